This is an optimization exercise on Yosys and OpenROAD, whose aim is small area, not a production implementation.
RTL that was checked went through simulation tests only; none was proved equivalent to the original.
Runs are listed by start time; runs that overlapped did not see each other's results, and the first one shown may already differ from the original design.
Some runs may be left out. An edit can pass the tests and still lose a function that they never use.
The RTL of runs 2 and 6 to 8 was laid out without a check of its function.
The clock port is modelled as an ideal driver; clocking choices that lean on that would not hold on a real chip.
No activity file was given, so power comes from the tool's default toggle rates.

### flow/config.mk
export PLATFORM = sky130hd
export DESIGN_NAME = whack_a_mole
export DESIGN_NICKNAME = whack_a_mole
export VERILOG_FILES = /design/flow/design.v
export SDC_FILE = /design/flow/constraint.sdc
export NUM_CORES = 4
export LEC_CHECK = 0
export CAP_MARGIN = 20
export CORE_MARGIN = 2
export CORE_UTILIZATION = 40
export SLEW_MARGIN = 20
### flow/constraint.sdc
create_clock -name core_clock -period 6.0 [get_ports {clk}]
set_input_delay 1.2000 -clock core_clock [delete_from_list [all_inputs] [get_ports {clk}]]
set_output_delay 1.2000 -clock core_clock [all_outputs]
set_load 0.01 [all_outputs]
### flow/design.v
module time_divider #(
	parameter N=2,
	WIDTH=8)
(
	input clk,
	input rst,
	input en,
	output reg clk_out,
	output tick);
reg [WIDTH-1:0] cnt;
wire wrap = (cnt==(N>>1)-1);
assign tick = en & wrap & ~clk_out;
always @(posedge clk)
begin
	if(rst) begin
		cnt<=0;
		clk_out<=0;
	end
	else if(en) begin
		if(wrap)	 
		begin
			clk_out<=~clk_out;
			cnt<=0;
		end
		else cnt<=cnt+1;
	end
end
endmodule
module getrandom(clk,rst,en,ran1,ran2);	 
	parameter MIN=2,MAX=5;            
input clk,rst,en;
output [2:0] ran1,ran2;
wire ran_tmp0,ran_tmp1,ran_tmp2,ran_tmp3,ran_tmp4,ran_tmp5;
wire w,z;
wire y;
D_ff FF0(clk,rst,en,y,ran_tmp0);
D_ff FF1(clk,rst,en,ran_tmp0,ran_tmp1);
D_ff FF2(clk,rst,en,ran_tmp1,ran_tmp2);
D_ff FF3(clk,rst,en,ran_tmp2,ran_tmp3);
D_ff FF4(clk,rst,en,ran_tmp3,ran_tmp4);
D_ff FF5(clk,rst,en,ran_tmp4,ran_tmp5);
nor nr1(z,ran_tmp0,ran_tmp1,ran_tmp2,ran_tmp3,ran_tmp4,ran_tmp5);
xor xr1(w,ran_tmp0,ran_tmp5);
xor xr2(y,w,z);
assign ran1=2+{ran_tmp4,ran_tmp3}%(MAX-MIN+1);           
assign ran2=2+{ran_tmp1,ran_tmp0}%(MAX-MIN+1);
endmodule
module D_ff(clk,clr,en,D,Q);	 
input clk,D,clr,en;
output reg Q;
always @(posedge clk)
begin
	if(clr) Q<=1'b0;
	else if(en) Q<=D;
end
endmodule
module keyboard_scan(clk,rst,row_b,col,row_location,col_location);	 
input clk,rst;
input [3:0] row_b;					 
output reg [3:0] col;
output reg [2:0] row_location,col_location;
wire [3:0] row;
reg [2:0] state;
reg [1:0] cnt;
wire clk_500k,en;
assign row=row_b;
time_divider #(4,1) td_500k(clk,rst,1'b1,clk_500k,en);
always@(posedge clk)
begin
	if(rst) begin
		col<=4'b0000;
		state<=0;
		row_location<=3'b100;
		col_location<=3'b100;
	end
	else if(en) begin
	case(state)
	0:
	begin
		col<=4'b0000;                
		row_location<=3'b100;        
		col_location<=3'b100;
		if(row!=4'b1111)             
		begin
			col<=4'b1110;
			state<=1;
		end
		else state<=0;
	end
	1:
	begin
		if(row!=4'b1111) state<=5;
		else begin
			col<=4'b1101;
			state<=2;
		end
	end
	2:
	begin
		if(row!=4'b1111) state<=5;
		else begin
			col<=4'b1011;
			state<=3;
		end
	end
	3:
	begin
		if(row!=4'b1111) state<=5;
		else begin
			col<=4'b0111;
			state<=4;
		end
	end
	4:
	begin
		if(row!=4'b1111) state<=5;
		else state<=0;
	end
	5:
	begin
		if(row!=4'b1111)
		begin
			if(row[0]==0) row_location<=3'b000;
			else if(row[1]==0) row_location<=3'b001;
			else if(row[2]==0) row_location<=3'b010;
			else row_location<=3'b011;
			if(col[0]==0) col_location<=3'b000;
			else if(col[1]==0) col_location<=3'b001;
			else if(col[2]==0) col_location<=3'b010;
			else col_location<=3'b011;
			state<=5;
		end
		else state<=0;
	end
	default: state<=state;
	endcase
	end
end
endmodule
module timer(clk,en,state,rst,time_shi,time_ge);	 
input clk,en,rst;
input [1:0] state;
output reg [3:0] time_shi,time_ge;
always@(posedge clk)
begin
	if(rst)                               
	begin
		time_shi<=4'b0100;
		time_ge<=4'b0000;
	end
	else if(en) begin
	if(state==2'b00)                      
	begin
		time_shi<=4'b0100;
		time_ge<=4'b0000;
	end
	else if(state==2'b01)					  
	begin
		if(time_ge==0&&time_shi!=0)
		begin
			time_ge<=4'b1001;
			time_shi<=time_shi-1;
		end
		else if(time_ge==0&&time_shi==0)   
		begin
			time_ge<=time_ge;
			time_shi<=time_shi;
		end
		else time_ge<=time_ge-1;
	end
	else begin									  
		time_ge<=time_ge;
		time_shi<=time_shi;
	end
	end
end
endmodule
module fsm(clk,rst,state,Ts,Tt);		 
input clk,rst,Ts,Tt;
output [1:0] state;
reg [1:0] state,next_state;
parameter state0=2'b00,state1=2'b01,state2=2'b10,state3=2'b11;
always @(posedge clk)
begin
	if(rst) state<=state0;
	else state<=next_state;
end
always @(state or Ts or Tt or rst)
begin
	case(state)
	state0:begin
	if(!rst) next_state=state1;
	else next_state=state0;
	end
	state1:begin
	if(Ts) next_state=state2;           
	else if(Tt) next_state=state3;      
	else next_state=state1;
	end
	state2:begin
	if(rst) next_state=state0;
	else next_state=state2;
	end
	default:begin
	if(rst) next_state=state0;
	else next_state=state3;
	end
endcase
end
endmodule
module controller(rowran,colran,row,col,time_shi,time_ge,clk,en_50,en_half,rst,hit,state,score_shi,score_ge);    
input [2:0] rowran,colran,row,col;               
input clk,en_50,en_half,rst;						 
input [3:0] time_shi,time_ge;                     
output reg hit;                                   
output [1:0] state;                               
output reg [3:0] score_shi,score_ge;              
reg Ts,Tt;
reg flag;
reg hit_tmp;
fsm central_fsm(clk,rst,state,Ts,Tt);
always@(posedge clk)
begin
	if(rst) begin
		hit<=0;
	end
	else if(en_50) begin
	if(state==2'b01)                    
	begin
		if((rowran==row+2)&&(colran==col+2))        
		begin
			hit<=1;
		end
		else begin
			hit<=0;
		end
	end
	else begin
		hit<=0;
	end
	end
end
always @(posedge clk)  
begin
 if(rst) hit_tmp<=0;
 else if(hit) hit_tmp<=1;
 else if(en_half) hit_tmp<=0;
end
always @(posedge clk)
begin
	if(rst)                              
	begin
	 flag<=1;
	 score_shi<=0;
	 score_ge<=0;
	end
	else if(en_50) begin
	if((hit==1)&&(flag==1)==1)       
	begin
		if(score_ge<9)
		begin
		 score_ge<=score_ge+1;
		 score_shi<=score_shi;
		end
		else begin
		 score_ge<=0;
		 score_shi<=score_shi+1;
		end
		flag<=0;
	end
	else begin
	 score_ge<=score_ge;
	 score_shi<=score_shi;
	 if(hit_tmp==0) flag<=1;            
	 else flag<=flag;
	end
	end
end
always @(score_shi or rst)
begin
	if(rst) Ts=0;
	else if(score_shi==1)                          
	Ts=1;
	else Ts=0;
end
always @(time_shi or time_ge or rst)
begin
	if(rst) Tt=0;
	else if(time_shi==0&&time_ge==0)               
	Tt=1;
	else Tt=0;
end
endmodule
module led_88(clk,en,en_half,rst,hit,row,col_r,col_g,state,rowran,colran);	 
input clk,en,en_half,rst,hit;
input [2:0] rowran,colran;
output reg [7:0] row,col_r,col_g;
input [1:0] state;
reg [2:0] cnt;
reg hit_tmp;
reg [3:0] col_4;
always @(colran)                
begin
	case(colran)
	3'b010: col_4=4'b0001;
	3'b011: col_4=4'b0010;
	3'b100: col_4=4'b0100;
	3'b101: col_4=4'b1000;
	default: col_4=4'b0000;
	endcase
end
always@(posedge clk)   
begin
 if(rst) hit_tmp<=0;
 else if(hit) hit_tmp<=1;
 else if(en_half) hit_tmp<=0;
end
always@(posedge clk)	          
begin
	if(rst)	cnt<=0;
	else if(en) begin
	if(cnt==3'b111) cnt<=0;
	else	cnt<=cnt+1;
	end
end
always @(cnt or state or col_4 or rowran or hit_tmp)
begin
	case(cnt)
	3'b000:begin
		row=8'b1111_1110;
		if(state!=2'b10) col_g=8'h00;
		else col_g=8'b0001_1000;
		col_r=8'h00;
	end
	3'b001:begin
		row=8'b1111_1101;
		if(state==2'b00||state==2'b01) col_g=8'b0111_1110;
		else if(state==2'b10) col_g=8'b0010_0100;
		else col_g=8'h00;
		if(state!=2'b11) col_r=8'h00;
		else col_r=8'b0100_0010;
	end
	3'b010:begin
		row=8'b1111_1011;
		if(state!=2'b11) col_g=8'b0100_0010;
		else col_g=8'h00;
		if(state==2'b01) begin
			if(cnt==rowran&&!hit_tmp) begin
				col_r={2'b00,col_4,2'b00};
			end
			else col_r=8'h00;
		end
		else if(state==2'b11) col_r=8'b0011_1100;
		else col_r=8'h00;
	end
	3'b011:begin
		row=8'b1111_0111;
		if(state==2'b00||state==2'b01) col_g=8'b0100_0010;
		else col_g=8'h00;
		if(state==2'b01) begin
			if(cnt==rowran&&!hit_tmp) begin
				col_r={2'b00,col_4,2'b00};
			end
			else col_r=8'h00;
		end
		else col_r=8'h00;
	end
	3'b100:begin
		row=8'b1110_1111;
		if(state==2'b00||state==2'b01) col_g=8'b0100_0010;
		else col_g=8'h00;
		if(state==2'b01) begin
			if(cnt==rowran&&!hit_tmp) begin
				col_r={2'b00,col_4,2'b00};
			end
			else col_r=8'h00;
		end
		else col_r=8'h00;
	end
	3'b101:begin
		row=8'b1101_1111;
		if(state==2'b00||state==2'b01) col_g=8'b0100_0010;
		else if(state==2'b10) col_g=8'b1010_0101;
		else col_g=8'h00;
		if(state==2'b01) begin
			if(cnt==rowran&&!hit_tmp) begin
				col_r={2'b00,col_4,2'b00};
			end
			else col_r=8'h00;
		end
		else if(state==2'b11) col_r=8'b0100_0010;
		else col_r=8'h00;
	end
	3'b110:begin
		row=8'b1011_1111;
		if(state==2'b00||state==2'b01) col_g=8'b0111_1110;
		else if(state==2'b10) col_g=8'b0100_0010;
		else col_g=8'h00;
		if(state!=2'b11) col_r=8'h00;
		else col_r=8'b1010_0101;
	end
	3'b111:begin
		row=8'b0111_1111;
		col_g=8'h00;
		col_r=8'h00;
	end
endcase
end
endmodule
module decoder(num,seg_led);	 
input [3:0] num;
output reg [7:0] seg_led;
always @(num)                     
begin
	case(num)
	4'd0: seg_led=8'b11111100;
	4'd1: seg_led=8'b01100000;
	4'd2: seg_led=8'b11011010;
	4'd3: seg_led=8'b11110010;
	4'd4: seg_led=8'b01100110;
	4'd5: seg_led=8'b10110110;
	4'd6: seg_led=8'b10111110;
	4'd7: seg_led=8'b11100000;
	4'd8: seg_led=8'b11111110;
	4'd9: seg_led=8'b11110110;
	default: seg_led=8'b00000000;
	endcase
end
endmodule
module buzzer(clk,clk_la,en_50,en_half,hit,rst,beep);	 
	input clk,clk_la,en_50,en_half,hit,rst;
	output beep;
	reg en,hit_tmp,flag;
	always@(posedge clk)	 
	begin
		if(rst) hit_tmp<=0;
		else if(hit) hit_tmp<=1;
		else if(en_half) hit_tmp<=0;
	end
	always@(posedge clk)
	begin
		if(rst)
		begin
			flag<=1;
			en<=0;
		end
		else if(en_50) begin
		if((hit==1)&&(flag==1)==1)			 
		begin
			en<=1;
			flag<=0;
		end
		else begin
			if(hit_tmp==0) flag<=1;
			else flag<=flag;
			if(hit==0) en<=0;                     
			else en<=en;
		end
		end
	end
	assign beep=en?clk_la:1'b0;
endmodule
module whack_a_mole (clk,rst,matrow,matcol_r,matcol_g,
		row_b,col,seg_select,dig_select,beep);		 
input clk,rst;           
input [3:0] row_b;       
output [3:0] col;        
output [7:0] matrow,matcol_r,matcol_g;   
output reg [7:0] seg_select;    
output reg [7:0] dig_select;    
output beep;				 
wire [2:0] colran,rowran;
wire [2:0] row_location,col_location;
wire hit;
wire [3:0] time_shi,time_ge;
wire [3:0]score_shi,score_ge;
wire [1:0] state;
wire [7:0] seg_time_1,seg_time_0;
wire [7:0] seg_score_1,seg_score_0;
wire clk_1k,clk_500,clk_1,clk_half,clk_50,clk_la;
wire en_1k,en_500,en_1,en_half,en_50,en_la;
time_divider #(20,4) td_1k(clk,rst,1'b1,clk_1k,en_1k);	 
time_divider #(2,2) td_500(clk,rst,en_1k,clk_500,en_500);  
time_divider #(10,4) td_50(clk,rst,en_500,clk_50,en_50);  
time_divider #(50,6) td_1(clk,rst,en_50,clk_1,en_1);   
time_divider #(2,2) td_half(clk,rst,en_1,clk_half,en_half); 
time_divider #(22,4) td_fa(clk,rst,1'b1,clk_la,en_la); 
getrandom gr1(.clk(clk),.rst(rst),.en(en_half),.ran1(rowran),.ran2(colran));
keyboard_scan kb(.clk(clk),.rst(rst),.row_b(row_b),.col(col),
	.row_location(row_location),.col_location(col_location));
timer time_counter(.clk(clk),.en(en_1),.state(state),.rst(rst),.time_shi(time_shi),.time_ge(time_ge));
controller center_control(.rowran(rowran),.colran(colran),.row(row_location),.col(col_location),
	.time_shi(time_shi),.time_ge(time_ge),.clk(clk),.en_50(en_50),.en_half(en_half),.rst(rst),.hit(hit),
	.state(state),.score_shi(score_shi),.score_ge(score_ge));
led_88 ld(.clk(clk),.en(en_500),.en_half(en_half),.rst(rst),.row(matrow),.col_g(matcol_g),.state(state),
				.col_r(matcol_r),.rowran(rowran),.colran(colran),.hit(hit));
always@(posedge clk)		 
begin
	if(rst)
	dig_select<=8'b1111_1110;
	else if(en_1k) begin
	dig_select[3:0]<={dig_select[2:0],dig_select[3]};
	dig_select[7:4]<=4'b1111;
	end
end
decoder deco_time_shi(time_shi,seg_time_1);
decoder deco_time_ge(time_ge,seg_time_0);
decoder deco_score_shi(score_shi,seg_score_1);
decoder deco_score_ge(score_ge,seg_score_0);
always @(dig_select[3:0] or seg_time_0 or seg_time_1 or seg_score_0 or seg_score_1)	       
begin
	case(dig_select[3:0])
	4'b1110: seg_select=seg_time_0;
	4'b1101: seg_select=seg_time_1;
	4'b1011: seg_select=seg_score_0;
	4'b0111: seg_select=seg_score_1;
	default: seg_select=8'b0000_0000;
	endcase
end
buzzer bz(.clk(clk),.clk_la(clk_la),.en_50(en_50),.en_half(en_half),.hit(hit),.rst(rst),.beep(beep));
endmodule
### flow/run.sh
#!/bin/bash
# synth_recipe.tcl (not shown) runs the flow's synth.tcl, then flattens the netlist and writes it again
# the make line also repeats each setting of config.mk as NAME=value (left out here)
make -C /OpenROAD-flow-scripts/flow DESIGN_CONFIG=/design/flow/config.mk WORK_HOME=/design/flow/orfs CLKGATE_MAP_FILE= SYNTH_SCRIPT=/design/flow/synth_recipe.tcl finish
==> run notes, run 1 <==
final setup skew=slightly below 9 ps; vias in the first global route=roughly 4700; initial DRC count=around 320; outcome=finished clean; Critical Path AT=about 3000 ps; Ys Warns=15; Cell variety after synth=79; slowest CP cell=or4b_2; FF/Latch Area=around 2100 um^2; via-per-instance ratio=5.428; routed wire length per instance=approximately 14 um; initial antenna violation count=0; final critical-path required period=4286 ps; CTS clk-pin slew, worst paths=about 70 ps; # DRC=0; CP Class=reg2out; Worst Min Path Start=kb.td_500k.cnt; fin nets=about 780; dominant synthesized flop cell=dfxtp_1; Leak=2.640 nW; Max stage delay on crit path=~660 ps; CTS Sinks=106; Max FO, Critical Path=7; reg-to-reg slack, setup=~2700 ps; first-pass GRT wire length=between 20000 and 25000 um; cell row count=between 40 and 50; endpoints failing setup=0; Crit path max-delay family=simple AND/OR/NAND/NOR gates; Slew HR=0.3907; CTS root buffer=clkbuf_16; Routed Antenna Nets=0; crit-path cells=ha_1 > nor2_1 > a21oi_1 > nor2b_1 > o21ai_0 > or4b_2 > o21ai_0 > clkdlybuf4s50_1; crit share post-route=0.7144; CTS tree=built; routability congestion estimate=0.8173; max-slew violation count=0; unrepaired setup endpoints after global routing=no; Max-Cap Viols=0; hold endpoint=kb.td_500k.cnt; CTS Hold Bufs=0; synth cell count leaders=dfxtp_1, nor2_1, nand2_1; share of cells above drive strength 1=0.06438; worst-margin pin slew=between 900 and 1000 ps; fmax=around 0.23 GHz; startpoint types=flop; most frequent cell after synthesis=dfxtp_1; post-synthesis sequential area ratio=0.3517; Initial Util=0.4120; Hold Path Class=reg2reg; Power Density=a little over 200 nW/um^2; average size of a mapped cell=between 8 and 9 um^2; reg2reg path depth=10; largest net degree at the start of global routing=47; Num CTS Buffers=9; Area Overhead vs Synth=12.55%; crit end category=output port; synthesized flop and latch total=106; RR Startpoint=td_1k.cnt[0]; Synth area leader=dfxtp_1; H-tree levels=3; Die Y=about 130 um; Area contributors post-synth=dfxtp_1, ha_1, nor2_1; Critical Path RT=about 4800 ps; CTS max path bufs=2; Detailed Route WL=between 10000 and 15000 um; # diodes=0; number of synthesized flops with an enable pin=0; via count=approximately 5000; drt first pass iters=5; Die X=between 100 and 150 um; Syn Inst Count=around 700; Pwr Total=1.378 mW; area of the multi-input gates=about 3500 um^2; post-cts resize count=0; clock latency (worst-skew pair)=360 ps; Peak VDD IR=0.1378 mV; IO buf count=45; final hold vios=0; Post-CTS Setup Bufs=0; io pins=51; Mapped Area=slightly above 6000 um^2; gr ovfl total=0; Core ar.=between 10000 and 15000 um^2; Detail Placement HPWL=9494 um; setup_tns=0 ps; GRT Total Usage=0.1676; FF-to-FF End=seg_time_0[7]; fill cell count=approximately 1400; DIE AREA=roughly 16000 um^2; share of the synthesized area in the top cell type=0.3517; Post-synth ARST share=0; cell mode on critical path=o21ai_0; Hold Slack=435.6 ps; hold path depth=1; Worst Path Buf+Inv=1
-- per-stage QoR --
| step | setup WS, ps | cell area, um^2 | util | cells |
|---|---|---|---|---|
| floorplan | 2843 | 6045 | - | 714 |
| global placement | 2199 | 6490 | 0.4432 | 898 |
| detailed placement | 2118 | 6490 | 0.4432 | 898 |
| CTS | 1727 | 6790 | 0.4637 | 914 |
| global route | 1521 | 6790 | 0.4637 | 914 |
| finish | 1714 | 6790 | 0.4637 | 914 |
-- worst reg2reg max path, cell delays in order (launching register included) --
cell      delay [ps]
dfxtp_1          380
ha_1             240
and4bb_2         450
nand3_1          480
nor3_1           470
nand2_1          160
a21oi_1          280
inv_1            150
ha_1             230
mux2_2           250
o21ai_0          160
-- flip-flops by register name, indices dropped and copies added (netlist names), 3 cells and up --
signal and count:
time_counter.time_ge 4, td_1k.cnt 4, dig_select 4, kb.state 3, kb.col 4, seg_score_1 7, time_counter.time_shi 4, td_50.cnt 4
seg_time_1 7, td_fa.cnt 4, center_control.score_ge 4, center_control.score_shi 4, td_1.cnt 6, seg_time_0 7, ld.cnt 3, kb.col_location 3
seg_score_0 7
-- worst max-delay path by stage --
stage / slack, ps / endpoint / cells past startpoint / startpoint
after floorplan: 2840 / matcol_r[2] / 8 / ld.cnt[0]
after global placement: 2200 / matcol_r[2] / 8 / ld.cnt[0]
after detailed placement: 2120 / matcol_r[2] / 8 / ld.cnt[0]
after CTS: 1730 / matcol_r[2] / 8 / ld.cnt[0]
after global routing: 1520 / matcol_r[2] / 8 / ld.cnt[0]
final: 1710 / matcol_r[2] / 8 / ld.cnt[0]
-- final cells by class --
cell class	count	area share
Sequential cell	106	0.3125
Clock inverter	7	0.01106
Multi-Input combinational cell	515	0.5165
Tap cell	184	0.03390
Inverter	47	0.02617
Timing Repair Buffer	46	0.06670
Clock buffer	9	0.03317
-- cell usage in the layout (no fill, tap or decap), types with 5 or more instances in the layout --
cell type        instances
or3_1                    8
nand2_1                 63
nor4_1                   5
nor3b_1                  5
clkbuf_16                9
nand3b_1                 5
nor2b_1                 12
a22o_1                  24
ha_1                    50
xnor2_1                 10
o21ai_0                 28
a31oi_1                  5
nand2b_1                 6
a21oi_1                 55
and2_1                   5
dfxtp_1                106
nor2_1                  74
inv_1                   45
nand3_1                 15
nor3_1                  20
and3_1                   8
a21o_1                   6
a41oi_1                  5
nand4_1                  8
mux2i_1                 11
a211oi_1                12
clkdlybuf4s50_1         44
conb_1                   5
-- metal layers --
metal | GRT usage | vias up | part of all wire
li1 | - | 2521 | -
met1 | 0.2204 | 2334 | 0.49
met2 | 0.2707 | 85 | 0.46
met3 | 0.03332 | 21 | 0.028
met4 | 0.06723 | 0 | 0.022
met5 | 0 | - | 0
-- power by group --
group | switching [mW] | internal (mW) | total [mW]
registers | 0.00970 | 0.712 | 0.721
clock network | 0.274 | 0.328 | 0.602
logic | 0.0329 | 0.0219 | 0.0548
-- kinds of logic (layout without fill, tap and decap cells) --
kind of cell,count (synthesis),after routing,synth area share
AOI/OAI and AO/OA,171,171,0.1987
muxes,14,14,0.02385
buffers and inverters,93,109,0.06885
xor gates and xnor gates,14,14,0.02032
DFF,106,106,0.3517
adders and majority gates,50,50,0.1037
and+or+nand+nor,261,261,0.2317
other,2,5,0.001245
==> inputs of run 2 (changes only) <==
==> flow/design.v (replaced) <==
module whack_a_mole (clk,rst,matrow,matcol_r,matcol_g,
		row_b,col,seg_select,dig_select,beep);
input clk,rst;
input [3:0] row_b;
output [3:0] col;
output [7:0] matrow,matcol_r,matcol_g;
output [7:0] seg_select;
output [7:0] dig_select;
output beep;
reg [1:0] a;
reg [2:0] b;
reg       c;
reg [2:0] m;
reg [2:0] e;
reg [4:0] f;
reg [3:0] q;
wire t1k   = (a==2'd1) & (b==3'd2);           
wire t500  = t1k & ~c;
wire t50   = t500 & (e==3'd4) & ~m[0];        
wire t1    = t50 & (f==5'd24) & (m[1:0]==2'b00);    
wire thalf = t1 & m[2];                       
wire kb_en = (a==2'd1);                       
always @(posedge clk) begin
	if (rst) begin
		a <= 0; b <= 0; c <= 0; m <= 0; e <= 0; f <= 0; q <= 0;
	end else begin
		a <= a + 2'd1;
		if (a==2'd3) b <= (b==3'd4) ? 3'd0 : b + 3'd1;
		if (t1k) c <= ~c;
		if (t500) begin
			m <= m + 3'd1;
			e <= (e==3'd4) ? 3'd0 : e + 3'd1;
		end
		if (t50) f <= (f==5'd24) ? 5'd0 : f + 5'd1;
		q <= (q==4'd10) ? 4'd0 : q + 4'd1;
	end
end
wire clk_la = q[0] ^ a[0];                    
reg [5:0] r;
wire r_in = (r[0]^r[5]) ^ ~|r;
always @(posedge clk) begin
	if (rst) r <= 6'd0;
	else if (thalf) r <= {r[4:0], r_in};
end
wire [1:0] R = {r[4], r[3]};                  
wire [1:0] C = {r[1], r[0]};                  
reg [1:0] mode;
reg [1:0] i;
reg       valid;
reg [1:0] rowloc;
wire key = ~&row_b;
always @(posedge clk) begin
	if (rst) begin
		mode <= 2'b00;
		valid <= 1'b0;
	end else if (kb_en) begin
		case (mode)
		2'b00, 2'b10: begin
			valid <= 1'b0;
			if (key) begin mode <= 2'b01; i <= 2'd0; end
			else mode <= 2'b00;
		end
		2'b01: begin
			if (key) mode <= 2'b11;
			else if (i==2'd3) mode <= 2'b10;
			else i <= i + 2'd1;
		end
		2'b11: begin
			if (key) begin
				valid <= 1'b1;
				rowloc <= ~row_b[0] ? 2'd0 : ~row_b[1] ? 2'd1 : ~row_b[2] ? 2'd2 : 2'd3;
			end else mode <= 2'b10;
		end
		endcase
	end
end
assign col = (mode==2'b00) ? 4'b0000 : ~(4'b0001 << i);
reg won, lost;
reg hit, hit_tmp, flag, en;
reg [3:0] sg;         
reg       ss;         
reg [2:0] ts;         
reg [3:0] tg;         
wire playing = ~won & ~lost;
wire score = hit & flag;
always @(posedge clk) begin
	if (rst) begin
		won <= 0; lost <= 0;
		hit <= 0; hit_tmp <= 0; flag <= 1; en <= 0;
		sg <= 0; ss <= 0; ts <= 3'd4; tg <= 0;
	end else begin
		if (playing & ss) won <= 1'b1;
		if (playing & ~ss & (ts==3'd0) & (tg==4'd0)) lost <= 1'b1;
		if (hit) hit_tmp <= 1'b1;
		else if (thalf) hit_tmp <= 1'b0;
		if (t50) begin
			hit <= playing & valid & (rowloc==R) & (i==C);
			if (score) begin
				flag <= 1'b0;
				en <= 1'b1;
				if (sg==4'd9) begin sg <= 0; ss <= 1'b1; end
				else sg <= sg + 4'd1;
			end else begin
				if (~hit_tmp) flag <= 1'b1;
				if (~hit) en <= 1'b0;
			end
		end
		if (t1 & playing) begin
			if (tg==4'd0) begin tg <= 4'd9; ts <= ts - 3'd1; end
			else tg <= tg - 4'd1;
		end
	end
end
assign beep = en & clk_la;
wire [1:0] di = {m[0]^c, c};
assign dig_select = {4'b1111, ~(4'b0001 << di)};
reg [3:0] digit;
always @(*) begin
	case (di)
	2'd0: digit = tg;
	2'd1: digit = {1'b0, ts};
	2'd2: digit = sg;
	default: digit = {3'b000, ss};
	endcase
end
reg [7:0] seg;
always @(*) begin
	case (digit)
	4'd0: seg = 8'b11111100;
	4'd1: seg = 8'b01100000;
	4'd2: seg = 8'b11011010;
	4'd3: seg = 8'b11110010;
	4'd4: seg = 8'b01100110;
	4'd5: seg = 8'b10110110;
	4'd6: seg = 8'b10111110;
	4'd7: seg = 8'b11100000;
	4'd8: seg = 8'b11111110;
	4'd9: seg = 8'b11110110;
	default: seg = 8'b00000000;
	endcase
end
assign seg_select = seg;
assign matrow = ~(8'b0000_0001 << m);
wire mole_on = playing & ~hit_tmp & (m[2]^m[1]) & ({m[2],m[0]}==R);
wire [7:0] mole = mole_on ? {2'b00, (4'b0001 << C), 2'b00} : 8'h00;
reg [7:0] cg, cr;
always @(*) begin
	cg = 8'h00; cr = 8'h00;
	case (m)
	3'd0: begin cg = won ? 8'h18 : 8'h00; end
	3'd1: begin cg = playing ? 8'h7E : won ? 8'h24 : 8'h00; cr = lost ? 8'h42 : 8'h00; end
	3'd2: begin cg = lost ? 8'h00 : 8'h42; cr = lost ? 8'h3C : mole; end
	3'd3: begin cg = playing ? 8'h42 : 8'h00; cr = mole; end
	3'd4: begin cg = playing ? 8'h42 : 8'h00; cr = mole; end
	3'd5: begin cg = playing ? 8'h42 : won ? 8'hA5 : 8'h00; cr = lost ? 8'h42 : mole; end
	3'd6: begin cg = playing ? 8'h7E : won ? 8'h42 : 8'h00; cr = lost ? 8'hA5 : 8'h00; end
	default: ;
	endcase
end
assign matcol_g = cg;
assign matcol_r = cr;
endmodule
==> run 2 against run 1 <==
Critical endpoint is now seg_select[7]. Clock-buffer cell count shrank 2. Sequential cell count fell by 54. Hold slack gained 21 ps. Global-route usage is 1.0 points lower. Synthesized cell count decreased by 45%. Still clean. Highest routed layer unchanged. Routed wire length decreased by 50%. Largest power group unchanged.
==> run notes, run 2 <==
worst-margin pin slew=813.9 ps (was 913.9 ps); H-tree levels=2 (was 3); IO buf count=45 (unchanged); RR Startpoint=m[0] (was td_1k.cnt[0]); vias in the first global route=2497 (was 4652); fin nets=453 (was 781); Cell Count, Final, Fillers Out=522 (was 914); highest-count cells in the layout ignoring fill and taps=dfxtp_1, nor2_1, clkdlybuf4s50_1 (was dfxtp_1, nor2_1, nand2_1); CTS Hold Bufs=0 (unchanged); via count=2657 (was 4961); Synth area leader=dfxtp_1 (unchanged); final setup skew=7.638 ps (was 8.725 ps); Initial Util=0.4068 (was 0.4120); first-pass GRT wire length=11380 um (was 22190 um); CTS clk-pin slew, worst paths=90 ps (was 70 ps); post-synthesis sequential area ratio=0.3284 (was 0.3517); # DRC=0 (unchanged); Post-synth ARST share=0 (unchanged); clock latency (worst-skew pair)=300 ps (was 360 ps); initial DRC count=142 (was 323); Detailed Route WL=6506 um (was 12970 um); fill cell count=828 (was 1408); placed instance count=515 (was 898); crit end category=output port (unchanged); Routed Antenna Nets=0 (unchanged); Area Overhead vs Synth=15.93% (was 12.55%); CP Class=reg2out (unchanged); GRT Total Usage=0.1573 (was 0.1676); global-route layer with the greatest usage=met2 (unchanged); Ys Warns=1 (was 15); setup slack after layout=1883 ps (was 1714 ps); Die Y=94.72 um (was 126.8 um); hold endpoint=valid (was kb.td_500k.cnt); max-slew violation count=0 (unchanged); Syn Inst Count=389 (was 711); Num CTS Buffers=5 (was 9); Power Density=161.8 nW/um^2 (was 203.0 nW/um^2); DIE AREA=8972 um^2 (was 16080 um^2); outcome=finished clean (unchanged); share of cells above drive strength 1=0.06954 (was 0.06438); startpoint types=flop (unchanged); Leak=1.467 nW (was 2.640 nW); number of synthesized flops with an enable pin=4 (was 0); fmax=0.2429 GHz (was 0.2333 GHz); largest net degree at the start of global routing=25 (was 47); Pwr Total=0.6174 mW (was 1.378 mW); Max-Cap Viols=0 (unchanged); final critical-path required period=4117 ps (was 4286 ps); average size of a mapped cell=8.462 um^2 (was 8.486 um^2); GR Util met1=0.1957 (was 0.2204); gr ovfl total=0 (unchanged); fin area=3816 um^2 (was 6790 um^2); commonest non-fill, non-tap cell in the layout=dfxtp_1 (unchanged); Cell variety after synth=62 (was 79); Post-CTS Setup Bufs=0 (unchanged); final hold vios=0 (unchanged); Detail Placement HPWL=4871 um (was 9494 um); Slew HR=0.4557 (was 0.3907); Final Core Density=0.4716 (was 0.4637); Core ar.=8093 um^2 (was 14640 um^2); Die X=94.72 um (was 126.8 um); # diodes=0 (unchanged); routed wire length per instance=12.46 um (was 14.19 um); CTS max path bufs=2 (unchanged); cell row count=33 (was 44); synth cell count leaders=dfxtp_1, nor2_1, nand2_1 (unchanged); post-cts resize count=0 (unchanged); FF-to-FF End=ts[2] (was seg_time_0[7]); io pins=51 (unchanged); crit-path cells=mux4_2 > ha_1 > mux2_1 > a21oi_1 > clkdlybuf4s50_1 (was ha_1 > nor2_1 > a21oi_1 > nor2b_1 > o21ai_0 > or4b_2 > o21ai_0 > clkdlybuf4s50_1); hold path depth=2 (was 1); Hold Slack=456.2 ps (was 435.6 ps); reg-to-reg slack, setup=3710 ps (was 2670 ps); Largest register FFs=6; Hold Path Class=reg2reg (unchanged); via-per-instance ratio=5.090 (was 5.428); unrepaired setup endpoints after global routing=no (unchanged); most frequent cell after synthesis=dfxtp_1 (unchanged); Critical Path RT=4800 ps (about the same); Max stage delay on crit path=780 ps (was 660 ps); top flop regs=r (6), f (5); Peak VDD IR=0.09464 mV (was 0.1378 mV); Worst Min Path Start=valid (was kb.td_500k.cnt); Max FO, Critical Path=16 (was 7); share of the synthesized area in the top cell type=0.2919 (was 0.3517); crit share post-route=0.6862 (was 0.7144); drt first pass iters=4 (was 5); setup_tns=0 ps (unchanged); initial antenna violation count=0 (unchanged); endpoints failing setup=0 (unchanged); Critical Path AT=2920 ps (was 3090 ps); worst slack, placed=2226 ps (was 2118 ps); routability congestion estimate=0.8146 (was 0.8173); slowest CP cell=dfxtp_1 (was or4b_2); CTS Sinks=52 (was 106); dominant synthesized flop cell=dfxtp_1 (unchanged); Biggest register=r; Mapped Area=3292 um^2 (was 6033 um^2); met3 Use GR=0.02873 (was 0.03332); met2 GRT Util=0.2742 (was 0.2707); Area contributors post-synth=dfxtp_1, ha_1, nor2_1 (unchanged); Placed Instance Area=3720 um^2 (was 6490 um^2); reg2reg path depth=6 (was 10); CTS root buffer=clkbuf_8 (was clkbuf_16); synthesized flop and latch total=52 (was 106); CTS tree=built (unchanged)
## run 2: cell families (layout without fill, tap and decap cells)
| family | after synthesis | after routing | share of synthesized area |
|---|---|---|---|
| multiplexers | 17 | 17 | 0.05777 |
| AO/OA/AOI/OAI | 76 | 76 | 0.1532 |
| buffers and inverters | 60 | 85 | 0.08894 |
| AND/OR/NAND/NOR | 139 | 139 | 0.2208 |
| flip-flops | 52 | 52 | 0.3284 |
| other | 2 | 5 | 0.002281 |
| adder cells (fa/ha/maj) | 30 | 30 | 0.1140 |
| XOR/XNOR | 13 | 13 | 0.03459 |
## run 2: worst max path at each step
stage	from	end	slack, ps
4_1_cts	m[2]	matcol_r[3]	1860
2_1_floorplan	m[2]	matcol_r[3]	2820
6_report	m[0]	seg_select[7]	1880
5_1_grt	m[2]	matcol_r[3]	1580
3_3_place_gp	m[0]	seg_select[7]	2250
3_5_place_dp	m[2]	matcol_r[3]	2230
## run 2: routing by layer
metal  part of all wire  wire length [um]  vias up
met3              0.041               269        7
li1                   -                 -     1368
met5                  0                 0        -
met2               0.46              3007       46
met1               0.48              3127     1236
met4              0.016               101        0
## run 2: cell type report
cell class                      count  area [um^2]  area share
Tap cell                          105        131.4     0.03443
Clock buffer                        7        96.34     0.02525
Inverter                           32        120.1     0.03148
Sequential cell                    52         1081      0.2833
Timing Repair Buffer               46        457.9      0.1200
Multi-Input combinational cell    280         1929      0.5056
## run 2: where the power goes
part           internal, mW  switching, mW  total (mW)
combinational        0.0204         0.0233      0.0438
clock                 0.103          0.110       0.213
sequential            0.355        0.00544       0.360
## run 2: critical path: cells and delay by family, from the launching register on
family | cells | cell delay [ps]
AOI/OAI and AO/OA | 1 | 140
adders and majority gates | 1 | 220
muxes | 2 | 940
buffers and inverters | 1 | 540
DFF | 1 | 780
==> inputs of run 3 (changes only) <==
--- a/flow/design.v
+++ b/flow/design.v
@@ -38,10 +38,75 @@
 wire clk_la = q[0] ^ a[0];                    
-reg [5:0] r;
-wire r_in = (r[0]^r[5]) ^ ~|r;
-always @(posedge clk) begin
-	if (rst) r <= 6'd0;
-	else if (thalf) r <= {r[4:0], r_in};
-end
-wire [1:0] R = {r[4], r[3]};                  
-wire [1:0] C = {r[1], r[0]};                  
+reg [2:0] ts;         
+reg [3:0] tg;         
+reg [3:0] rc;
+always @(*) begin
+	case ({ts, tg[3:1]})
+	6'b000000: rc = 4'b1111;
+	6'b000001: rc = 4'b0101;
+	6'b000010: rc = 4'b0010;
+	6'b000011: rc = 4'b1011;
+	6'b000100: rc = 4'b1101;
+	6'b000101: rc = 4'b1101;
+	6'b000110: rc = 4'b1101;
+	6'b000111: rc = 4'b1101;
+	6'b001000: rc = 4'b0100;
+	6'b001001: rc = 4'b1010;
+	6'b001010: rc = 4'b0111;
+	6'b001011: rc = 4'b1001;
+	6'b001100: rc = 4'b0110;
+	6'b001101: rc = 4'b0110;
+	6'b001110: rc = 4'b0110;
+	6'b001111: rc = 4'b0110;
+	6'b010000: rc = 4'b1001;
+	6'b010001: rc = 4'b1110;
+	6'b010010: rc = 4'b1101;
+	6'b010011: rc = 4'b1110;
+	6'b010100: rc = 4'b1111;
+	6'b010101: rc = 4'b1111;
+	6'b010110: rc = 4'b1111;
+	6'b010111: rc = 4'b1111;
+	6'b011000: rc = 4'b1111;
+	6'b011001: rc = 4'b0111;
+	6'b011010: rc = 4'b0011;
+	6'b011011: rc = 4'b0011;
+	6'b011100: rc = 4'b0001;
+	6'b011101: rc = 4'b0001;
+	6'b011110: rc = 4'b0001;
+	6'b011111: rc = 4'b0001;
+	6'b100000: rc = 4'b0000;
+	6'b100001: rc = 4'b0000;
+	6'b100010: rc = 4'b0000;
+	6'b100011: rc = 4'b0000;
+	6'b100100: rc = 4'b0000;
+	6'b100101: rc = 4'b0000;
+	6'b100110: rc = 4'b0000;
+	6'b100111: rc = 4'b0000;
+	6'b101000: rc = 4'b0000;
+	6'b101001: rc = 4'b0000;
+	6'b101010: rc = 4'b0000;
+	6'b101011: rc = 4'b0000;
+	6'b101100: rc = 4'b0000;
+	6'b101101: rc = 4'b0000;
+	6'b101110: rc = 4'b0000;
+	6'b101111: rc = 4'b0000;
+	6'b110000: rc = 4'b0000;
+	6'b110001: rc = 4'b0000;
+	6'b110010: rc = 4'b0000;
+	6'b110011: rc = 4'b0000;
+	6'b110100: rc = 4'b0000;
+	6'b110101: rc = 4'b0000;
+	6'b110110: rc = 4'b0000;
+	6'b110111: rc = 4'b0000;
+	6'b111000: rc = 4'b0000;
+	6'b111001: rc = 4'b0000;
+	6'b111010: rc = 4'b0000;
+	6'b111011: rc = 4'b0000;
+	6'b111100: rc = 4'b0000;
+	6'b111101: rc = 4'b0000;
+	6'b111110: rc = 4'b0000;
+	6'b111111: rc = 4'b0000;
+	endcase
+end
+wire [1:0] R = rc[3:2];                       
+wire [1:0] C = rc[1:0];                       
 reg [1:0] mode;
@@ -81,4 +146,2 @@
 reg       ss;         
-reg [2:0] ts;         
-reg [3:0] tg;         
 wire playing = ~won & ~lost;
==> run 3 against run 2 <==
Clock power rose by 6%. Total power fell by 4.8%. Critical path depth rose by 3. Via count rose by 7.3%. Critical path type unchanged. Largest cell class unchanged. Largest power group unchanged. Highest routed layer unchanged.
==> run notes, run 3 <==
outcome=finished clean (unchanged); Power Density=153.3 nW/um^2 (was 161.8 nW/um^2); largest net degree at the start of global routing=42 (was 25); fin nets=480 (was 453); synth cell count leaders=nor2_1, dfxtp_1, nand2_1 (was dfxtp_1, nor2_1, nand2_1); most frequent cell after synthesis=nor2_1 (was dfxtp_1); Post-CTS Setup Bufs=0 (unchanged); Detail Placement HPWL=5426 um (was 4871 um); initial antenna violation count=0 (unchanged); Num CTS Buffers=5 (unchanged); CTS max path bufs=2 (unchanged); Mapped Area=3282 um^2 (was 3292 um^2); final critical-path required period=4469 ps (was 4117 ps); slowest CP cell=clkdlybuf4s50_1 (was dfxtp_1); Pwr Total=0.5877 mW (was 0.6174 mW); CP Class=reg2out (unchanged); Area Overhead vs Synth=16.85% (was 15.93%); Leak=1.420 nW (was 1.467 nW); Largest register FFs=5 (was 6); CTS clk-pin slew, worst paths=100 ps (was 90 ps); average size of a mapped cell=7.985 um^2 (was 8.462 um^2); Detailed Route WL=7108 um (was 6506 um); CTS Sinks=46 (was 52); via-per-instance ratio=5.222 (was 5.090); Syn Inst Count=411 (was 389); Ys Warns=1 (unchanged); Area contributors post-synth=dfxtp_1, ha_1, nor2_1 (unchanged); Slew HR=0.4324 (was 0.4557); post-cts resize count=0 (unchanged); Critical Path AT=3270 ps (was 2920 ps); routability congestion estimate=0.8765 (was 0.8146); initial DRC count=154 (was 142); Die X=94.58 um (was 94.72 um); crit-path cells=inv_1 > ha_1 > or3b_1 > a21oi_1 > nor4_1 > or2_1 > o41ai_1 > clkdlybuf4s50_1 (was mux4_2 > ha_1 > mux2_1 > a21oi_1 > clkdlybuf4s50_1); H-tree levels=2 (unchanged); crit share post-route=0.7449 (was 0.6862); io pins=51 (unchanged); drt first pass iters=4 (unchanged); number of synthesized flops with an enable pin=4 (unchanged); max-slew violation count=0 (unchanged); CTS Hold Bufs=0 (unchanged); CTS root buffer=clkbuf_8 (unchanged); DIE AREA=8945 um^2 (was 8972 um^2); Routed Antenna Nets=0 (unchanged); Cell variety after synth=65 (was 62); Synth area leader=dfxtp_1 (unchanged); RR Startpoint=tg[1] (was m[0]); CTS tree=built (unchanged); highest-count cells in the layout ignoring fill and taps=nor2_1, clkdlybuf4s50_1, dfxtp_1 (was dfxtp_1, nor2_1, clkdlybuf4s50_1); Max-Cap Viols=0 (unchanged); Post-synth ARST share=0 (unchanged); crit end category=output port (unchanged); dominant synthesized flop cell=dfxtp_1 (unchanged); endpoints failing setup=0 (unchanged); GRT Total Usage=0.1680 (was 0.1573); Die Y=94.58 um (was 94.72 um); Worst Path Buf+Inv=2 (was 1); final hold vios=0 (unchanged); CP startpoint=tg[1] (was m[0]); setup_tns=0 ps (unchanged); Crit path max-delay family=buffers and inverters (was multiplexers); final setup skew=11.56 ps (was 7.638 ps); share of the synthesized area in the top cell type=0.2562 (was 0.2919); Peak VDD IR=0.07647 mV (was 0.09464 mV); # diodes=0 (unchanged); Max stage delay on crit path=600 ps (was 780 ps); Critical Path RT=4800 ps (about the same); fmax=0.2237 GHz (was 0.2429 GHz); worst-margin pin slew=843.6 ps (was 813.9 ps); first-pass GRT wire length=12250 um (was 11380 um); routed wire length per instance=13.02 um (was 12.46 um); Core ar.=8093 um^2 (unchanged); # DRC=0 (unchanged); Hold Path Class=reg2reg (unchanged); vias in the first global route=2650 (was 2497); synthesized flop and latch total=46 (was 52); Initial Util=0.4055 (was 0.4068); cell row count=33 (unchanged); Worst Min Path Start=valid (unchanged); IO buf count=45 (unchanged); via count=2851 (was 2657); fill cell count=848 (was 828); share of cells above drive strength 1=0.06349 (was 0.06954); unrepaired setup endpoints after global routing=no (unchanged); startpoint types=flop (unchanged); commonest non-fill, non-tap cell in the layout=nor2_1 (was dfxtp_1); Biggest register=f (was r); post-synthesis sequential area ratio=0.2928 (was 0.3284); clock latency (worst-skew pair)=300 ps (about the same); gr ovfl total=0 (unchanged); Max FO, Critical Path=10 (was 16)
run 3: cell families (layout without fill, tap and decap cells):
logic type	Yosys count	after routing	share of synthesized area
AND/OR/NAND/NOR	157	157	0.2383
AO/OA/AOI/OAI	85	85	0.1662
buffers and inverters	61	88	0.08730
flip-flops	46	46	0.2928
adder cells (fa/ha/maj)	34	34	0.1296
multiplexers	14	14	0.05147
XOR/XNOR	12	12	0.03202
other	2	5	0.002288
run 3: layout make-up:
cell class                      instances  area, um^2  share of cell area
Clock inverter                          2       13.76            0.003589
Tap cell                              105       131.4             0.03426
Inverter                               33       123.9             0.03230
Sequential cell                        46       960.9              0.2506
Multi-Input combinational cell        307        2046              0.5334
Timing Repair Buffer                   47       465.4              0.1214
Clock buffer                            6       93.84             0.02447
run 3: path summary, 6_finish.rpt:
kind              slack [ps]          end  cells after the start
hold / removal           470        valid                      2
setup reg to reg        3660          hit                      7
hold reg to reg          470        valid                      2
setup / recovery        1530  matcol_r[2]                      8
run 3: power breakdown:
part           leakage (nW)  switching (mW)  internal (mW)
logic                 0.987          0.0225         0.0197
registers             0.377         0.00577          0.315
clock network        0.0567           0.116          0.108
total                  1.42           0.145          0.443
run 3: tightest hold or removal path, cell delays in order, from the launching register on:
cell	delay, ps
dfxtp_1	300
inv_1	70
a21oi_1	60
run 3: through the flow:
| stage | setup WS, ps | hold slack [ps] | area, um^2 | util | instances |
|---|---|---|---|---|---|
| 2_1_floorplan | 2393 | 429.2 | 3293 | - | 414 |
| 3_3_place_gp | 1959 | 448.5 | 3727 | 0.4606 | 538 |
| 3_5_place_dp | 1884 | 456.6 | 3727 | 0.4606 | 538 |
| 4_1_cts | 1532 | 473.1 | 3835 | 0.4739 | 546 |
| 5_1_grt | 1327 | 508.4 | 3835 | 0.4739 | 546 |
| 6_report | 1531 | 470.6 | 3835 | 0.4739 | 546 |
run 3: routing by layer:
metal | global-route usage | wire length, um | vias to the layer above
li1 | - | - | 1457
met1 | 0.2165 | 3316 | 1316
met2 | 0.2893 | 3289 | 70
met3 | 0.02235 | 379 | 8
met4 | 0.05676 | 123 | 0
met5 | 0 | 0 | -
==> inputs of run 4 (changes only) <==
==> flow/flow/run.sh (new file) <==
#!/bin/bash
# Own layout flow: the standard ORFS flow (standard.sh) with
#  - synthesis: the standard flow's synthesis script, but ABC maps with an area script (abc_area.abc)
#  - port buffers: smallest buffer cell instead of the default
#  - CTS: small clock buffers, no dummy loads
# Every tool's output goes to a log file in this folder.
set -euo pipefail
W=$(pwd)
F=$W/flow
# synthesis script: synth_recipe.tcl, sourcing a copy of ORFS synth.tcl whose ABC call uses our script
sed -e "s#^source \$::env(SCRIPTS_DIR)/synth_preamble.tcl#source \$::env(SCRIPTS_DIR)/synth_preamble.tcl\nset abc_args [list -script $F/abc_area.abc {*}\$lib_args {*}\$lib_dont_use_args -constr \$::env(OBJECTS_DIR)/abc.constr]#" \
  "$FLOW_HOME/scripts/synth.tcl" > $W/synth_area.tcl
grep -q "abc_area.abc" $W/synth_area.tcl
sed -e "s#^source \$::env(SCRIPTS_DIR)/synth.tcl#source $W/synth_area.tcl#" $W/synth_recipe.tcl > $W/my_synth.tcl
grep -q "synth_area.tcl" $W/my_synth.tcl
CTS="-sink_clustering_enable -repair_clock_nets -dont_use_dummy_load -buf_list {sky130_fd_sc_hd__clkbuf_2 sky130_fd_sc_hd__clkbuf_4 sky130_fd_sc_hd__clkbuf_8}"
[ -f $F/cts_args.txt ] && CTS=$(cat $F/cts_args.txt)
bash standard.sh SYNTH_SCRIPT=$W/my_synth.tcl \
  "BUFFER_PORTS_ARGS=-buffer_cell sky130_fd_sc_hd__buf_1" \
  "CTS_ARGS=$CTS" \
  finish > $W/flow_make.log 2>&1
==> flow/flow/abc_area.abc (new file) <==
strash
ifraig
scorr
dc2
strash
&get -n
&dch -f
&nf -a
&put
topo
==> flow/standard.sh (new file) <==
#!/bin/bash
# synth_recipe.tcl (not shown) runs the flow's synth.tcl, then flattens the netlist and writes it again
# the make line also repeats each setting of config.mk as NAME=value (left out here)
make -C /OpenROAD-flow-scripts/flow DESIGN_CONFIG=/design/flow/config.mk WORK_HOME=/design/flow/orfs CLKGATE_MAP_FILE= SYNTH_SCRIPT=/design/flow/synth_recipe.tcl "${@:-finish}"
removed: flow/run.sh
==> run 4 against run 3 <==
Fmax rose by 8.6%. Synthesized cell count fell by 12%. Still clean on timing, DRC and antenna. Die area fell by 11%. Utilization fell by 2.4 points. Hold slack improved by 4.1 ps. Critical path depth rose by 2. Non-clock buffer count fell by 1. Critical path type unchanged. Routed wire length fell by 12%. Clock power fell by 23%.
==> run notes, run 4 <==
outcome=finished clean (unchanged); final critical-path required period=4115 ps (was 4469 ps); Routed Antenna Nets=0 (unchanged); Cell Count, Final, Fillers Out=503 (was 546); CTS root buffer=clkbuf_8 (unchanged); Synth Area in Compound Gates=0.1740 (was 0.1662); Post-CTS Setup Bufs=0 (unchanged); CTS clk-pin slew, worst paths=80 ps (was 100 ps); Largest register FFs=5 (unchanged); Die X=89.34 um (was 94.58 um); routability congestion estimate=0.8714 (was 0.8765); crit end category=output port (unchanged); Post-synth ARST share=0 (unchanged); gr ovfl total=0 (unchanged); Hold Path Class=reg2reg (unchanged); dominant synthesized flop cell=dfxtp_1 (unchanged); cell row count=31 (was 33); # DRC=0 (unchanged); setup_tns=0 ps (unchanged); clock latency (worst-skew pair)=300 ps (about the same); Power Density=164.6 nW/um^2 (was 153.3 nW/um^2); vias in the first global route=2185 (was 2650); Peak VDD IR=0.09184 mV (was 0.07647 mV); Mapped Area=2913 um^2 (was 3282 um^2); IO buf count=45 (unchanged); io pins=51 (unchanged); Biggest register=f (unchanged); synthesized flop and latch total=46 (unchanged); average size of a mapped cell=8.069 um^2 (was 7.985 um^2); via-per-instance ratio=5.119 (was 5.222); post-cts resize count=0 (unchanged); Pwr Total=0.5283 mW (was 0.5877 mW); Area Overhead vs Synth=10.22% (was 16.85%); max-slew violation count=0 (unchanged); share of cells above drive strength 1=0.01733 (was 0.06349); via count=2575 (was 2851); drt first pass iters=4 (unchanged); Core ar.=7137 um^2 (was 8093 um^2); unrepaired setup endpoints after global routing=no (unchanged); crit share post-route=0.6859 (was 0.7449); DIE AREA=7981 um^2 (was 8945 um^2); synth cell count leaders=nor2_1, dfxtp_1, ha_1 (was nor2_1, dfxtp_1, nand2_1); placed instance count=498 (was 538); post-synthesis mux area share=0.01117 (was 0.05147); Critical Path AT=2920 ps (was 3270 ps); Critical Path RT=4800 ps (about the same); endpoints failing setup=0 (unchanged); H-tree levels=2 (unchanged); initial antenna violation count=0 (unchanged); Detail Placement HPWL=4739 um (was 5426 um); post-synthesis sequential area ratio=0.3299 (was 0.2928); largest family of logic cells by synthesized area=simple AND/OR/NAND/NOR gates (unchanged); Num CTS Buffers=5 (unchanged); Area contributors post-synth=dfxtp_1, ha_1, nor2_1 (unchanged); Post-Synth Simple-Gate Area=0.2315 (was 0.2383); post-synthesis xor/xnor area fraction=0.03909 (was 0.03202); highest-count cells in the layout ignoring fill and taps=nor2_1, buf_1, dfxtp_1 (was nor2_1, clkdlybuf4s50_1, dfxtp_1); Detailed Route WL=6286 um (was 7108 um); final setup skew=7.652 ps (was 11.56 ps); fin nets=446 (was 480); Syn Inst Count=361 (was 411); routed wire length per instance=12.50 um (was 13.02 um); Post-Synth Adder-Cell Area=0.1460 (was 0.1296); Max FO, Critical Path=7 (was 10); first-pass GRT wire length=10230 um (was 12250 um); largest net degree at the start of global routing=38 (was 42); Synth area leader=dfxtp_1 (unchanged); number of synthesized flops with an enable pin=4 (unchanged); startpoint types=flop (unchanged); Ys Warns=1 (unchanged); CTS Sinks=46 (unchanged); # diodes=0 (unchanged); GRT Total Usage=0.1634 (was 0.1680); commonest non-fill, non-tap cell in the layout=nor2_1 (unchanged); initial DRC count=102 (was 154); worst-margin pin slew=892.0 ps (was 843.6 ps); share of the synthesized area in the top cell type=0.2887 (was 0.2562); Slew HR=0.3999 (was 0.4324); CTS Hold Bufs=0 (unchanged); Max-Cap Viols=0 (unchanged); final hold vios=0 (unchanged); CP Class=reg2out (unchanged); Leak=1.201 nW (was 1.420 nW); Cell variety after synth=47 (was 65); CTS tree=built (unchanged); CTS max path bufs=2 (unchanged); most frequent cell after synthesis=nor2_1 (unchanged); Initial Util=0.4081 (was 0.4055); Die Y=89.34 um (was 94.58 um); fmax=0.2430 GHz (was 0.2237 GHz)
[run 4: cell types whose count changed in the layout (fill, tap and decap cells not counted), sizes merged, moves of 5 or more]
| cell | before | now |
|---|---|---|
| inv | 34 | 0 |
| clkdlybuf4s50 | 45 | 0 |
| mux2i | 9 | 1 |
| nor3 | 8 | 14 |
| buf | 2 | 46 |
| a21oi | 31 | 24 |
| nor2 | 57 | 52 |
| clkinv | 1 | 29 |
[run 4: logic make-up (layout without fill, tap and decap cells)]
kind of cell / Yosys count / after routing
buffers and inverters: 40 / 80
xor gates and xnor gates: 13 / 13
adders and majority gates: 34 / 34
muxes: 2 / 2
DFF: 46 / 46
and+or+nand+nor: 143 / 143
AOI/OAI and AO/OA: 81 / 81
other: 2 / 5
[run 4: final cells by class]
class / instances / area (um^2)
Fill cell: 746 / 3926
Multi-Input combinational cell: 278 / 1772
Sequential cell: 46 / 960.9
Timing Repair Buffer: 46 / 176.4
Tap cell: 99 / 123.9
Inverter: 29 / 108.9
Clock buffer: 5 / 68.82
[run 4: final timing paths]
path / startpoint / end / depth (start not counted) / slack, ps
max: tg[1] / matcol_r[3] / 10 / 1880
min: e[1] / e[1] / 2 / 470
max reg2reg: a[0] / ts[2] / 8 / 2710
min reg2reg: e[1] / e[1] / 2 / 470
[run 4: metal layers]
layer  track usage  share of wire  routed length [um]  up-vias
met3       0.02585          0.043                 270       11
li1              -              -                   -     1331
met1        0.2293           0.49                3099     1171
met2        0.2492           0.45                2808       62
met5             0              0                   0        -
met4       0.06784          0.017                 108        0
[run 4: stage by stage]
| step | utilization | cell area, um^2 | worst slack, ps | hold slack (ps) |
|---|---|---|---|---|
| global placement | 0.4402 | 3142 | 2313 | 459.9 |
| global route | 0.4499 | 3211 | 1500 | 496.5 |
| floorplan | - | 2924 | 2499 | 440.0 |
| CTS | 0.4499 | 3211 | 1905 | 482.5 |
| detailed placement | 0.4402 | 3142 | 2245 | 470.2 |
| finish | 0.4499 | 3211 | 1885 | 474.7 |
[run 4: critical path, cell delays in order, from the launching register on]
cell	delay (ps)
dfxtp_1	450
clkinv_1	210
ha_1	260
nor4b_1	290
a21oi_1	60
o21ai_0	340
xnor2_1	180
nand4_1	120
or3b_1	390
o21ai_0	150
buf_1	170
[run 4: power breakdown]
| group | switching (mW) | leakage (nW) | internal, mW |
|---|---|---|---|
| logic | 0.0218 | 0.788 | 0.0124 |
| clock network | 0.0974 | 0.0359 | 0.0753 |
| registers | 0.00649 | 0.377 | 0.315 |
==> inputs of run 5 (changes only) <==
--- a/flow/flow/run.sh
+++ b/flow/flow/run.sh
@@ -17,3 +17,3 @@
 [ -f $F/cts_args.txt ] && CTS=$(cat $F/cts_args.txt)
-bash standard.sh SYNTH_SCRIPT=$W/my_synth.tcl \
+bash standard.sh SYNTH_SCRIPT=$W/my_synth.tcl ADDER_MAP_FILE= \
   "BUFFER_PORTS_ARGS=-buffer_cell sky130_fd_sc_hd__buf_1" \
==> run 5 against run 4 <==
Final area down 13%. Global-route usage decreased by 0.14 points. Register-to-register slack gained 380 ps. Still clean on timing, DRC and antenna. Critical path depth fell by 3. Sequential share of layout area rose by 4.4 points.
==> run notes, run 5 <==
average size of a mapped cell=7.761 um^2 (was 8.069 um^2); Ys Warns=1 (unchanged); H-tree levels=2 (unchanged); Power Density=189.9 nW/um^2 (was 164.6 nW/um^2); dominant synthesized flop cell=dfxtp_1 (unchanged); Initial Util=0.4211 (was 0.4081); Cell variety after synth=49 (was 47); DIE AREA=6957 um^2 (was 7981 um^2); Post-CTS Setup Bufs=0 (unchanged); endpoints failing setup=0 (unchanged); IO buf count=45 (unchanged); crit share post-route=0.6007 (was 0.6859); Detailed Route WL=5765 um (was 6286 um); routed wire length per instance=12.98 um (was 12.50 um); clock latency (worst-skew pair)=300 ps (about the same); outcome=finished clean (unchanged); Area Overhead vs Synth=10.91% (was 10.22%); crit end category=output port (unchanged); via-per-instance ratio=5.480 (was 5.119); Die X=83.41 um (was 89.34 um); Worst Min Path Start=e[2] (was e[1]); FF/Latch Area=960.9 um^2 (unchanged); Critical Path RT=4800 ps (about the same); post-cts resize count=0 (unchanged); initial DRC count=145 (was 102); Slew HR=0.5723 (was 0.3999); Hold Path Class=reg2reg (unchanged); routability congestion estimate=0.7838 (was 0.8714); synthesized flop and latch total=46 (unchanged); most frequent cell after synthesis=nor2_1 (unchanged); number of synthesized flops with an enable pin=4 (unchanged); CTS clk-pin slew, worst paths=90 ps (was 80 ps); CTS tree=built (unchanged); vias in the first global route=2008 (was 2185); # DRC=0 (unchanged); Area contributors post-synth=dfxtp_1, nor2_1, a21oi_1 (was dfxtp_1, ha_1, nor2_1); Largest register FFs=5 (unchanged); final hold vios=0 (unchanged); Max-Cap Viols=0 (unchanged); fin area=2798 um^2 (was 3211 um^2); worst-margin pin slew=636.7 ps (was 892.0 ps); hold path depth=1 (was 2); highest-count cells in the layout ignoring fill and taps=nor2_1, buf_1, dfxtp_1 (unchanged); placed instance count=439 (was 498); reg2reg path depth=6 (was 8); gr ovfl total=0 (unchanged); Num CTS Buffers=5 (unchanged); Detail Placement HPWL=4258 um (was 4739 um); Die Y=83.41 um (was 89.34 um); Placed Instance Area=2729 um^2 (was 3142 um^2); share of the synthesized area in the top cell type=0.3333 (was 0.2887); synth cell count leaders=nor2_1, dfxtp_1, nand2_1 (was nor2_1, dfxtp_1, ha_1); Peak VDD IR=0.1345 mV (was 0.09184 mV); area of the multi-input gates=1419 um^2 (was 1772 um^2); Mapped Area=2522 um^2 (was 2913 um^2); CTS Hold Bufs=0 (unchanged); largest net degree at the start of global routing=34 (was 38); Cell Count, Final, Fillers Out=444 (was 503); reg-to-reg slack, setup=3090 ps (was 2710 ps); GRT Total Usage=0.1621 (was 0.1634); Biggest register=f (unchanged); fin nets=377 (was 446); share of cells above drive strength 1=0.02168 (was 0.01733); Synth area leader=dfxtp_1 (unchanged); worst slack, placed=2736 ps (was 2245 ps); setup slack after layout=2396 ps (was 1885 ps); setup_tns=0 ps (unchanged); FF-to-FF End=ts[2] (unchanged); Core ar.=5991 um^2 (was 7137 um^2); startpoint types=flop (unchanged); post-synthesis sequential area ratio=0.3810 (was 0.3299); first-pass GRT wire length=9363 um (was 10230 um); CTS root buffer=clkbuf_8 (unchanged); CTS Sinks=46 (unchanged); unrepaired setup endpoints after global routing=no (unchanged); RR Startpoint=m[0] (was a[0]); Routed Antenna Nets=0 (unchanged); Syn Inst Count=325 (was 361); Max FO, Critical Path=20 (was 7); cell row count=28 (was 31); io pins=51 (unchanged); max-slew violation count=0 (unchanged); hold endpoint=e[2] (was e[1]); fmax=0.2774 GHz (was 0.2430 GHz); final critical-path required period=3604 ps (was 4115 ps); # diodes=0 (unchanged); via count=2433 (was 2575); initial antenna violation count=0 (unchanged); fill cell count=612 (was 746); Critical Path AT=2400 ps (was 2920 ps); CP Class=reg2out (unchanged); CTS max path bufs=2 (unchanged); Post-synth ARST share=0 (unchanged); drt first pass iters=4 (unchanged); final setup skew=18.06 ps (was 7.652 ps); Leak=0.9493 nW (was 1.201 nW)
run 5: changes by cell type after synthesis, moves of 5 or more:
cell / before / now
clkinv_1: 29 / 19
o21ai_0: 21 / 10
nor2_1: 52 / 45
a21oi_1: 24 / 29
nor3_1: 14 / 26
o31ai_1: 0 / 5
ha_1: 34 / 0
run 5: kinds of logic (layout without fill, tap and decap cells):
kind of cell / Yosys count / count (layout) / share of synthesized area
and+or+nand+nor: 155 / 155 / 0.3031
AOI/OAI and AO/OA: 77 / 77 / 0.1945
other: 2 / 5 / 0.002977
muxes: 1 / 1 / 0.008928
DFF: 46 / 46 / 0.3810
buffers and inverters: 30 / 71 / 0.06101
xor gates and xnor gates: 14 / 14 / 0.04861
run 5: power breakdown:
group	internal [mW]	total (mW)	leakage (nW)	switching (mW)
logic	0.0130	0.0360	0.536	0.0231
clock network	0.0752	0.171	0.0359	0.0955
registers	0.315	0.324	0.377	0.00895
run 5: worst max path at each step:
stage / startpoint / end / slack (ps)
2_1_floorplan: tg[1] / matcol_r[2] / 3080
3_3_place_gp: ts[0] / matcol_r[2] / 2770
3_5_place_dp: m[0] / seg_select[4] / 2740
4_1_cts: m[0] / seg_select[4] / 2400
5_1_grt: m[0] / seg_select[4] / 2170
6_report: m[0] / seg_select[4] / 2400
run 5: layout make-up:
class                   instances  share of cell area
multi-input cells             252              0.5072
flip-flops and latches         46              0.3435
repair buffers                 47             0.06574
well taps                      75             0.03354
inverters                      19             0.02549
clock buffers                   5             0.02460
run 5: metal layers:
metal	routed length, um	share of wire	GRT usage
met1	2845	0.49	0.2232
met2	2432	0.42	0.2471
met3	385	0.067	0.03877
met4	102	0.018	0.05865
met5	0	0	0
run 5: per-stage QoR:
step	util	hold slack, ps	power [mW]
final	0.4670	469.2	0.5312
after global routing	0.4670	508.8	0.5567
after CTS	0.4670	472.0	0.5378
after detailed placement	0.4555	459.5	0.3677
after global placement	0.4555	457.9	0.3672
after floorplan	-	422.8	0.3560
run 5: worst max-delay path, cell delays in order, from the launching register on:
cell and delay, ps:
dfxtp_1 730, nor2b_1 340, a22oi_1 130, nand2_1 230, o21ai_0 130, nand2b_1 180, a31oi_1 180, buf_1 170
==> inputs of run 6 (changes only) <==
--- a/flow/design.v
+++ b/flow/design.v
@@ -22,2 +22,8 @@
 wire kb_en = (a==2'd1);                       
+wire ended = f[4] & f[3] & f[2];
+wire won  = ended & ~f[0];
+wire lost = ended & f[0];
+wire playing = ~ended;
+wire time0;
+wire ss;
 always @(posedge clk) begin
@@ -33,3 +39,7 @@
 		end
-		if (t50) f <= (f==5'd24) ? 5'd0 : f + 5'd1;
+		if (playing) begin
+			if (ss) f <= 5'b11100;                  
+			else if (time0) f <= 5'b11101;          
+			else if (t50) f <= (f==5'd24) ? 5'd0 : f + 5'd1;
+		end
 		q <= (q==4'd10) ? 4'd0 : q + 4'd1;
@@ -142,7 +152,7 @@
 assign col = (mode==2'b00) ? 4'b0000 : ~(4'b0001 << i);
-reg won, lost;
 reg hit, hit_tmp, flag, en;
-reg [3:0] sg;         
-reg       ss;         
-wire playing = ~won & ~lost;
+reg [3:0] sc;         
+assign ss = sc[3] & sc[1];                    
+wire [3:0] sg = {sc[3] & ~sc[1], sc[2], sc[1] & ~sc[3], sc[0]};    
+assign time0 = (ts==3'd0) & (tg==4'd0);
 wire score = hit & flag;
@@ -150,8 +160,5 @@
 	if (rst) begin
-		won <= 0; lost <= 0;
 		hit <= 0; hit_tmp <= 0; flag <= 1; en <= 0;
-		sg <= 0; ss <= 0; ts <= 3'd4; tg <= 0;
+		sc <= 0; ts <= 3'd4; tg <= 0;
 	end else begin
-		if (playing & ss) won <= 1'b1;
-		if (playing & ~ss & (ts==3'd0) & (tg==4'd0)) lost <= 1'b1;
 		if (hit) hit_tmp <= 1'b1;
@@ -163,4 +170,3 @@
 				en <= 1'b1;
-				if (sg==4'd9) begin sg <= 0; ss <= 1'b1; end
-				else sg <= sg + 4'd1;
+				sc <= sc + 4'd1;
 			end else begin
@@ -170,3 +176,3 @@
 		end
-		if (t1 & playing) begin
+		if (t1) begin                         
 			if (tg==4'd0) begin tg <= 4'd9; ts <= ts - 3'd1; end
@@ -190,3 +196,3 @@
 always @(*) begin
-	case (digit)
+	casez (digit)
 	4'd0: seg = 8'b11111100;
@@ -199,5 +205,4 @@
 	4'd7: seg = 8'b11100000;
-	4'd8: seg = 8'b11111110;
-	4'd9: seg = 8'b11110110;
-	default: seg = 8'b00000000;
+	4'b1??0: seg = 8'b11111110;
+	default: seg = 8'b11110110;
 	endcase
--- a/flow/flow/run.sh
+++ b/flow/flow/run.sh
@@ -20,2 +20,3 @@
   "CTS_ARGS=$CTS" \
+  SKIP_REPAIR_TIE_FANOUT=1 \
   finish > $W/flow_make.log 2>&1
==> flow/flow/cts_args.txt (new file) <==
-sink_clustering_enable -repair_clock_nets -dont_use_dummy_load -sink_clustering_size 50 -sink_clustering_max_diameter 300 -buf_list {sky130_fd_sc_hd__clkbuf_4 sky130_fd_sc_hd__clkbuf_8 sky130_fd_sc_hd__clkbuf_16}
==> run 6 against run 5 <==
Still clean on timing, DRC and antenna. Global-route usage rose by 2.0 points. Sequential share of layout area fell by 1.4 points. Hold slack improved by 16 ps. Routed wire length rose by 1.6%. Critical path depth fell by 1.
==> run notes, run 6 <==
share of cells above drive strength 1=0.02192 (was 0.02168); Slew HR=0.4845 (was 0.5723); Detailed Route WL=5856 um (was 5765 um); Die X=82.48 um (was 83.41 um); final hold vios=0 (unchanged); endpoints failing setup=0 (unchanged); Critical Path RT=4800 ps (about the same); Max-Cap Viols=0 (unchanged); Initial Util=0.4161 (was 0.4211); worst-margin pin slew=773.3 ps (was 636.7 ps); CP Class=reg2out (unchanged); cell row count=28 (unchanged); Routed Antenna Nets=0 (unchanged); CTS tree=built (unchanged); Peak VDD IR=0.1196 mV (was 0.1345 mV); post-cts resize count=0 (unchanged); fin area=2735 um^2 (was 2798 um^2); most frequent cell after synthesis=nor2_1 (unchanged); gr ovfl total=0 (unchanged); Critical Path AT=2560 ps (was 2400 ps); routed wire length per instance=13.31 um (was 12.98 um); Area contributors post-synth=dfxtp_1, nor2_1, a21oi_1 (unchanged); Num CTS Buffers=5 (unchanged); CTS clk-pin slew, worst paths=80 ps (was 90 ps); IO buf count=45 (unchanged); CTS max path bufs=2 (unchanged); Cell variety after synth=52 (was 49); first-pass GRT wire length=9618 um (was 9363 um); CTS Hold Bufs=0 (unchanged); Largest register FFs=5 (unchanged); io pins=51 (unchanged); clock latency (worst-skew pair)=300 ps (about the same); outcome=finished clean (unchanged); dominant synthesized flop cell=dfxtp_1 (unchanged); crit end category=output port (unchanged); final setup skew=14.56 ps (was 18.06 ps); crit-path cells=nor2_1 > a221oi_1 > a21oi_1 > o211ai_1 > nand2_1 > buf_1 (was nor2b_1 > a22oi_1 > nand2_1 > o21ai_0 > nand2b_1 > a31oi_1 > buf_1); slowest CP cell=a221oi_1 (was dfxtp_1); synthesized flop and latch total=43 (was 46); Core ar.=5921 um^2 (was 5991 um^2); Area Overhead vs Synth=11.02% (was 10.91%); fin nets=373 (was 377); post-synthesis sequential area ratio=0.3657 (was 0.3810); drt first pass iters=4 (unchanged); reg2reg path depth=7 (was 6); max-slew violation count=0 (unchanged); Max stage delay on crit path=740 ps (was 730 ps); setup_tns=0 ps (unchanged); commonest non-fill, non-tap cell in the layout=nor2_1; Power Density=187.9 nW/um^2 (was 189.9 nW/um^2); Post-synth ARST share=0 (unchanged); highest-count cells in the layout ignoring fill and taps=nor2_1, buf_1, dfxtp_1 (unchanged); Post-CTS Setup Bufs=0 (unchanged); Max FO, Critical Path=18 (was 20); GRT Total Usage=0.1822 (was 0.1621); # DRC=0 (unchanged); CTS root buffer=clkbuf_8 (unchanged); Crit path max-delay family=compound AO/OA/AOI/OAI gates (was simple AND/OR/NAND/NOR gates); Placed Instance Area=2666 um^2 (was 2729 um^2); DIE AREA=6803 um^2 (was 6957 um^2); Detail Placement HPWL=4271 um (was 4258 um); vias in the first global route=2114 (was 2008); routability congestion estimate=0.8354 (was 0.7838); Die Y=82.48 um (was 83.41 um); initial DRC count=225 (was 145); fmax=0.2660 GHz (was 0.2774 GHz); startpoint types=flop (unchanged); Critical Path Stages=6 (was 7); H-tree levels=2 (unchanged); fill cell count=620 (was 612); Hold Path Class=reg2reg (unchanged); initial antenna violation count=0 (unchanged); final critical-path required period=3759 ps (was 3604 ps); Worst Path Buf+Inv=1 (unchanged); Syn Inst Count=323 (was 325); number of synthesized flops with an enable pin=4 (unchanged); hold path depth=1 (unchanged); via-per-instance ratio=5.495 (was 5.480); largest net degree at the start of global routing=28 (was 34); Ys Warns=1 (unchanged); crit share post-route=0.6266 (was 0.6007); Mapped Area=2464 um^2 (was 2522 um^2); via count=2418 (was 2433); Leak=0.9239 nW (was 0.9493 nW); # diodes=0 (unchanged); unrepaired setup endpoints after global routing=no (unchanged); Synth area leader=dfxtp_1 (unchanged); CTS Sinks=43 (was 46); synth cell count leaders=nor2_1, dfxtp_1, a21oi_1 (was nor2_1, dfxtp_1, nand2_1); Biggest register=f (unchanged); share of the synthesized area in the top cell type=0.3169 (was 0.3333); average size of a mapped cell=7.627 um^2 (was 7.761 um^2)
run 6: changes by cell type in the layout (fill, tap and decap cells not counted), sizes merged, moves of 3 or more:
| cell | delta |
|---|---|
| a21oi | +4 |
| and2 | -3 |
| clkinv | -5 |
| conb | -3 |
| dfxtp | -3 |
| nand2 | -4 |
| nand2b | +6 |
| nand3 | +3 |
| nor3 | -13 |
| o21ai | +9 |
| o31ai | -3 |
| xnor2 | -5 |
run 6: per-stage QoR:
| step | utilization | cells | hold slack [ps] | worst slack, ps | power [mW] |
|---|---|---|---|---|---|
| floorplan | - | 323 | 422.8 | 2874 | 0.3393 |
| global route | 0.4620 | 440 | 503.0 | 1967 | 0.5356 |
| CTS | 0.4620 | 440 | 488.8 | 2249 | 0.5205 |
| global placement | 0.4503 | 435 | 458.3 | 2650 | 0.3517 |
| detailed placement | 0.4503 | 435 | 474.3 | 2568 | 0.3525 |
| finish | 0.4620 | 440 | 485.4 | 2241 | 0.5139 |
run 6: routing by layer:
metal / global-route usage / up-vias / routed length (um)
li1: - / 1260 / -
met1: 0.2440 / 1126 / 2869
met2: 0.2927 / 26 / 2734
met3: 0.03043 / 6 / 178
met4: 0.07000 / 0 / 74
met5: 0 / - / 0
run 6: final timing paths:
kind | startpoint | endpoint | slack (ps)
max reg2reg | a[0] | ts[2] | 3340
max | m[0] | seg_select[2] | 2240
min | e[2] | e[2] | 490
min reg2reg | e[2] | e[2] | 490
run 6: area by class of cell:
| cell class | count | area (um^2) | share of cell area |
|---|---|---|---|
| inverter | 14 | 52.55 | 0.01921 |
| tap | 75 | 93.84 | 0.03431 |
| multi-input combinational | 255 | 1428 | 0.5220 |
| sequential | 43 | 900.9 | 0.3294 |
| timing repair buffer | 48 | 191.4 | 0.06999 |
| clock buffer | 5 | 68.82 | 0.02516 |
run 6: worst reg2reg max path, delay by kind of cell (launching register included):
| kind | cells | cell delay [ps] |
|---|---|---|
| DFF | 1 | 490 |
| and+or+nand+nor | 7 | 2100 |
run 6: report_power, final:
group	total (mW)	switching (mW)	internal (mW)
registers	0.305	0.00968	0.295
logic	0.0404	0.0259	0.0146
clock network	0.168	0.0932	0.0752
total	0.514	0.129	0.385
run 6: cells by family (layout without fill, tap and decap cells):
| family | after synthesis | count (layout) | synth area share |
|---|---|---|---|
| AO/OA/AOI/OAI | 93 | 93 | 0.2362 |
| XOR/XNOR | 10 | 10 | 0.03555 |
| buffers and inverters | 25 | 67 | 0.05485 |
| flip-flops | 43 | 43 | 0.3657 |
| other | 2 | 2 | 0.003048 |
| AND/OR/NAND/NOR | 150 | 150 | 0.3047 |
==> inputs of run 7 (changes only) <==
--- a/flow/design.v
+++ b/flow/design.v
@@ -48,4 +48,5 @@
 wire clk_la = q[0] ^ a[0];                    
-reg [2:0] ts;         
+reg [1:0] ts;         
 reg [3:0] tg;         
+wire t40 = tg[3] & tg[1];                     
 reg [3:0] rc;
@@ -53,66 +54,34 @@
 	case ({ts, tg[3:1]})
-	6'b000000: rc = 4'b1111;
-	6'b000001: rc = 4'b0101;
-	6'b000010: rc = 4'b0010;
-	6'b000011: rc = 4'b1011;
-	6'b000100: rc = 4'b1101;
-	6'b000101: rc = 4'b1101;
-	6'b000110: rc = 4'b1101;
-	6'b000111: rc = 4'b1101;
-	6'b001000: rc = 4'b0100;
-	6'b001001: rc = 4'b1010;
-	6'b001010: rc = 4'b0111;
-	6'b001011: rc = 4'b1001;
-	6'b001100: rc = 4'b0110;
-	6'b001101: rc = 4'b0110;
-	6'b001110: rc = 4'b0110;
-	6'b001111: rc = 4'b0110;
-	6'b010000: rc = 4'b1001;
-	6'b010001: rc = 4'b1110;
-	6'b010010: rc = 4'b1101;
-	6'b010011: rc = 4'b1110;
-	6'b010100: rc = 4'b1111;
-	6'b010101: rc = 4'b1111;
-	6'b010110: rc = 4'b1111;
-	6'b010111: rc = 4'b1111;
-	6'b011000: rc = 4'b1111;
-	6'b011001: rc = 4'b0111;
-	6'b011010: rc = 4'b0011;
-	6'b011011: rc = 4'b0011;
-	6'b011100: rc = 4'b0001;
-	6'b011101: rc = 4'b0001;
-	6'b011110: rc = 4'b0001;
-	6'b011111: rc = 4'b0001;
-	6'b100000: rc = 4'b0000;
-	6'b100001: rc = 4'b0000;
-	6'b100010: rc = 4'b0000;
-	6'b100011: rc = 4'b0000;
-	6'b100100: rc = 4'b0000;
-	6'b100101: rc = 4'b0000;
-	6'b100110: rc = 4'b0000;
-	6'b100111: rc = 4'b0000;
-	6'b101000: rc = 4'b0000;
-	6'b101001: rc = 4'b0000;
-	6'b101010: rc = 4'b0000;
-	6'b101011: rc = 4'b0000;
-	6'b101100: rc = 4'b0000;
-	6'b101101: rc = 4'b0000;
-	6'b101110: rc = 4'b0000;
-	6'b101111: rc = 4'b0000;
-	6'b110000: rc = 4'b0000;
-	6'b110001: rc = 4'b0000;
-	6'b110010: rc = 4'b0000;
-	6'b110011: rc = 4'b0000;
-	6'b110100: rc = 4'b0000;
-	6'b110101: rc = 4'b0000;
-	6'b110110: rc = 4'b0000;
-	6'b110111: rc = 4'b0000;
-	6'b111000: rc = 4'b0000;
-	6'b111001: rc = 4'b0000;
-	6'b111010: rc = 4'b0000;
-	6'b111011: rc = 4'b0000;
-	6'b111100: rc = 4'b0000;
-	6'b111101: rc = 4'b0000;
-	6'b111110: rc = 4'b0000;
-	6'b111111: rc = 4'b0000;
+	5'b00000: rc = 4'b1111;
+	5'b00001: rc = 4'b0101;
+	5'b00010: rc = 4'b0010;
+	5'b00011: rc = 4'b1011;
+	5'b00100: rc = 4'b1101;
+	5'b00101: rc = 4'b0000;
+	5'b00110: rc = 4'b1101;
+	5'b00111: rc = 4'b0000;
+	5'b01000: rc = 4'b0100;
+	5'b01001: rc = 4'b1010;
+	5'b01010: rc = 4'b0111;
+	5'b01011: rc = 4'b1001;
+	5'b01100: rc = 4'b0110;
+	5'b01101: rc = 4'b0110;
+	5'b01110: rc = 4'b0110;
+	5'b01111: rc = 4'b0110;
+	5'b10000: rc = 4'b1001;
+	5'b10001: rc = 4'b1110;
+	5'b10010: rc = 4'b1101;
+	5'b10011: rc = 4'b1110;
+	5'b10100: rc = 4'b1111;
+	5'b10101: rc = 4'b1111;
+	5'b10110: rc = 4'b1111;
+	5'b10111: rc = 4'b1111;
+	5'b11000: rc = 4'b1111;
+	5'b11001: rc = 4'b0111;
+	5'b11010: rc = 4'b0011;
+	5'b11011: rc = 4'b0011;
+	5'b11100: rc = 4'b0001;
+	5'b11101: rc = 4'b0001;
+	5'b11110: rc = 4'b0001;
+	5'b11111: rc = 4'b0001;
 	endcase
@@ -155,4 +124,3 @@
 assign ss = sc[3] & sc[1];                    
-wire [3:0] sg = {sc[3] & ~sc[1], sc[2], sc[1] & ~sc[3], sc[0]};    
-assign time0 = (ts==3'd0) & (tg==4'd0);
+assign time0 = (ts==2'd0) & (tg==4'd0);
 wire score = hit & flag;
@@ -161,3 +129,3 @@
 		hit <= 0; hit_tmp <= 0; flag <= 1; en <= 0;
-		sc <= 0; ts <= 3'd4; tg <= 0;
+		sc <= 0; ts <= 2'd0; tg <= 4'd10;
 	end else begin
@@ -177,4 +145,4 @@
 		if (t1) begin                         
-			if (tg==4'd0) begin tg <= 4'd9; ts <= ts - 3'd1; end
-			else tg <= tg - 4'd1;
+			if (tg==4'd0) begin tg <= 4'd9; ts <= ts - 2'd1; end
+			else begin tg <= tg - 4'd1; if (t40) ts <= 2'd3; end
 		end
@@ -189,4 +157,4 @@
 	2'd0: digit = tg;
-	2'd1: digit = {1'b0, ts};
-	2'd2: digit = sg;
+	2'd1: digit = {1'b0, t40, ts};
+	2'd2: digit = sc;
 	default: digit = {3'b000, ss};
@@ -196,3 +164,3 @@
 always @(*) begin
-	casez (digit)
+	case (digit)
 	4'd0: seg = 8'b11111100;
@@ -205,4 +173,7 @@
 	4'd7: seg = 8'b11100000;
-	4'b1??0: seg = 8'b11111110;
-	default: seg = 8'b11110110;
+	4'd8: seg = 8'b11111110;
+	4'd9: seg = 8'b11110110;
+	4'd12: seg = 8'b11111110;
+	4'd13: seg = 8'b11110110;
+	default: seg = 8'b11111100;
 	endcase
==> flow/flow/run.sh (replaced) <==
#!/bin/bash
# Own layout flow: the standard ORFS flow (standard.sh) with
#  - synthesis: the standard flow's synthesis script, but the ABC mapping step is replaced by
#    abc_multi.tcl (area-oriented ABC scripts abc_s*.abc, smallest result kept)
#    and no half/full-adder cell extraction
#  - port buffers: the smallest buffer cell instead of the default
#  - clock: the flip-flops are split into a few groups by position; one clock
#    buffer per group, driven by the clock port, drives the group (pre_cts.tcl);
#    TritonCTS is then told to skip the clock nets
# Each tool's output goes to a log file in this folder (flow_make.log, orfs/logs).
set -euo pipefail
W=$(pwd)
F=$W/flow
export MY_FLOW_DIR=$F
sed -e "s#^\( *\)log_cmd abc {\*}\$abc_args#\1source $F/abc_multi.tcl#" \
  "$FLOW_HOME/scripts/synth.tcl" > $W/synth_area.tcl
grep -q "abc_multi.tcl" $W/synth_area.tcl
sed -e "s#^source \$::env(SCRIPTS_DIR)/synth.tcl#source $W/synth_area.tcl#" $W/synth_recipe.tcl > $W/my_synth.tcl
grep -q "synth_area.tcl" $W/my_synth.tcl
CTS="-sink_clustering_enable -dont_use_dummy_load"
CLKBUF=sky130_fd_sc_hd__clkbuf_8
[ -f $F/clock_buffer.txt ] && CLKBUF=$(cat $F/clock_buffer.txt)
CLKGROUPS=2
[ -f $F/clock_groups.txt ] && CLKGROUPS=$(cat $F/clock_groups.txt)
bash standard.sh SYNTH_SCRIPT=$W/my_synth.tcl ADDER_MAP_FILE= \
  "BUFFER_PORTS_ARGS=-buffer_cell sky130_fd_sc_hd__buf_1" \
  "CTS_ARGS=$CTS" PRE_CTS_TCL=$F/pre_cts.tcl MY_CLOCK_BUFFER=$CLKBUF MY_CLOCK_CLUSTERS=$CLKGROUPS \
  SKIP_REPAIR_TIE_FANOUT=1 \
  finish > $W/flow_make.log 2>&1
==> flow/flow/abc_multi.tcl (new file) <==
# Map the combinational logic with ABC several times (different deepsyn seeds)
# and keep the smallest result. Sourced by synth_area.tcl in place of its abc call.
set lib0 [lindex $::env(LIB_FILES) 0]
design -save pre_abc
set best_area 1e30
set best_s -1
foreach s {0 1 2 3} {
  design -load pre_abc
  log_cmd abc -script $::env(MY_FLOW_DIR)/abc_s$s.abc {*}$lib_args {*}$lib_dont_use_args -constr $::env(OBJECTS_DIR)/abc.constr
  set st [tee -q -s result.string stat -liberty $lib0]
  if { [regexp {Chip area for module '[^']*': ([0-9.eE+]+)} $st -> area] } {
    puts "ABC try $s: area $area"
    if { $area < $best_area } {
      set best_area $area
      set best_s $s
    }
  }
  design -save abc_res_$s
}
puts "ABC best try: $best_s (area $best_area)"
design -load abc_res_$best_s
==> flow/flow/abc_s0.abc (new file) <==
strash
&get -n
&deepsyn -T 10 -S 0
&put
dc2
strash
&get -n
&dch -f
&nf -a -R 1000
&put
topo
==> flow/flow/abc_s1.abc (new file) <==
strash
&get -n
&deepsyn -T 10 -S 1
&put
dc2
strash
&get -n
&dch -f
&nf -a -R 1000
&put
topo
==> flow/flow/abc_s2.abc (new file) <==
strash
&get -n
&deepsyn -T 10 -S 2
&put
dc2
strash
&get -n
&dch -f
&nf -a -R 1000
&put
topo
==> flow/flow/abc_s3.abc (new file) <==
strash
&get -n
&deepsyn -T 10 -S 3
&put
dc2
strash
&get -n
&dch -f
&nf -a -R 1000
&put
topo
==> flow/flow/clock_groups.txt (new file) <==
3
==> flow/flow/pre_cts.tcl (new file) <==
# Clock distribution: the flip-flops are split into MY_CLOCK_CLUSTERS groups by
# position (k-means); one clock buffer placed at each group's centroid drives
# that group, and the clock port drives only these buffers. TritonCTS is then
# told to skip the clock nets.
set block [ord::get_db_block]
set dbu [$block getDbUnitsPerMicron]
set net [$block findNet clk]
set k 1
if { [info exists ::env(MY_CLOCK_CLUSTERS)] } { set k $::env(MY_CLOCK_CLUSTERS) }
set pts {}
foreach it [$net getITerms] {
  set bb [[$it getInst] getBBox]
  lappend pts [list [expr {([$bb xMin] + [$bb xMax]) / 2.0}] [expr {([$bb yMin] + [$bb yMax]) / 2.0}] $it]
}
set n [llength $pts]
# initial centres: points spread along x
set sorted [lsort -real -index 0 $pts]
set cx {}
set cy {}
for {set c 0} {$c < $k} {incr c} {
  set p [lindex $sorted [expr {int(($c + 0.5) * $n / $k)}]]
  lappend cx [lindex $p 0]
  lappend cy [lindex $p 1]
}
for {set iter 0} {$iter < 50} {incr iter} {
  set asg {}
  foreach p $pts {
    set best 0
    set bd 1e30
    for {set c 0} {$c < $k} {incr c} {
      set d [expr {abs([lindex $p 0] - [lindex $cx $c]) + abs([lindex $p 1] - [lindex $cy $c])}]
      if { $d < $bd } { set bd $d; set best $c }
    }
    lappend asg $best
  }
  set nx {}
  set ny {}
  for {set c 0} {$c < $k} {incr c} {
    set sx 0.0; set sy 0.0; set m 0
    foreach p $pts a $asg {
      if { $a == $c } { set sx [expr {$sx + [lindex $p 0]}]; set sy [expr {$sy + [lindex $p 1]}]; incr m }
    }
    if { $m > 0 } {
      lappend nx [expr {$sx / $m}]
      lappend ny [expr {$sy / $m}]
    } else {
      lappend nx [lindex $cx $c]
      lappend ny [lindex $cy $c]
    }
  }
  set cx $nx
  set cy $ny
}
for {set c 0} {$c < $k} {incr c} {
  set pins {}
  foreach p $pts a $asg {
    if { $a == $c } {
      set it [lindex $p 2]
      lappend pins [sta::find_pin "[[$it getInst] getName]/[[$it getMTerm] getName]"]
    }
  }
  if { [llength $pins] == 0 } { continue }
  set x [expr {[lindex $cx $c] / $dbu}]
  set y [expr {[lindex $cy $c] / $dbu}]
  puts "clock group $c: [llength $pins] flip-flops, buffer at ($x, $y)"
  insert_buffer -buffer_cell $::env(MY_CLOCK_BUFFER) -net clk -load_pins $pins \
    -location [list $x $y] -buffer_name clkbuf_$c -net_name clk_$c
  lappend skip clk_$c
}
lappend skip clk
set_cts_config -skip_nets $skip
--- a/flow/config.mk
+++ b/flow/config.mk
@@ -9,3 +9,3 @@
 export CORE_MARGIN = 2
-export CORE_UTILIZATION = 40
+export CORE_UTILIZATION = 70
 export SLEW_MARGIN = 20
removed: flow/flow/abc_area.abc
removed: flow/flow/cts_args.txt
==> run 7 against run 6 <==
Global-route usage grew 7.6 points. Critical path type unchanged. Synthesized cell count shrank 7.1%. Fmax grew 0.71%. Die area shrank 45%. Critical path depth grew 4. Largest cell class unchanged. Setup slack gained 27 ps. Routed wire length shrank 17%. Hold slack lost 19 ps. First-iteration DRC count shrank 58%.
==> run notes, run 7 <==
outcome=finished clean (unchanged); Synth Area in Compound Gates=0.2069 (was 0.2362); fin nets=347 (was 373); Hold Path Class=reg2reg (unchanged); clock latency (worst-skew pair)=160 ps (was 300 ps); commonest non-fill, non-tap cell in the layout=nor2_1 (unchanged); CTS clk-pin slew, worst paths=110 ps (was 80 ps); Max FO, Critical Path=5 (was 18); Power Internal=0.3443 mW (was 0.3852 mW); Final Core Density=0.8089 (was 0.4620); CP Class=reg2out (unchanged); Post-synth ARST share=0 (unchanged); routed wire length per instance=12.62 um (was 13.31 um); highest-count cells in the layout ignoring fill and taps=nor2_1, buf_1, dfxtp_1 (unchanged); post-cts resize count=0 (unchanged); Post-Synth Adder-Cell Area=0 (unchanged); via count=2238 (was 2418); share of cells above drive strength 1=0.01475 (was 0.02192); Critical Path AT=2530 ps (was 2560 ps); synth cell count leaders=nor2_1, dfxtp_1, a21oi_1 (unchanged); initial antenna violation count=0 (unchanged); gr ovfl total=0 (unchanged); Routed Antenna Nets=0 (unchanged); # DRC=0 (unchanged); number of synthesized flops with an enable pin=4 (unchanged); Sw Ratio=0.2105 (was 0.2505); crit end category=output port (unchanged); Gate power share=0.067 (was 0.079); Critical Path RT=4800 ps (about the same); vias in the first global route=1845 (was 2114); fmax=0.2679 GHz (was 0.2660 GHz); Post-Synth Simple-Gate Area=0.3051 (was 0.3047); share of power burned in registers=0.675 (was 0.594); CTS Hold Bufs=0 (unchanged); Max-Cap Viols=0 (unchanged); final hold vios=0 (unchanged); Die X=61.23 um (was 82.48 um); Synth area leader=dfxtp_1 (unchanged); cell row count=20 (was 28); Detailed Route WL=4835 um (was 5856 um); DIE AREA=3749 um^2 (was 6803 um^2); Peak VDD IR=0.2197 mV (was 0.1196 mV); Area contributors post-synth=dfxtp_1, nor2_1, a21oi_1 (unchanged); average size of a mapped cell=7.641 um^2 (was 7.627 um^2); dominant synthesized flop cell=dfxtp_1 (unchanged); io pins=51 (unchanged); initial DRC count=95 (was 225); clock power share=0.259 (was 0.328); Leak=0.8839 nW (was 0.9239 nW); routability congestion estimate=0.8168 (was 0.8354); Largest register FFs=5 (unchanged); largest net degree at the start of global routing=36 (was 28); first-pass GRT wire length=7652 um (was 9618 um); endpoints failing setup=0 (unchanged); post-synthesis mux area share=0.008734 (was 0); Pwr Total=0.4361 mW (was 0.5139 mW); fill cell count=225 (was 620); via-per-instance ratio=5.843 (was 5.495); Initial Util=0.7447 (was 0.4161); Slew HR=0.4672 (was 0.4845); startpoint types=flop (unchanged); post-synthesis sequential area ratio=0.3843 (was 0.3657); largest family of logic cells by synthesized area=simple AND/OR/NAND/NOR gates (unchanged); Cell variety after synth=44 (was 52); unrepaired setup endpoints after global routing=no (unchanged); Die Y=61.23 um (was 82.48 um); post-synthesis xor/xnor area fraction=0.03439 (was 0.03555); Post-CTS Setup Bufs=0 (unchanged); final critical-path required period=3733 ps (was 3759 ps); Ys Warns=1 (unchanged); drt first pass iters=4 (unchanged); GRT Total Usage=0.2580 (was 0.1822); synthesized flop and latch total=42 (was 43); Mapped Area=2292 um^2 (was 2464 um^2); sw power=0.09179 mW (was 0.1288 mW); Detail Placement HPWL=3765 um (was 4271 um); Biggest register=f (unchanged); Core ar.=3078 um^2 (was 5921 um^2); most frequent cell after synthesis=nor2_1 (unchanged); final setup skew=33.18 ps (was 14.56 ps); IO buf count=45 (unchanged); Syn Inst Count=300 (was 323); share of the synthesized area in the top cell type=0.3319 (was 0.3169); max-slew violation count=0 (unchanged); setup_tns=0 ps (unchanged); Area Overhead vs Synth=8.625% (was 11.02%); crit share post-route=0.6221 (was 0.6266); Power Density=175.2 nW/um^2 (was 187.9 nW/um^2); worst-margin pin slew=793.1 ps (was 773.3 ps); # diodes=0 (unchanged)
run 7: logic make-up after synthesis:
logic type | after synthesis
buf+inv | 24
simple gates | 145
xor+xnor | 9
other cells | 2
compound gates | 76
mux | 2
flops | 42
run 7: layer usage:
layer | wire length (um) | GRT usage | part of all wire
met1 | 2115 | 0.3197 | 0.44
met2 | 2517 | 0.5030 | 0.52
met3 | 203 | 0.01471 | 0.042
met4 | 0 | 0.02795 | 0
met5 | 0 | 0 | 0
run 7: path summary, 6_finish.rpt:
check	slack [ps]	start	end	cells after the start
worst max-delay path	2270	tg[2]	matcol_r[5]	10
worst min-delay path	470	valid	valid	1
worst max register to register	2420	a[0]	ts[1]	13
worst min register to register	470	valid	valid	1
run 7: area by class of cell, without the clock buffers:
class	count	area (um^2)	share of cell area
Inverter	13	48.80	0.01960
Timing Repair Buffer	47	183.9	0.07387
Sequential cell	42	880.8	0.3538
Multi-Input combinational cell	234	1280	0.5141
Tap cell	44	55.05	0.02211
run 7: power by group through the flow:
stage	combinational (mW)	clock [mW]	sequential [mW]
after floorplan	0.0210	0	0.299
after global placement	0.0280	0	0.300
after detailed placement	0.0292	0	0.301
after CTS	0.0293	0.0877	0.301
after global routing	0.0327	0.122	0.295
final	0.0291	0.113	0.294
run 7: stage by stage:
stage | std cells | instance area (um^2) | hold WS [ps] | worst slack (ps)
after floorplan | 300 | 2292 | 426.7 | 2475
after global placement | 380 | 2449 | 442.3 | 2496
after detailed placement | 380 | 2449 | 442.1 | 2452
after CTS | 383 | 2490 | 442.1 | 2437
after global routing | 383 | 2490 | 482.4 | 1915
final | 383 | 2490 | 466.3 | 2267
run 7: worst max-delay path: stages, from the launching register on:
cell      delay [ps]
dfxtp_1          400
nor2b_1          330
xnor2_1          130
nor2_1           150
nor2_1            60
a211oi_1         380
mux2i_1          130
nor4_1           360
nand2_1          120
o21ai_0          170
buf_1            170
==> inputs of run 8 (changes only) <==
==> flow/flow/clock_buffer.txt (new file) <==
sky130_fd_sc_hd__clkbuf_4
==> flow/flow/clock_groups.txt (replaced) <==
4
==> run 8 against run 7 <==
Still clean on timing, DRC and antenna. First-iteration DRC count decreased by 12%. Global-route usage increased by 0.18 points. Final area decreased by 0.45%. Fmax decreased by 1.6%. Utilization decreased by 0.37 points. Synthesized cell count unchanged. Sequential power about the same. Total power decreased by 3.6%. Sequential cell count unchanged. Hold slack got worse by 7.4 ps. Via count increased by 0.85%. Highest routed layer is now met4.
==> run notes, run 8 <==
Detail Placement HPWL=3765 um (unchanged); share of the synthesized area in the top cell type=0.3319 (unchanged); dominant synthesized flop cell=dfxtp_1 (unchanged); CP Class=reg2out (unchanged); Max-Cap Viols=0 (unchanged); post-synthesis xor/xnor area fraction=0.03439 (unchanged); cell row count=20 (unchanged); fin nets=348 (was 347); drt first pass iters=4 (unchanged); Syn Inst Count=300 (unchanged); routed wire length per instance=12.70 um (was 12.62 um); setup slack after layout=2208 ps (was 2267 ps); Ys Warns=1 (unchanged); Die Y=61.23 um (unchanged); Post-synth ARST share=0 (unchanged); largest net degree at the start of global routing=36 (unchanged); Initial Util=0.7447 (unchanged); vias in the first global route=1847 (was 1845); # diodes=0 (unchanged); worst slack, placed=2452 ps (unchanged); gr ovfl total=0 (unchanged); Area contributors post-synth=dfxtp_1, nor2_1, a21oi_1 (unchanged); Largest register FFs=5 (unchanged); Mapped Area=2292 um^2 (unchanged); GRT Total Usage=0.2597 (was 0.2580); initial antenna violation count=0 (unchanged); Post-Synth Adder-Cell Area=0 (unchanged); IO buf count=45 (unchanged); Area Overhead vs Synth=8.133% (was 8.625%); Biggest register=f (unchanged); Detailed Route WL=4875 um (was 4835 um); final critical-path required period=3792 ps (was 3733 ps); Post-Synth Simple-Gate Area=0.3051 (unchanged); post-synthesis mux area share=0.008734 (unchanged); Max FO, Critical Path=5 (unchanged); endpoints failing setup=0 (unchanged); outcome=finished clean (unchanged); Cell variety after synth=44 (unchanged); setup_tns=0 ps (unchanged); via count=2257 (was 2238); Post-CTS Setup Bufs=0 (unchanged); first-pass GRT wire length=7672 um (was 7652 um); largest family of logic cells by synthesized area=simple AND/OR/NAND/NOR gates (unchanged); average size of a mapped cell=7.641 um^2 (unchanged); Critical Path RT=4800 ps (about the same); worst-margin pin slew=792.7 ps (was 793.1 ps); Hold Path Class=reg2reg (unchanged); routability congestion estimate=0.8168 (unchanged); crit share post-route=0.6320 (was 0.6221); share of cells above drive strength 1=0.01765 (was 0.01475); fmax=0.2637 GHz (was 0.2679 GHz); final setup skew=28.95 ps (was 33.18 ps); clock latency (worst-skew pair)=170 ps (was 160 ps); CTS clk-pin slew, worst paths=120 ps (was 110 ps); final hold vios=0 (unchanged); unrepaired setup endpoints after global routing=no (unchanged); io pins=51 (unchanged); synth cell count leaders=nor2_1, dfxtp_1, a21oi_1 (unchanged); Critical Path AT=2590 ps (was 2530 ps); post-cts resize count=0 (unchanged); Core ar.=3078 um^2 (unchanged); startpoint types=flop (unchanged); Die X=61.23 um (unchanged); via-per-instance ratio=5.878 (was 5.843); fill cell count=232 (was 225); Hold Slack=458.9 ps (was 466.3 ps); Slew HR=0.4675 (was 0.4672); fin area=2479 um^2 (was 2490 um^2); Leak=0.8807 nW (was 0.8839 nW); Pwr Total=0.4204 mW (was 0.4361 mW); max-slew violation count=0 (unchanged); # DRC=0 (unchanged); Power Density=169.6 nW/um^2 (was 175.2 nW/um^2); Synth area leader=dfxtp_1 (unchanged); Routed Antenna Nets=0 (unchanged); number of synthesized flops with an enable pin=4 (unchanged); Peak VDD IR=0.2357 mV (was 0.2197 mV); CTS Hold Bufs=0 (unchanged); most frequent cell after synthesis=nor2_1 (unchanged); crit end category=output port (unchanged); Synth Area in Compound Gates=0.2069 (unchanged); synthesized flop and latch total=42 (unchanged); commonest non-fill, non-tap cell in the layout=nor2_1 (unchanged); post-synthesis sequential area ratio=0.3843 (unchanged); Placed Instance Area=2449 um^2 (unchanged); DIE AREA=3749 um^2 (unchanged); highest-count cells in the layout ignoring fill and taps=nor2_1, buf_1, dfxtp_1 (unchanged); initial DRC count=84 (was 95)
## run 8: cell counts after synthesis
No cell type changed its count.
## run 8: area by class of cell, without the clock buffers
type	instances	area, um^2	area share
Inverter	13	48.80	0.01969
Multi-Input combinational cell	234	1280	0.5164
Sequential cell	42	880.8	0.3554
Tap cell	44	55.05	0.02221
Timing Repair Buffer	47	183.9	0.07420
## run 8: critical path, cell delays in order, from the launching register on
cell	delay, ps
dfxtp_1	430
nor2b_1	340
xnor2_1	130
nor2_1	150
nor2_1	60
a211oi_1	380
mux2i_1	130
nor4_1	360
nand2_1	120
o21ai_0	170
buf_1	170
## run 8: path summary, 6_finish.rpt
kind,slack [ps],from,depth (start not counted),to
setup / recovery,2210,tg[2],10,matcol_r[5]
hold / removal,460,valid,1,valid
setup reg to reg,2450,a[0],13,ts[1]
hold reg to reg,460,valid,1,valid
## run 8: cell families after synthesis
logic type | after synthesis
and+or+nand+nor | 145
AOI/OAI and AO/OA | 76
DFF | 42
buffers and inverters | 24
xor gates and xnor gates | 9
muxes | 2
other | 2
## run 8: layer usage
layer | vias up | global-route usage | share of wire
met5 | - | 0 | 0
met4 | 0 | 0.02174 | 0.0055
met3 | 2 | 0.02311 | 0.040
met2 | 48 | 0.5061 | 0.51
met1 | 1059 | 0.3197 | 0.44
li1 | 1148 | - | -
## run 8: through the flow
step                      utilization  std cells
final                          0.8053        384
after CTS                      0.8053        384
after floorplan                     -        300
after detailed placement       0.7955        380
after global routing           0.8053        384
after global placement         0.7955        380
## run 8: power by group
part	switching [mW]	total (mW)	internal, mW	leakage (nW)
Sequential	0.00576	0.294	0.289	0.345
Combinational	0.0193	0.0291	0.00984	0.517
Clock	0.0649	0.0969	0.0320	0.0184
==> inputs of run 9 (changes only) <==
--- a/flow/design.v
+++ b/flow/design.v
@@ -16,5 +16,5 @@
 reg [3:0] q;
-wire t1k   = (a==2'd1) & (b==3'd2);           
+wire t1k   = (a==2'd1) & b[1] & b[0];         
 wire t500  = t1k & ~c;
-wire t50   = t500 & (e==3'd4) & ~m[0];        
+wire t50   = t500 & e[2] & ~e[1] & ~m[0];     
 wire t1    = t50 & (f==5'd24) & (m[1:0]==2'b00);    
@@ -33,3 +33,3 @@
 		a <= a + 2'd1;
-		if (a==2'd3) b <= (b==3'd4) ? 3'd0 : b + 3'd1;
+		if (a==2'd3) b <= {b[1:0], ~(b[2] | b[1])};
 		if (t1k) c <= ~c;
@@ -37,3 +37,3 @@
 			m <= m + 3'd1;
-			e <= (e==3'd4) ? 3'd0 : e + 3'd1;
+			e <= {e[1:0], ~(e[2] | e[1])};
 		end
@@ -103,4 +103,3 @@
 			valid <= 1'b0;
-			if (key) begin mode <= 2'b01; i <= 2'd0; end
-			else mode <= 2'b00;
+			mode <= key ? 2'b01 : 2'b00;
 		end
@@ -109,11 +108,16 @@
 			else if (i==2'd3) mode <= 2'b10;
-			else i <= i + 2'd1;
 		end
 		2'b11: begin
-			if (key) begin
-				valid <= 1'b1;
-				rowloc <= ~row_b[0] ? 2'd0 : ~row_b[1] ? 2'd1 : ~row_b[2] ? 2'd2 : 2'd3;
-			end else mode <= 2'b10;
+			if (key) valid <= 1'b1;
+			else mode <= 2'b10;
 		end
 		endcase
+	end
+end
+always @(posedge clk) begin
+	if (kb_en) begin
+		if (~mode[0]) i <= 2'd0;
+		else if (~mode[1] & ~key & (i!=2'd3)) i <= i + 2'd1;
+		if ((mode==2'b11) & key)
+			rowloc <= ~row_b[0] ? 2'd0 : ~row_b[1] ? 2'd1 : ~row_b[2] ? 2'd2 : 2'd3;
 	end
--- a/flow/flow/run.sh
+++ b/flow/flow/run.sh
@@ -20,5 +20,5 @@
 CTS="-sink_clustering_enable -dont_use_dummy_load"
-CLKBUF=sky130_fd_sc_hd__clkbuf_8
+CLKBUF=sky130_fd_sc_hd__clkbuf_4
 [ -f $F/clock_buffer.txt ] && CLKBUF=$(cat $F/clock_buffer.txt)
-CLKGROUPS=2
+CLKGROUPS=4
 [ -f $F/clock_groups.txt ] && CLKGROUPS=$(cat $F/clock_groups.txt)
--- a/flow/flow/pre_cts.tcl
+++ b/flow/flow/pre_cts.tcl
@@ -1,3 +1,3 @@
-# Clock distribution: the flip-flops are split into MY_CLOCK_CLUSTERS groups by
-# position (k-means); one clock buffer placed at each group's centroid drives
+# Clock distribution: the flip-flops are split into MY_CLOCK_CLUSTERS groups of
+# near-equal size by position (k-means with a size cap); one clock buffer placed at each group's centroid drives
 # that group, and the clock port drives only these buffers. TritonCTS is then
@@ -24,12 +24,24 @@
 }
-for {set iter 0} {$iter < 50} {incr iter} {
-  set asg {}
+# k-means with a size cap: each flip-flop goes to the nearest centre that still
+# has room, closest pairs first
+set cap [expr {($n + $k - 1) / $k}]
+for {set iter 0} {$iter < 30} {incr iter} {
+  set pairs {}
+  set idx 0
   foreach p $pts {
-    set best 0
-    set bd 1e30
     for {set c 0} {$c < $k} {incr c} {
       set d [expr {abs([lindex $p 0] - [lindex $cx $c]) + abs([lindex $p 1] - [lindex $cy $c])}]
-      if { $d < $bd } { set bd $d; set best $c }
+      lappend pairs [list $d $idx $c]
     }
-    lappend asg $best
+    incr idx
+  }
+  set pairs [lsort -real -index 0 $pairs]
+  set asg [lrepeat $n -1]
+  set cnt [lrepeat $k 0]
+  foreach pr $pairs {
+    lassign $pr d idx c
+    if { [lindex $asg $idx] >= 0 } { continue }
+    if { [lindex $cnt $c] >= $cap } { continue }
+    lset asg $idx $c
+    lset cnt $c [expr {[lindex $cnt $c] + 1}]
   }
removed: flow/flow/clock_buffer.txt
removed: flow/flow/clock_groups.txt
==> run 9 against run 8 <==
Final area is 2.4% lower. Total power rose by 1.1%. Still clean. Largest power group unchanged. Register-to-register slack improved by 270 ps. Die area decreased by 2.1%. Clock skew is 19 ps lower. Global-route usage down 0.27 points.
==> run notes, run 9 <==
Syn Inst Count=283 (was 300); Cell Count, Final, Fillers Out=366 (was 384); met3 Use GR=0.01919 (was 0.02311); routability congestion estimate=0.8291 (was 0.8168); Detailed Route WL=4603 um (was 4875 um); hold path depth=2 (was 1); Area Overhead vs Synth=7.984% (was 8.133%); Hold Slack=475.2 ps (was 458.9 ps); CP Class=reg2out (unchanged); highest-count cells in the layout ignoring fill and taps=buf_1, dfxtp_1, nor2_1 (was nor2_1, buf_1, dfxtp_1); post-synthesis sequential area ratio=0.3931 (was 0.3843); post-cts resize count=0 (unchanged); final setup skew=9.859 ps (was 28.95 ps); Detail Placement HPWL=3375 um (was 3765 um); # diodes=0 (unchanged); endpoints failing setup=0 (unchanged); drt first pass iters=4 (unchanged); synthesized flop and latch total=42 (unchanged); Core ar.=3053 um^2 (was 3078 um^2); Max FO, Critical Path=20 (was 5); max-slew violation count=0 (unchanged); Slew HR=0.5669 (was 0.4675); crit end category=output port (unchanged); vias in the first global route=1772 (was 1847); routed wire length per instance=12.58 um (was 12.70 um); via count=2121 (was 2257); global-route layer with the greatest usage=met2 (unchanged); first-pass GRT wire length=7507 um (was 7672 um); GRT Total Usage=0.2571 (was 0.2597); FF-to-FF End=tg[3] (was ts[1]); via-per-instance ratio=5.795 (was 5.878); CTS Hold Bufs=0 (unchanged); Area contributors post-synth=dfxtp_1, a21oi_1, nor2_1 (was dfxtp_1, nor2_1, a21oi_1); clock latency (worst-skew pair)=170 ps (about the same); Critical Path AT=2860 ps (was 2590 ps); outcome=finished clean (unchanged); final critical-path required period=4065 ps (was 3792 ps); Peak VDD IR=0.1756 mV (was 0.2357 mV); # DRC=0 (unchanged); Max stage delay on crit path=710 ps (was 430 ps); cell mode on critical path=nor2_1 (unchanged); hold endpoint=e[0] (was valid); slowest CP cell=dfxtp_1 (unchanged); Biggest register=f (unchanged); Crit path max-delay family=compound AO/OA/AOI/OAI gates (was simple AND/OR/NAND/NOR gates); number of synthesized flops with an enable pin=4 (unchanged); Post-synth ARST share=0 (unchanged); commonest non-fill, non-tap cell in the layout=buf_1 (was nor2_1); Largest register FFs=5 (unchanged); reg2reg path depth=9 (was 13); Leak=0.8367 nW (was 0.8807 nW); worst-margin pin slew=643.8 ps (was 792.7 ps); Max-Cap Viols=0 (unchanged); fmax=0.2460 GHz (was 0.2637 GHz); final hold vios=0 (unchanged); dominant synthesized flop cell=dfxtp_1 (unchanged); cell row count=20 (unchanged); Routed Antenna Nets=0 (unchanged); initial DRC count=169 (was 84); Power Density=175.7 nW/um^2 (was 169.6 nW/um^2); crit share post-route=0.6775 (was 0.6320); IO buf count=45 (unchanged); CTS clk-pin slew, worst paths=110 ps (was 120 ps); Synth area leader=dfxtp_1 (unchanged); Worst Min Path Start=e[0] (was valid); share of the synthesized area in the top cell type=0.3395 (was 0.3319); GR Util met1=0.3548 (was 0.3197); Mapped Area=2241 um^2 (was 2292 um^2); Die Y=60.58 um (was 61.23 um); startpoint types=flop (unchanged); largest net degree at the start of global routing=35 (was 36); Critical Path RT=4800 ps (about the same); initial antenna violation count=0 (unchanged); setup_tns=0 ps (unchanged); gr ovfl total=0 (unchanged); RR Startpoint=m[0] (was a[0]); Initial Util=0.7340 (was 0.7447); Die X=60.58 um (was 61.23 um); Ys Warns=1 (unchanged); reg-to-reg slack, setup=2720 ps (was 2450 ps); unrepaired setup endpoints after global routing=no (unchanged); io pins=51 (unchanged); Hold Path Class=reg2reg (unchanged); average size of a mapped cell=7.918 um^2 (was 7.641 um^2); met2 GRT Util=0.4593 (was 0.5061); Cell variety after synth=43 (was 44); fin nets=330 (was 348); DIE AREA=3670 um^2 (was 3749 um^2); most frequent cell after synthesis=dfxtp_1 (was nor2_1); crit-path cells=nor2_1 > a221oi_1 > nor2_1 > nor2_1 > o21ai_0 > o21ai_0 > o21a_1 > a21oi_1 > a21oi_1 > buf_1 (was nor2b_1 > xnor2_1 > nor2_1 > nor2_1 > a211oi_1 > mux2i_1 > nor4_1 > nand2_1 > o21ai_0 > buf_1); Post-CTS Setup Bufs=0 (unchanged); synth cell count leaders=dfxtp_1, nor2_1, a21oi_1 (was nor2_1, dfxtp_1, a21oi_1); placed instance count=362 (was 380); share of cells above drive strength 1=0.01863 (was 0.01765); Worst Path Buf+Inv=1 (unchanged)
run 9: worst max-delay path by stage:
stage / depth (start not counted) / endpoint / slack, ps / startpoint
floorplan: 8 / seg_select[3] / 2370 / m[0]
global placement: 9 / seg_select[3] / 2350 / m[0]
detailed placement: 10 / seg_select[3] / 2190 / m[0]
CTS: 10 / seg_select[3] / 2180 / m[0]
global route: 10 / seg_select[3] / 1540 / m[0]
finish: 10 / seg_select[3] / 1940 / m[0]
run 9: cell type report, without the clock buffers:
type                    instances  area, um^2
repair buffers                 46       176.4
multi-input cells             218        1232
well taps                      44       55.05
inverters                      12       45.04
flip-flops and latches         42       880.8
fillers                       242       633.1
run 9: per-layer routing:
metal / wire length [um] / part of all wire / vias up
li1: - / - / 1101
met2: 2144 / 0.47 / 65
met5: 0 / 0 / -
met1: 2128 / 0.46 / 952
met3: 298 / 0.065 / 3
met4: 32 / 0.0070 / 0
run 9: stage by stage:
| stage | setup WS (ps) | total power [mW] | area [um^2] | util |
|---|---|---|---|---|
| global route | 1539 | 0.4393 | 2420 | 0.7926 |
| detailed placement | 2192 | 0.3288 | 2390 | 0.7828 |
| floorplan | 2369 | 0.3202 | 2241 | - |
| finish | 1935 | 0.4252 | 2420 | 0.7926 |
| CTS | 2181 | 0.4033 | 2420 | 0.7926 |
| global placement | 2354 | 0.3280 | 2390 | 0.7828 |
run 9: kinds of logic (layout without fill, tap and decap cells):
family          after synthesis  in the layout  synth area share
other cells                   2              2          0.003351
mux                           2              2           0.01452
flops                        42             42            0.3931
simple gates                121            121            0.2635
compound gates               86             86            0.2412
buf+inv                      23             62           0.05695
xor+xnor                      7              7           0.02736
run 9: power by group:
part           leakage (nW)  switching (mW)  internal, mW
Clock                0.0184          0.0704        0.0321
Combinational         0.473          0.0175       0.00986
Sequential            0.345         0.00679         0.289
Total                 0.837          0.0947         0.330
run 9: worst reg2reg max path, stage by stage, from the launching register on:
cell      delay (ps)
dfxtp_1          510
nor2_1           310
clkinv_1         170
or4_1            590
nor2_1           290
nand4_1          340
or3_1            490
nor3_1           200
nand2_1          100
a21o_1           170
==> inputs of run 10 (changes only) <==
--- a/flow/design.v
+++ b/flow/design.v
@@ -125,3 +125,3 @@
 assign col = (mode==2'b00) ? 4'b0000 : ~(4'b0001 << i);
-reg hit, hit_tmp, flag, en;
+reg hit, hit_tmp, hm, en;
 reg [3:0] sc;         
@@ -129,6 +129,6 @@
 assign time0 = (ts==2'd0) & (tg==4'd0);
-wire score = hit & flag;
+wire score = hit & ~hm;
 always @(posedge clk) begin
 	if (rst) begin
-		hit <= 0; hit_tmp <= 0; flag <= 1; en <= 0;
+		hit <= 0; hit_tmp <= 0; hm <= 0; en <= 0;
 		sc <= 0; ts <= 2'd0; tg <= 4'd10;
@@ -139,10 +139,5 @@
 			hit <= playing & valid & (rowloc==R) & (i==C);
-			if (score) begin
-				flag <= 1'b0;
-				en <= 1'b1;
-				sc <= sc + 4'd1;
-			end else begin
-				if (~hit_tmp) flag <= 1'b1;
-				if (~hit) en <= 1'b0;
-			end
+			hm <= hit_tmp;
+			en <= hit & (en | ~hm);
+			if (score) sc <= sc + 4'd1;
 		end
--- a/flow/flow/run.sh
+++ b/flow/flow/run.sh
@@ -27,3 +27,3 @@
   "CTS_ARGS=$CTS" PRE_CTS_TCL=$F/pre_cts.tcl MY_CLOCK_BUFFER=$CLKBUF MY_CLOCK_CLUSTERS=$CLKGROUPS \
-  SKIP_REPAIR_TIE_FANOUT=1 \
+  SKIP_REPAIR_TIE_FANOUT=1 SYNTH_INSBUF=0 \
   finish > $W/flow_make.log 2>&1
--- a/flow/flow/abc_multi.tcl
+++ b/flow/flow/abc_multi.tcl
@@ -6,3 +6,3 @@
 set best_s -1
-foreach s {0 1 2 3} {
+foreach s {0 1 2 3 4 5 6 7} {
   design -load pre_abc
==> flow/flow/abc_s4.abc (new file) <==
strash
&get -n
&deepsyn -T 10 -S 4
&put
dc2
strash
&get -n
&dch -f
&nf -a -R 1000
&put
topo
==> flow/flow/abc_s5.abc (new file) <==
strash
&get -n
&deepsyn -T 10 -S 5
&put
dc2
strash
&get -n
&dch -f
&nf -a -R 1000
&put
topo
==> flow/flow/abc_s6.abc (new file) <==
strash
&get -n
&deepsyn -T 10 -S 6
&put
dc2
strash
&get -n
&dch -f
&nf -a -R 1000
&put
topo
==> flow/flow/abc_s7.abc (new file) <==
strash
&get -n
&deepsyn -T 10 -S 7
&put
dc2
strash
&get -n
&dch -f
&nf -a -R 1000
&put
topo
==> run 10 against run 9 <==
Register-to-register slack better by 120 ps. Critical path type unchanged. Critical path depth unchanged. Sequential power about the same. Hold slack worse by 18 ps. Final area fell by 1.2%. Highest routed layer unchanged. Largest cell class unchanged. Critical endpoint is now seg_select[1]. Total power is 0.84% higher. Still clean on timing, DRC and antenna.
==> run notes, run 10 <==
outcome=finished clean (unchanged); Die X=59.34 um (was 60.58 um); Final Core Density=0.8029 (was 0.7926); setup slack after layout=2360 ps (was 1935 ps); unrepaired setup endpoints after global routing=no (unchanged); Mapped Area=2143 um^2 (was 2241 um^2); average size of a mapped cell=7.468 um^2 (was 7.918 um^2); Die Y=59.34 um (was 60.58 um); drt first pass iters=5 (was 4); cell row count=20 (unchanged); Slew HR=0.6182 (was 0.5669); via count=2190 (was 2121); # diodes=0 (unchanged); Initial Util=0.7197 (was 0.7340); largest net degree at the start of global routing=33 (was 35); Post-CTS Setup Bufs=0 (unchanged); share of the synthesized area in the top cell type=0.3549 (was 0.3395); GRT Total Usage=0.2863 (was 0.2571); Cell Count, Final, Fillers Out=370 (was 366); area of the multi-input gates=1217 um^2 (was 1232 um^2); most frequent cell after synthesis=nor2_1 (was dfxtp_1); Pwr Total=0.4287 mW (was 0.4252 mW); DIE AREA=3521 um^2 (was 3670 um^2); worst slack, placed=2602 ps (was 2192 ps); placed instance count=366 (was 362); fmax=0.2747 GHz (was 0.2460 GHz); setup_tns=0 ps (unchanged); Largest register FFs=5 (unchanged); Peak VDD IR=0.1809 mV (was 0.1756 mV); crit share post-route=0.6067 (was 0.6775); vias in the first global route=1935 (was 1772); Critical Path AT=2440 ps (was 2860 ps); CP Class=reg2out (unchanged); Cell variety after synth=39 (was 43); Synth area leader=dfxtp_1 (unchanged); Area contributors post-synth=dfxtp_1, a21oi_1, nor2_1 (unchanged); Area Overhead vs Synth=11.56% (was 7.984%); Syn Inst Count=287 (was 283); # DRC=0 (unchanged); clock latency (worst-skew pair)=170 ps (about the same); post-cts resize count=0 (unchanged); CTS clk-pin slew, worst paths=120 ps (was 110 ps); Detailed Route WL=4874 um (was 4603 um); Detail Placement HPWL=3693 um (was 3375 um); number of synthesized flops with an enable pin=4 (unchanged); first-pass GRT wire length=8079 um (was 7507 um); Biggest register=f (unchanged); fill cell count=238 (was 242); endpoints failing setup=0 (unchanged); Ys Warns=1 (unchanged); routability congestion estimate=0.8855 (was 0.8291); routed wire length per instance=13.17 um (was 12.58 um); Max-Cap Viols=0 (unchanged); Max FO, Critical Path=18 (was 20); Core ar.=2978 um^2 (was 3053 um^2); worst-margin pin slew=572.7 ps (was 643.8 ps); initial DRC count=103 (was 169); synthesized flop and latch total=42 (unchanged); via-per-instance ratio=5.919 (was 5.795); Critical Path RT=4800 ps (about the same); dominant synthesized flop cell=dfxtp_1 (unchanged); Power Density=179.3 nW/um^2 (was 175.7 nW/um^2); max-slew violation count=0 (unchanged); post-synthesis sequential area ratio=0.4110 (was 0.3931); synth cell count leaders=nor2_1, nand2_1, dfxtp_1 (was dfxtp_1, nor2_1, a21oi_1); final critical-path required period=3640 ps (was 4065 ps); crit end category=output port (unchanged); Post-synth ARST share=0 (unchanged); CTS Hold Bufs=0 (unchanged); FF/Latch Area=880.8 um^2 (unchanged); highest-count cells in the layout ignoring fill and taps=nor2_1, buf_1, nand2_1 (was buf_1, dfxtp_1, nor2_1); final hold vios=0 (unchanged); IO buf count=45 (unchanged); final setup skew=13.25 ps (was 9.859 ps); Leak=0.8644 nW (was 0.8367 nW); share of cells above drive strength 1=0.01484 (was 0.01863); startpoint types=flop (unchanged); Routed Antenna Nets=0 (unchanged); Hold Path Class=reg2reg (unchanged); initial antenna violation count=0 (unchanged); fin nets=345 (was 330); gr ovfl total=0 (unchanged); io pins=51 (unchanged)
run 10: cell count changes after synthesis, sizes merged, moves of 5 or more:
| cell | change |
|---|---|
| xnor2 | -5 |
| buf | -11 |
| nand2 | +18 |
| a22o | -5 |
| a21oi | +5 |
| nor2 | +10 |
run 10: worst paths after layout:
kind	from	end	slack, ps	cells past startpoint
worst min register to register	e[0]	e[1]	460	2
worst max register to register	a[0]	tg[3]	2840	10
worst max-delay path	m[0]	seg_select[1]	2360	10
worst min-delay path	e[0]	e[1]	460	2
run 10: through the flow:
step                      area [um^2]  hold slack, ps
after global routing             2391           517.3
after floorplan                  2143           426.2
after global placement           2361           442.6
final                            2391           457.6
after CTS                        2391           449.0
after detailed placement         2361           447.3
run 10: power by group:
| part | switching [mW] | leakage [nW] | internal, mW |
|---|---|---|---|
| Sequential | 0.00772 | 0.345 | 0.289 |
| Clock | 0.0717 | 0.0184 | 0.0321 |
| Combinational | 0.0183 | 0.501 | 0.00972 |
run 10: cell families after synthesis:
group | count (synthesis) | synth area share
mux | 3 | 0.01401
other cells | 2 | 0.003504
compound gates | 82 | 0.2300
xor+xnor | 3 | 0.01226
buf+inv | 12 | 0.02101
flops | 42 | 0.4110
simple gates | 143 | 0.3082
run 10: layout make-up, without the clock buffers:
cell class | count | share of cell area
Inverter | 12 | 0.01884
Multi-Input combinational cell | 233 | 0.5092
Tap cell | 33 | 0.01727
Sequential cell | 42 | 0.3684
Timing Repair Buffer | 46 | 0.07378
run 10: critical path, stage by stage, from the launching register on:
cell,delay [ps]
dfxtp_1,690
nor2b_1,370
o21ai_0,170
o221ai_1,150
nand2_1,150
clkinv_1,70
nor2_1,50
o22ai_1,260
nand3b_1,130
nand2_1,80
buf_1,140
run 10: metal layers:
layer  routed length, um  part of all wire  GRT usage  vias to the layer above
li1                    -                 -          -                     1131
met1                2175              0.45     0.3826                      994
met2                2402              0.49     0.4992                       56
met3                 198             0.041    0.02183                        9
met4                  97             0.020    0.07143                        0
met5                   0                 0          0                        -
==> inputs of run 11 (changes only) <==
--- a/flow/flow/run.sh
+++ b/flow/flow/run.sh
@@ -6,2 +6,4 @@
 #  - port buffers: the smallest buffer cell instead of the default
+#  - tie cells: one conb cell drives both the constant-1 and constant-0 outputs
+#    (post_floorplan.tcl)
 #  - clock: the flip-flops are split into a few groups by position; one clock
@@ -27,3 +29,3 @@
   "CTS_ARGS=$CTS" PRE_CTS_TCL=$F/pre_cts.tcl MY_CLOCK_BUFFER=$CLKBUF MY_CLOCK_CLUSTERS=$CLKGROUPS \
-  SKIP_REPAIR_TIE_FANOUT=1 SYNTH_INSBUF=0 \
+  SKIP_REPAIR_TIE_FANOUT=1 SYNTH_INSBUF=0 POST_FLOORPLAN_TCL=$F/post_floorplan.tcl \
   finish > $W/flow_make.log 2>&1
--- a/flow/flow/abc_multi.tcl
+++ b/flow/flow/abc_multi.tcl
@@ -6,3 +6,3 @@
 set best_s -1
-foreach s {0 1 2 3 4 5 6 7} {
+foreach s {0 1 2 3 4 5 6 7 8 9 10 11} {
   design -load pre_abc
==> flow/flow/abc_s10.abc (new file) <==
strash
&get -n
&deepsyn -T 10 -S 10
&put
dc2
strash
&get -n
&dch -f
&nf -a -R 1000
&put
topo
==> flow/flow/abc_s11.abc (new file) <==
strash
&get -n
&deepsyn -T 10 -S 11
&put
dc2
strash
&get -n
&dch -f
&nf -a -R 1000
&put
topo
==> flow/flow/abc_s8.abc (new file) <==
strash
&get -n
&deepsyn -T 10 -S 8
&put
dc2
strash
&get -n
&dch -f
&nf -a -R 1000
&put
topo
==> flow/flow/abc_s9.abc (new file) <==
strash
&get -n
&deepsyn -T 10 -S 9
&put
dc2
strash
&get -n
&dch -f
&nf -a -R 1000
&put
topo
==> flow/flow/post_floorplan.tcl (new file) <==
# The synthesis leaves one tie cell for the constant-1 outputs and one for the
# constant-0 output; a conb cell has both a HI and a LO pin, so keep one cell
# and drive both nets from it.
set block [ord::get_db_block]
set hi_inst ""
set lo_inst ""
foreach inst [$block getInsts] {
  if { [[$inst getMaster] getName] ne "sky130_fd_sc_hd__conb_1" } { continue }
  set hi [[$inst findITerm HI] getNet]
  set lo [[$inst findITerm LO] getNet]
  if { $hi ne "NULL" && $lo eq "NULL" && $hi_inst eq "" } { set hi_inst $inst }
  if { $lo ne "NULL" && $hi eq "NULL" && $lo_inst eq "" } { set lo_inst $inst }
}
if { $hi_inst ne "" && $lo_inst ne "" } {
  set lo_net [[$lo_inst findITerm LO] getNet]
  [$lo_inst findITerm LO] disconnect
  [$hi_inst findITerm LO] connect $lo_net
  puts "tie cells merged: [$hi_inst getName] now drives [$lo_net getName]; removed [$lo_inst getName]"
  odb::dbInst_destroy $lo_inst
}
--- a/flow/config.mk
+++ b/flow/config.mk
@@ -7,5 +7,5 @@
 export LEC_CHECK = 0
-export CAP_MARGIN = 20
+export CAP_MARGIN = 0
 export CORE_MARGIN = 2
 export CORE_UTILIZATION = 70
-export SLEW_MARGIN = 20
+export SLEW_MARGIN = 0
==> run 11 against run 10 <==
Routed wire length shrank 2.9%. Global-route usage is 1.1 points lower. Critical endpoint unchanged. Critical path type unchanged. Sequential power about the same. Clock skew increased by 3.1 ps. Area after synthesis unchanged. Total power fell by 0.55%. Utilization is 0.13 points lower. Fmax up 0.50%.
==> run notes, run 11 <==
endpoints failing setup=0 (unchanged); RR Startpoint=a[0] (unchanged); slowest CP cell=dfxtp_1 (unchanged); gr ovfl total=0 (unchanged); largest net degree at the start of global routing=38 (was 33); Post-Synth Simple-Gate Area=0.3082 (unchanged); Peak VDD IR=0.1460 mV (was 0.1809 mV); post-cts resize count=0 (unchanged); synth cell count leaders=nor2_1, nand2_1, dfxtp_1 (unchanged); Crit path max-delay family=simple AND/OR/NAND/NOR gates (unchanged); drt first pass iters=4 (was 5); Cell variety after synth=39 (unchanged); Critical Path RT=4800 ps (about the same); CTS clk-pin slew, worst paths=110 ps (was 120 ps); share of power burned in registers=0.696 (was 0.693); first-pass GRT wire length=7734 um (was 8079 um); worst slack, placed=2598 ps (was 2602 ps); crit share post-route=0.6037 (was 0.6067); fmax=0.2761 GHz (was 0.2747 GHz); setup_tns=0 ps (unchanged); Synth Area in Compound Gates=0.2300 (unchanged); crit-path cells=nor2b_1 > o21ai_0 > o221ai_1 > nand2_1 > clkinv_1 > nor2_1 > o22ai_1 > nand3b_1 > nand2_1 > buf_1 (unchanged); Max-Cap Viols=0 (unchanged); Critical Path Stages=10 (unchanged); share of cells above drive strength 1=0.01488 (was 0.01484); Post-CTS Setup Bufs=0 (unchanged); most frequent cell after synthesis=nor2_1 (unchanged); Slew HR=0.6135 (was 0.6182); post-synthesis xor/xnor area fraction=0.01226 (unchanged); largest family of logic cells by synthesized area=simple AND/OR/NAND/NOR gates (unchanged); startpoint types=flop (unchanged); synthesized flop and latch total=42 (unchanged); hold path depth=2 (unchanged); # diodes=0 (unchanged); Core ar.=2978 um^2 (unchanged); sw power=0.09543 mW (was 0.09774 mW); final setup skew=16.39 ps (was 13.25 ps); routed wire length per instance=12.83 um (was 13.17 um); Synth area leader=dfxtp_1 (unchanged); Die Y=59.34 um (unchanged); via-per-instance ratio=5.897 (was 5.919); clock power share=0.238 (was 0.242); Worst Path Buf+Inv=2 (unchanged); IO buf count=45 (unchanged); cell row count=20 (unchanged); Post-synth ARST share=0 (unchanged); Post-Synth Adder-Cell Area=0 (unchanged); Mapped Area=2143 um^2 (unchanged); clock latency (worst-skew pair)=170 ps (about the same); routability congestion estimate=0.9265 (was 0.8855); Worst Min Path Start=e[0] (unchanged); cell mode on critical path=nand2_1 (unchanged); Max stage delay on crit path=700 ps (was 690 ps); Gate power share=0.066 (was 0.065); met3 Use GR=0.02402 (was 0.02183); Max FO, Critical Path=18 (unchanged); share of the synthesized area in the top cell type=0.3549 (unchanged); global-route layer with the greatest usage=met2 (unchanged); setup slack after layout=2378 ps (was 2360 ps); fin nets=345 (unchanged); Sw Ratio=0.2238 (was 0.2280); Power Density=178.6 nW/um^2 (was 179.3 nW/um^2); Ys Warns=1 (unchanged); Hold Path Class=reg2reg (unchanged); Die X=59.34 um (unchanged); Biggest register=f (unchanged); # DRC=0 (unchanged); CTS Hold Bufs=0 (unchanged); number of synthesized flops with an enable pin=4 (unchanged); Area contributors post-synth=dfxtp_1, a21oi_1, nor2_1 (unchanged); io pins=51 (unchanged); met2 GRT Util=0.4882 (was 0.4992); crit end category=output port (unchanged); Critical Path AT=2420 ps (was 2440 ps); via count=2176 (was 2190); initial antenna violation count=0 (unchanged); CP startpoint=m[0] (unchanged); unrepaired setup endpoints after global routing=no (unchanged); initial DRC count=100 (was 103); GR Util met1=0.3748 (was 0.3826); Leak=0.8611 nW (was 0.8644 nW); max-slew violation count=0 (unchanged); Area Overhead vs Synth=11.38% (was 11.56%); average size of a mapped cell=7.468 um^2 (unchanged); Detail Placement HPWL=3550 um (was 3693 um); final critical-path required period=3622 ps (was 3640 ps); reg2reg path depth=10 (unchanged); dominant synthesized flop cell=dfxtp_1 (unchanged); Syn Inst Count=287 (unchanged); Detailed Route WL=4735 um (was 4874 um); Power Internal=0.3310 mW (about the same); highest-count cells in the layout ignoring fill and taps=nor2_1, buf_1, nand2_1 (unchanged); Routed Antenna Nets=0 (unchanged); outcome=finished clean (unchanged); Largest register FFs=5 (unchanged); CP Class=reg2out (unchanged); GRT Total Usage=0.2755 (was 0.2863); Initial Util=0.7197 (unchanged); DIE AREA=3521 um^2 (unchanged); post-synthesis mux area share=0.01401 (unchanged); post-synthesis sequential area ratio=0.4110 (unchanged); worst-margin pin slew=578.9 ps (was 572.7 ps); vias in the first global route=1810 (was 1935); final hold vios=0 (unchanged)
[run 11: cell type report, without the clock buffers]
class / count / area, um^2
fill: 222 / 590.6
timing repair buffer: 46 / 176.4
sequential: 42 / 880.8
multi-input combinational: 232 / 1214
inverter: 12 / 45.04
tap: 33 / 41.29
[run 11: final timing paths]
path	endpoint	slack [ps]
worst min-delay path	e[1]	470
worst max register to register	tg[3]	2820
worst max-delay path	seg_select[1]	2380
worst min register to register	e[1]	470
[run 11: worst min-delay path: cells and delay by family (launching register included)]
family           cells  cell delay (ps)
flip-flops           1              330
AO/OA/AOI/OAI        1               50
AND/OR/NAND/NOR      1               50
[run 11: logic make-up after synthesis]
family                 count (synthesis)
buffers and inverters                 12
AO/OA/AOI/OAI                         82
AND/OR/NAND/NOR                      143
XOR/XNOR                               3
flip-flops                            42
other                                  2
multiplexers                           3
[run 11: per-stage QoR]
step	hold WS, ps	power (mW)	cells	instance area, um^2	utilization
2_1_floorplan	426.2	0.3195	287	2143	-
3_3_place_gp	443.4	0.3303	365	2357	0.7916
3_5_place_dp	452.0	0.3315	365	2357	0.7916
4_1_cts	452.0	0.4058	369	2387	0.8017
5_1_grt	510.9	0.4429	369	2387	0.8017
6_report	467.8	0.4264	369	2387	0.8017
[run 11: metal layers]
metal  part of all wire  vias to the layer above  wire length (um)
met5                  0                        -                 0
met4              0.010                        0                48
met3              0.049                        5               232
met2               0.48                       61              2284
met1               0.46                      977              2169
li1                   -                     1133                 -
[run 11: power by group through the flow]
stage / Clock, mW / Combinational (mW) / Sequential, mW
after floorplan: 0 / 0.0181 / 0.301
after global placement: 0 / 0.0274 / 0.303
after detailed placement: 0 / 0.0284 / 0.303
after CTS: 0.0743 / 0.0284 / 0.303
after global routing: 0.112 / 0.0326 / 0.298
final: 0.101 / 0.0282 / 0.297
==> inputs of run 12 (changes only) <==
--- a/flow/flow/run.sh
+++ b/flow/flow/run.sh
@@ -6,2 +6,4 @@
 #  - port buffers: the smallest buffer cell instead of the default
+#  - reset port: a buf_4 port buffer (pre_global_place.tcl), since it drives
+#    most flip-flops
 #  - tie cells: one conb cell drives both the constant-1 and constant-0 outputs
@@ -29,3 +31,3 @@
   "CTS_ARGS=$CTS" PRE_CTS_TCL=$F/pre_cts.tcl MY_CLOCK_BUFFER=$CLKBUF MY_CLOCK_CLUSTERS=$CLKGROUPS \
-  SKIP_REPAIR_TIE_FANOUT=1 SYNTH_INSBUF=0 POST_FLOORPLAN_TCL=$F/post_floorplan.tcl \
+  SKIP_REPAIR_TIE_FANOUT=1 SYNTH_INSBUF=0 POST_FLOORPLAN_TCL=$F/post_floorplan.tcl PRE_GLOBAL_PLACE_TCL=$F/pre_global_place.tcl \
   finish > $W/flow_make.log 2>&1
==> flow/flow/pre_global_place.tcl (new file) <==
# The reset input fans out to most flip-flops, so the default small port
# buffer would get a second buffer from repair_design. Give the reset port a
# larger port buffer instead, and keep buffer_ports from adding another.
insert_buffer -buffer_cell sky130_fd_sc_hd__buf_4 -net rst -buffer_name rst_port_buf -net_name rst_buf
set_dont_touch [get_nets rst]
==> run 12 against run 11 <==
Still clean. Critical path depth did not move. First-iteration DRC count rose by 25%. Combinational power barely moved. Clock skew up 2.8 ps. Largest cell class unchanged. Largest power group unchanged.
==> run notes, run 12 <==
outcome=finished clean (unchanged); startpoint types=flop (unchanged); setup_tns=0 ps (unchanged); Slew HR=0.6014 (was 0.6135); # DRC=0 (unchanged); IO buf count=44 (was 45); fmax=0.2726 GHz (was 0.2761 GHz); largest net degree at the start of global routing=38 (unchanged); Ys Warns=1 (unchanged); Power Density=178.2 nW/um^2 (was 178.6 nW/um^2); # diodes=0 (unchanged); via-per-instance ratio=5.970 (was 5.897); share of the synthesized area in the top cell type=0.3549 (unchanged); max-slew violation count=0 (unchanged); final setup skew=19.17 ps (was 16.39 ps); crit share post-route=0.6113 (was 0.6037); Placed Instance Area=2354 um^2 (was 2357 um^2); Leak=0.8599 nW (was 0.8611 nW); DIE AREA=3521 um^2 (unchanged); io pins=51 (unchanged); Hold Path Class=reg2reg (unchanged); Critical Path RT=4800 ps (about the same); slowest CP cell=dfxtp_1 (unchanged); first-pass GRT wire length=8155 um (was 7734 um); Synth area leader=dfxtp_1 (unchanged); post-synthesis sequential area ratio=0.4110 (unchanged); most frequent cell after synthesis=nor2_1 (unchanged); Die Y=59.34 um (unchanged); vias in the first global route=1845 (was 1810); fin nets=344 (was 345); crit-path cells=nor2b_1 > o21ai_0 > o221ai_1 > nand2_1 > clkinv_1 > nor2_1 > o22ai_1 > nand3b_1 > nand2_1 > buf_1 (unchanged); number of synthesized flops with an enable pin=4 (unchanged); final hold vios=0 (unchanged); Post-synth ARST share=0 (unchanged); CTS Hold Bufs=0 (unchanged); Area Overhead vs Synth=11.21% (was 11.38%); synth cell count leaders=nor2_1, nand2_1, dfxtp_1 (unchanged); gr ovfl total=0 (unchanged); Cell variety after synth=39 (unchanged); initial DRC count=125 (was 100); endpoints failing setup=0 (unchanged); Initial Util=0.7197 (unchanged); final critical-path required period=3668 ps (was 3622 ps); routed wire length per instance=13.48 um (was 12.83 um); Syn Inst Count=287 (unchanged); Mapped Area=2143 um^2 (unchanged); routability congestion estimate=0.9090 (was 0.9265); post-cts resize count=0 (unchanged); fin area=2384 um^2 (was 2387 um^2); Biggest register=f (unchanged); CP Class=reg2out (unchanged); Max FO, Critical Path=18 (unchanged); Peak VDD IR=0.1488 mV (was 0.1460 mV); drt first pass iters=4 (unchanged); clock latency (worst-skew pair)=180 ps (was 170 ps); average size of a mapped cell=7.468 um^2 (unchanged); Post-CTS Setup Bufs=0 (unchanged); initial antenna violation count=0 (unchanged); Die X=59.34 um (unchanged); synthesized flop and latch total=42 (unchanged); Core ar.=2978 um^2 (unchanged); Largest register FFs=5 (unchanged); Critical Path AT=2470 ps (was 2420 ps); Max stage delay on crit path=710 ps (was 700 ps); highest-count cells in the layout ignoring fill and taps=nor2_1, buf_1, nand2_1 (unchanged); commonest non-fill, non-tap cell in the layout=nor2_1; GRT Total Usage=0.2915 (was 0.2755); worst-margin pin slew=597.1 ps (was 578.9 ps); share of cells above drive strength 1=0.01493 (was 0.01488); CTS clk-pin slew, worst paths=100 ps (was 110 ps); via count=2197 (was 2176); fill cell count=223 (was 222); Routed Antenna Nets=0 (unchanged); cell row count=20 (unchanged); unrepaired setup endpoints after global routing=no (unchanged); dominant synthesized flop cell=dfxtp_1 (unchanged); cell mode on critical path=nand2_1 (unchanged); Detail Placement HPWL=3681 um (was 3550 um); crit end category=output port (unchanged); Area contributors post-synth=dfxtp_1, a21oi_1, nor2_1 (unchanged); Hold Slack=458.1 ps (was 467.8 ps); Max-Cap Viols=0 (unchanged); Detailed Route WL=4961 um (was 4735 um)
-- run 12: area by class of cell, without the clock buffers --
| cell class | count | area [um^2] | share of cell area |
|---|---|---|---|
| Sequential cell | 42 | 880.8 | 0.3696 |
| Inverter | 12 | 45.04 | 0.01890 |
| Tap cell | 33 | 41.29 | 0.01732 |
| Multi-Input combinational cell | 232 | 1214 | 0.5092 |
| Timing Repair Buffer | 45 | 172.7 | 0.07244 |
-- run 12: report_power, final --
group	switching, mW	leakage (nW)	total [mW]	internal [mW]
combinational	0.0185	0.496	0.0281	0.00960
sequential	0.00785	0.345	0.297	0.289
clock	0.0677	0.0184	0.0997	0.0320
total	0.0940	0.860	0.425	0.331
-- run 12: final timing paths --
kind              slack, ps            end  startpoint  depth (start not counted)
hold / removal          460           e[1]        e[0]                          2
setup reg to reg       2830          tg[3]        a[0]                         10
hold reg to reg         460           e[1]        e[0]                          2
setup / recovery       2330  seg_select[1]        m[0]                         10
-- run 12: kinds of logic (layout without fill, tap and decap cells) --
kind of cell / Yosys count / count (layout) / synth area share
buffers and inverters: 12 / 61 / 0.02101
AO/OA/AOI/OAI: 82 / 82 / 0.2300
AND/OR/NAND/NOR: 143 / 143 / 0.3082
XOR/XNOR: 3 / 3 / 0.01226
flip-flops: 42 / 42 / 0.4110
multiplexers: 3 / 3 / 0.01401
other: 2 / 1 / 0.003504
-- run 12: worst max-delay path: cells and delay by family, from the launching register on --
| kind | cells | cell delay, ps |
|---|---|---|
| AO/OA/AOI/OAI | 3 | 590 |
| AND/OR/NAND/NOR | 5 | 780 |
| flip-flops | 1 | 710 |
| buffers and inverters | 2 | 220 |
-- run 12: per-layer routing --
metal	track usage	vias up	part of all wire
met5	0	-	0
met4	0.03896	0	0.012
met3	0.02183	7	0.055
met2	0.5243	82	0.50
met1	0.3898	976	0.43
li1	-	1132	-
-- run 12: per-stage QoR --
step                setup slack (ps)  instances  power (mW)  utilization
floorplan                       2785        287      0.3195            -
global placement                2603        364      0.3301       0.7903
detailed placement              2558        364      0.3314       0.7903
CTS                             2551        368      0.4059       0.8004
global route                    2075        368      0.4412       0.8004
finish                          2332        368      0.4248       0.8004

-- afterwards: timing with drivers on the ports --
In the flow no input, the clock included, has a driving cell. The finished layouts below were timed again as built, in two steps. Step 1: set_driving_cell puts a clkbuf_16 on clk and a buf_2 on each other input, an assumption about the parent block. Step 2 also shifts input and output timing later by t, the mid clock arrival at the registers, as if the neighbouring blocks saw the same clock. Three values: no drivers, after step 1, after step 2; two values: the first two.
run	t, ns	setup WS [ns]	clock arrival spread, ns	worst register clock-pin slew, ns	pins driven straight from the clock port
run 1	0.391	1.714 / 1.673 / 2.064	0.010 / 0.010	0.08 / 0.08	1
run 2	0.329	1.883 / 1.853 / 2.182	0.008 / 0.008	0.09 / 0.09	1
run 3	0.327	1.531 / 1.502 / 1.829	0.012 / 0.012	0.10 / 0.10	1
run 4	0.323	1.885 / 1.857 / 2.180	0.008 / 0.008	0.08 / 0.08	1
run 5	0.321	2.396 / 2.368 / 2.688	0.018 / 0.019	0.09 / 0.09	1
run 6	0.322	2.241 / 2.209 / 2.530	0.014 / 0.015	0.08 / 0.08	1
run 7	0.193	2.267 / 2.223 / 2.415	0.034 / 0.033	0.11 / 0.11	3
run 8	0.200	2.208 / 2.165 / 2.365	0.028 / 0.029	0.12 / 0.12	4
run 9	0.214	1.935 / 1.886 / 2.100	0.009 / 0.010	0.11 / 0.11	4
run 10	0.214	2.360 / 2.312 / 2.527	0.014 / 0.013	0.12 / 0.12	4
run 11	0.212	2.378 / 2.332 / 2.544	0.017 / 0.016	0.12 / 0.12	4
run 12	0.213	2.332 / 2.286 / 2.499	0.019 / 0.019	0.12 / 0.12	4
After both steps every run listed still meets setup and hold.
